Context: an optimization exercise on an open-source flow, tuned for small area. The choices shown serve that exercise and are no tape-out recipe. The RTL was checked by simulation tests, not by an equivalence proof against the original design. Runs are listed by start time; runs that overlapped did not see each other's results, and the first one shown may already differ from the original design. The series may have gaps, and a smaller design here may also do less where the tests do not look. No activity file was given, so power comes from the tool's default toggle rates.

## flow/run.sh

```bash
#!/bin/bash
# synth_recipe.tcl (not shown) runs the flow's synth.tcl, then flattens the netlist and writes it again
# the make line also repeats each setting of config.mk as NAME=value (left out here)
make -C /OpenROAD-flow-scripts/flow DESIGN_CONFIG=/design/flow/config.mk WORK_HOME=/design/flow/orfs CLKGATE_MAP_FILE= SYNTH_SCRIPT=/design/flow/synth_recipe.tcl finish
```

## flow/design.v

```verilog
module sa_mac (input [7:0] a, input [7:0] b, input [23:0] c, output [23:0] s);
  wire p1;
  assign p1 = a[0] & b[0];
  wire p2;
  assign p2 = a[0] & b[1];
  wire p3;
  assign p3 = a[0] & b[2];
  wire p4;
  assign p4 = a[0] & b[3];
  wire p5;
  assign p5 = a[0] & b[4];
  wire p6;
  assign p6 = a[0] & b[5];
  wire p7;
  assign p7 = a[0] & b[6];
  wire p8;
  assign p8 = ~(a[0] & b[7]);
  wire p9;
  assign p9 = a[1] & b[0];
  wire p10;
  assign p10 = a[1] & b[1];
  wire p11;
  assign p11 = a[1] & b[2];
  wire p12;
  assign p12 = a[1] & b[3];
  wire p13;
  assign p13 = a[1] & b[4];
  wire p14;
  assign p14 = a[1] & b[5];
  wire p15;
  assign p15 = a[1] & b[6];
  wire p16;
  assign p16 = ~(a[1] & b[7]);
  wire p17;
  assign p17 = a[2] & b[0];
  wire p18;
  assign p18 = a[2] & b[1];
  wire p19;
  assign p19 = a[2] & b[2];
  wire p20;
  assign p20 = a[2] & b[3];
  wire p21;
  assign p21 = a[2] & b[4];
  wire p22;
  assign p22 = a[2] & b[5];
  wire p23;
  assign p23 = a[2] & b[6];
  wire p24;
  assign p24 = ~(a[2] & b[7]);
  wire p25;
  assign p25 = a[3] & b[0];
  wire p26;
  assign p26 = a[3] & b[1];
  wire p27;
  assign p27 = a[3] & b[2];
  wire p28;
  assign p28 = a[3] & b[3];
  wire p29;
  assign p29 = a[3] & b[4];
  wire p30;
  assign p30 = a[3] & b[5];
  wire p31;
  assign p31 = a[3] & b[6];
  wire p32;
  assign p32 = ~(a[3] & b[7]);
  wire p33;
  assign p33 = a[4] & b[0];
  wire p34;
  assign p34 = a[4] & b[1];
  wire p35;
  assign p35 = a[4] & b[2];
  wire p36;
  assign p36 = a[4] & b[3];
  wire p37;
  assign p37 = a[4] & b[4];
  wire p38;
  assign p38 = a[4] & b[5];
  wire p39;
  assign p39 = a[4] & b[6];
  wire p40;
  assign p40 = ~(a[4] & b[7]);
  wire p41;
  assign p41 = a[5] & b[0];
  wire p42;
  assign p42 = a[5] & b[1];
  wire p43;
  assign p43 = a[5] & b[2];
  wire p44;
  assign p44 = a[5] & b[3];
  wire p45;
  assign p45 = a[5] & b[4];
  wire p46;
  assign p46 = a[5] & b[5];
  wire p47;
  assign p47 = a[5] & b[6];
  wire p48;
  assign p48 = ~(a[5] & b[7]);
  wire p49;
  assign p49 = a[6] & b[0];
  wire p50;
  assign p50 = a[6] & b[1];
  wire p51;
  assign p51 = a[6] & b[2];
  wire p52;
  assign p52 = a[6] & b[3];
  wire p53;
  assign p53 = a[6] & b[4];
  wire p54;
  assign p54 = a[6] & b[5];
  wire p55;
  assign p55 = a[6] & b[6];
  wire p56;
  assign p56 = ~(a[6] & b[7]);
  wire p57;
  assign p57 = ~(a[7] & b[0]);
  wire p58;
  assign p58 = ~(a[7] & b[1]);
  wire p59;
  assign p59 = ~(a[7] & b[2]);
  wire p60;
  assign p60 = ~(a[7] & b[3]);
  wire p61;
  assign p61 = ~(a[7] & b[4]);
  wire p62;
  assign p62 = ~(a[7] & b[5]);
  wire p63;
  assign p63 = ~(a[7] & b[6]);
  wire p64;
  assign p64 = a[7] & b[7];
  wire s65;
  wire c66;
  sa_mac_ha u_s65 (.x(p6), .y(p13), .s(s65), .co(c66));
  wire s67;
  wire c68;
  sa_mac_fa u_s67 (.x(p7), .y(p14), .z(p21), .s(s67), .co(c68));
  wire s69;
  wire c70;
  sa_mac_ha u_s69 (.x(p28), .y(p35), .s(s69), .co(c70));
  wire s71;
  wire c72;
  sa_mac_fa u_s71 (.x(p8), .y(p15), .z(p22), .s(s71), .co(c72));
  wire s73;
  wire c74;
  sa_mac_fa u_s73 (.x(p29), .y(p36), .z(p43), .s(s73), .co(c74));
  wire s75;
  wire c76;
  sa_mac_ha u_s75 (.x(p50), .y(p57), .s(s75), .co(c76));
  wire s77;
  wire c78;
  sa_mac_fa u_s77 (.x(p16), .y(p23), .z(p30), .s(s77), .co(c78));
  wire s79;
  wire c80;
  sa_mac_fa u_s79 (.x(p37), .y(p44), .z(p51), .s(s79), .co(c80));
  wire s81;
  wire c82;
  sa_mac_fa u_s81 (.x(p58), .y(1'b1), .z(c[8]), .s(s81), .co(c82));
  wire s83;
  wire c84;
  sa_mac_fa u_s83 (.x(p24), .y(p31), .z(p38), .s(s83), .co(c84));
  wire s85;
  wire c86;
  sa_mac_fa u_s85 (.x(p45), .y(p52), .z(p59), .s(s85), .co(c86));
  wire s87;
  wire c88;
  sa_mac_fa u_s87 (.x(p32), .y(p39), .z(p46), .s(s87), .co(c88));
  wire s89;
  wire c90;
  sa_mac_ha u_s89 (.x(p4), .y(p11), .s(s89), .co(c90));
  wire s91;
  wire c92;
  sa_mac_fa u_s91 (.x(p5), .y(p12), .z(p19), .s(s91), .co(c92));
  wire s93;
  wire c94;
  sa_mac_ha u_s93 (.x(p26), .y(p33), .s(s93), .co(c94));
  wire s95;
  wire c96;
  sa_mac_fa u_s95 (.x(s65), .y(p20), .z(p27), .s(s95), .co(c96));
  wire s97;
  wire c98;
  sa_mac_fa u_s97 (.x(p34), .y(p41), .z(c[5]), .s(s97), .co(c98));
  wire s99;
  wire c100;
  sa_mac_fa u_s99 (.x(s67), .y(s69), .z(p42), .s(s99), .co(c100));
  wire s101;
  wire c102;
  sa_mac_fa u_s101 (.x(p49), .y(c[6]), .z(c66), .s(s101), .co(c102));
  wire s103;
  wire c104;
  sa_mac_fa u_s103 (.x(s71), .y(s73), .z(s75), .s(s103), .co(c104));
  wire s105;
  wire c106;
  sa_mac_fa u_s105 (.x(c[7]), .y(c68), .z(c70), .s(s105), .co(c106));
  wire s107;
  wire c108;
  sa_mac_fa u_s107 (.x(s77), .y(s79), .z(s81), .s(s107), .co(c108));
  wire s109;
  wire c110;
  sa_mac_fa u_s109 (.x(c72), .y(c74), .z(c76), .s(s109), .co(c110));
  wire s111;
  wire c112;
  sa_mac_fa u_s111 (.x(s83), .y(s85), .z(c[9]), .s(s111), .co(c112));
  wire s113;
  wire c114;
  sa_mac_fa u_s113 (.x(c78), .y(c80), .z(c82), .s(s113), .co(c114));
  wire s115;
  wire c116;
  sa_mac_fa u_s115 (.x(s87), .y(p53), .z(p60), .s(s115), .co(c116));
  wire s117;
  wire c118;
  sa_mac_fa u_s117 (.x(c[10]), .y(c84), .z(c86), .s(s117), .co(c118));
  wire s119;
  wire c120;
  sa_mac_fa u_s119 (.x(p40), .y(p47), .z(p54), .s(s119), .co(c120));
  wire s121;
  wire c122;
  sa_mac_fa u_s121 (.x(p61), .y(c[11]), .z(c88), .s(s121), .co(c122));
  wire s123;
  wire c124;
  sa_mac_fa u_s123 (.x(p48), .y(p55), .z(p62), .s(s123), .co(c124));
  wire s125;
  wire c126;
  sa_mac_ha u_s125 (.x(p3), .y(p10), .s(s125), .co(c126));
  wire s127;
  wire c128;
  sa_mac_fa u_s127 (.x(s89), .y(p18), .z(p25), .s(s127), .co(c128));
  wire s129;
  wire c130;
  sa_mac_fa u_s129 (.x(s91), .y(s93), .z(c[4]), .s(s129), .co(c130));
  wire s131;
  wire c132;
  sa_mac_fa u_s131 (.x(s95), .y(s97), .z(c92), .s(s131), .co(c132));
  wire s133;
  wire c134;
  sa_mac_fa u_s133 (.x(s99), .y(s101), .z(c96), .s(s133), .co(c134));
  wire s135;
  wire c136;
  sa_mac_fa u_s135 (.x(s103), .y(s105), .z(c100), .s(s135), .co(c136));
  wire s137;
  wire c138;
  sa_mac_fa u_s137 (.x(s107), .y(s109), .z(c104), .s(s137), .co(c138));
  wire s139;
  wire c140;
  sa_mac_fa u_s139 (.x(s111), .y(s113), .z(c108), .s(s139), .co(c140));
  wire s141;
  wire c142;
  sa_mac_fa u_s141 (.x(s115), .y(s117), .z(c112), .s(s141), .co(c142));
  wire s143;
  wire c144;
  sa_mac_fa u_s143 (.x(s119), .y(s121), .z(c116), .s(s143), .co(c144));
  wire s145;
  wire c146;
  sa_mac_fa u_s145 (.x(s123), .y(c[12]), .z(c120), .s(s145), .co(c146));
  wire s147;
  wire c148;
  sa_mac_fa u_s147 (.x(p56), .y(p63), .z(c[13]), .s(s147), .co(c148));
  wire s149;
  wire c150;
  sa_mac_ha u_s149 (.x(p2), .y(p9), .s(s149), .co(c150));
  wire s151;
  wire c152;
  sa_mac_fa u_s151 (.x(s125), .y(p17), .z(c[2]), .s(s151), .co(c152));
  wire s153;
  wire c154;
  sa_mac_fa u_s153 (.x(s127), .y(c[3]), .z(c126), .s(s153), .co(c154));
  wire s155;
  wire c156;
  sa_mac_fa u_s155 (.x(s129), .y(c90), .z(c128), .s(s155), .co(c156));
  wire s157;
  wire c158;
  sa_mac_fa u_s157 (.x(s131), .y(c94), .z(c130), .s(s157), .co(c158));
  wire s159;
  wire c160;
  sa_mac_fa u_s159 (.x(s133), .y(c98), .z(c132), .s(s159), .co(c160));
  wire s161;
  wire c162;
  sa_mac_fa u_s161 (.x(s135), .y(c102), .z(c134), .s(s161), .co(c162));
  wire s163;
  wire c164;
  sa_mac_fa u_s163 (.x(s137), .y(c106), .z(c136), .s(s163), .co(c164));
  wire s165;
  wire c166;
  sa_mac_fa u_s165 (.x(s139), .y(c110), .z(c138), .s(s165), .co(c166));
  wire s167;
  wire c168;
  sa_mac_fa u_s167 (.x(s141), .y(c114), .z(c140), .s(s167), .co(c168));
  wire s169;
  wire c170;
  sa_mac_fa u_s169 (.x(s143), .y(c118), .z(c142), .s(s169), .co(c170));
  wire s171;
  wire c172;
  sa_mac_fa u_s171 (.x(s145), .y(c122), .z(c144), .s(s171), .co(c172));
  wire s173;
  wire c174;
  sa_mac_fa u_s173 (.x(s147), .y(c124), .z(c146), .s(s173), .co(c174));
  wire s175;
  wire c176;
  sa_mac_fa u_s175 (.x(p64), .y(c[14]), .z(c148), .s(s175), .co(c176));
  wire s177;
  wire c178;
  sa_mac_ha u_s177 (.x(1'b1), .y(c[15]), .s(s177), .co(c178));
  wire [15:0] r0 = {s177, s175, s173, s171, s169, s167, s165, s163, s161, s159, s157, s155, s153, s151, s149, p1};
  wire [15:0] r1 = {c176, c174, c172, c170, c168, c166, c164, c162, c160, c158, c156, c154, c152, c150, c[1], c[0]};
  wire [16:0] cy; assign cy[0] = 1'b0;
  sa_mac_ha u_cpa0 (.x(r0[0]), .y(r1[0]), .s(s[0]), .co(cy[1]));
  sa_mac_fa u_cpa1 (.x(r0[1]), .y(r1[1]), .z(cy[1]), .s(s[1]), .co(cy[2]));
  sa_mac_fa u_cpa2 (.x(r0[2]), .y(r1[2]), .z(cy[2]), .s(s[2]), .co(cy[3]));
  sa_mac_fa u_cpa3 (.x(r0[3]), .y(r1[3]), .z(cy[3]), .s(s[3]), .co(cy[4]));
  sa_mac_fa u_cpa4 (.x(r0[4]), .y(r1[4]), .z(cy[4]), .s(s[4]), .co(cy[5]));
  assign {cy[16], s[15:5]} = {1'b0, r0[15:5]} + {1'b0, r1[15:5]} + cy[5];
  wire hi_inc = (c178 & cy[16]);
  wire hi_dec = ~hi_inc & ~(c178 ^ cy[16]);
  wire [7:0] ones, zeros;    
  assign ones[0] = 1'b1; assign zeros[0] = 1'b1;
  assign ones[1] = ones[0] & c[16];
  assign zeros[1] = zeros[0] & ~c[16];
  assign ones[2] = ones[1] & c[17];
  assign zeros[2] = zeros[1] & ~c[17];
  assign ones[3] = ones[2] & c[18];
  assign zeros[3] = zeros[2] & ~c[18];
  assign ones[4] = ones[3] & c[19];
  assign zeros[4] = zeros[3] & ~c[19];
  assign ones[5] = ones[4] & c[20];
  assign zeros[5] = zeros[4] & ~c[20];
  assign ones[6] = ones[5] & c[21];
  assign zeros[6] = zeros[5] & ~c[21];
  assign ones[7] = ones[6] & c[22];
  assign zeros[7] = zeros[6] & ~c[22];
  assign s[23:16] = c[23:16] ^ ((ones & {8{hi_inc}}) | (zeros & {8{hi_dec}}));
endmodule
module sa_mac_fa (input x, input y, input z, output s, output co);
  assign s = x ^ y ^ z;
  assign co = (x & y) | (x & z) | (y & z);
endmodule
module sa_mac_ha (input x, input y, output s, output co);
  assign s = x ^ y;
  assign co = x & y;
endmodule
module sa_array_top (
    input  logic         i_clk,
    input  logic         i_rstn,
    input  logic [31:0]  i_a_arr,         
    input  logic [31:0]  i_b_arr,         
    input  logic [95:0]  i_c_arr,         
    input  logic         i_reg_clear,
    input  logic         i_pipeline_en,
    input  logic [3:0]   i_cswitch_arr,
    input  logic         i_cscan_en,
    input  logic [1:0]   i_thres,
    output logic [95:0]  o_c_arr          
);
logic pen, clr;
assign pen = i_pipeline_en;
assign clr = i_reg_clear;
logic s_ld, s_hold;
assign s_ld   =  pen & ~clr;
assign s_hold = ~pen & ~clr;
logic [3:0][4:0][7:0]  a_q;
logic [4:0][3:0][7:0]  b_q;
logic [3:0][3:0]       cs_q;
logic [3:0][3:0][23:0] mac_q;
logic [3:0][3:0][23:0] sc_q;
logic [1:0]  thr_q;
logic [3:0][3:0]       neg_q;
always_ff @(posedge i_clk or negedge i_rstn) begin
    if (~i_rstn)      thr_q <= '0;
    else if (pen)     thr_q <= i_thres;
end
function automatic logic is_small(input logic [7:0] v, input logic [1:0] t);
    case (t)
        2'd1:    is_small = (v[7:1] == 7'h00) | (v[7:1] == 7'h7f);
        2'd2:    is_small = (v[7:2] == 6'h00) | (v[7:2] == 6'h3f);
        2'd3:    is_small = (v[7:3] == 5'h00) | (v[7:3] == 5'h1f);
        default: is_small = 1'b0;
    endcase
endfunction
genvar r, c;
generate
    for (r = 0; r < 4; r++) begin : g_arow
        for (c = 0; c < 5; c++) begin : g_acol
            logic [7:0] a_in;
            if (c == 0) begin : g_in
                assign a_in = i_a_arr[(3-r)*8 +: 8];
            end else begin : g_nb
                assign a_in = a_q[r][c-1];
            end
            logic [7:0] a_d;
            sa_sel2 #(.W(8)) u_a (.x(a_in), .sx(s_ld), .y(a_q[r][c]), .sy(s_hold), .o(a_d));
            always_ff @(posedge i_clk or negedge i_rstn) begin
                if (~i_rstn) a_q[r][c] <= '0;
                else         a_q[r][c] <= a_d;
            end
        end
    end
    for (r = 0; r < 5; r++) begin : g_brow
        for (c = 0; c < 4; c++) begin : g_bcol
            logic [7:0] b_in;
            if (r == 0) begin : g_in
                assign b_in = i_b_arr[(3-c)*8 +: 8];
            end else begin : g_nb
                assign b_in = b_q[r-1][c];
            end
            logic [7:0] b_d;
            sa_sel2 #(.W(8)) u_b (.x(b_in), .sx(s_ld), .y(b_q[r][c]), .sy(s_hold), .o(b_d));
            always_ff @(posedge i_clk or negedge i_rstn) begin
                if (~i_rstn) b_q[r][c] <= '0;
                else         b_q[r][c] <= b_d;
            end
        end
    end
    for (r = 0; r < 4; r++) begin : g_row
        for (c = 0; c < 4; c++) begin : g_col
            logic        cs_in;
            logic [23:0] c_in;
            logic [7:0]  a_op, b_op;
            logic        neg;
            logic [7:0]  a_g;
            logic [23:0] acc_base, acc_sum;
            if (r == 0) begin : g_csin
                assign cs_in = i_cswitch_arr[3-c];
            end else begin : g_csnb
                assign cs_in = cs_q[r-1][c];
            end
            if (c == 3) begin : g_cin
                assign c_in = i_c_arr[(3-r)*24 +: 24];
            end else begin : g_cnb
                assign c_in = sc_q[r][c+1];
            end
            assign a_op = a_q[r][c+1];
            assign b_op = b_q[r+1][c];
            always_ff @(posedge i_clk or negedge i_rstn) begin
                if (~i_rstn)  neg_q[r][c] <= 1'b0;
                else if (pen) neg_q[r][c] <= is_small(a_q[r][c], thr_q) & is_small(b_q[r][c], thr_q);
            end
            assign neg  = neg_q[r][c];
            assign a_g  = a_op & {8{~neg}};
            sa_sel2 #(.W(24)) u_base (.x(sc_q[r][c]), .sx(cs_q[r][c]), .y(mac_q[r][c]), .sy(~cs_q[r][c]), .o(acc_base));
            sa_mac u_mac (.a(a_g), .b(b_op), .c(acc_base), .s(acc_sum));
            logic s_sc_m, s_sc_c, s_sc_h;
            assign s_sc_m = s_ld &  cs_q[r][c];
            assign s_sc_c = s_ld & ~cs_q[r][c] & i_cscan_en;
            assign s_sc_h = ~clr & ~(pen & (cs_q[r][c] | i_cscan_en));
            logic [23:0] mac_d, sc_d;
            sa_sel2 #(.W(24)) u_macd (.x(acc_sum), .sx(s_ld), .y(mac_q[r][c]), .sy(s_hold), .o(mac_d));
            sa_sel3 #(.W(24)) u_scd (.x(mac_q[r][c]), .sx(s_sc_m), .y(c_in), .sy(s_sc_c),
                                     .z(sc_q[r][c]), .sz(s_sc_h), .o(sc_d));
            always_ff @(posedge i_clk or negedge i_rstn) begin
                if (~i_rstn) begin
                    cs_q[r][c]  <= 1'b0;
                    mac_q[r][c] <= '0;
                    sc_q[r][c]  <= '0;
                end else begin
                    cs_q[r][c]  <= (cs_in & s_ld) | (cs_q[r][c] & s_hold);
                    mac_q[r][c] <= mac_d;
                    sc_q[r][c]  <= sc_d;
                end
            end
        end
        assign o_c_arr[(3-r)*24 +: 24] = sc_q[r][0];
    end
endgenerate
endmodule
module sa_sel2 #(parameter W = 8) (
    input  logic [W-1:0] x, input logic sx,
    input  logic [W-1:0] y, input logic sy,
    output logic [W-1:0] o
);
genvar i;
generate
    for (i = 0; i < W; i++) begin : g_bit
        sa_ao22 u_ao (.a(x[i]), .sa(sx), .b(y[i]), .sb(sy), .o(o[i]));
    end
endgenerate
endmodule
module sa_sel3 #(parameter W = 8) (
    input  logic [W-1:0] x, input logic sx,
    input  logic [W-1:0] y, input logic sy,
    input  logic [W-1:0] z, input logic sz,
    output logic [W-1:0] o
);
genvar i;
generate
    for (i = 0; i < W; i++) begin : g_bit
        sa_ao222 u_ao (.a(x[i]), .sa(sx), .b(y[i]), .sb(sy), .c(z[i]), .sc(sz), .o(o[i]));
    end
endgenerate
endmodule
module sa_ao22 (input logic a, sa, b, sb, output logic o);
assign o = (a & sa) | (b & sb);
endmodule
module sa_ao222 (input logic a, sa, b, sb, c, sc, output logic o);
assign o = (a & sa) | (b & sb) | (c & sc);
endmodule
```

## flow/config.mk

```make
export PLATFORM = sky130hd
export DESIGN_NAME = sa_array_top
export DESIGN_NICKNAME = sa_array_top
export VERILOG_FILES = /design/flow/design.v
export SDC_FILE = /design/flow/constraint.sdc
export NUM_CORES = 4
export LEC_CHECK = 0
export CAP_MARGIN = 20
export CORE_MARGIN = 2
export CORE_UTILIZATION = 55
export CTS_BUF_LIST = sky130_fd_sc_hd__clkbuf_8
export CTS_CLUSTER_SIZE = 20
export PLACE_DENSITY = 0.65
export SETUP_SLACK_MARGIN = 0.15
export SLEW_MARGIN = 20
export SYNTH_HIERARCHICAL = 1
export SYNTH_MINIMUM_KEEP_SIZE = 0
```

## flow/constraint.sdc

```tcl
create_clock -name core_clock -period 6.0 [get_ports {i_clk}]
set_input_delay 1.2000 -clock core_clock [delete_from_list [all_inputs] [get_ports {i_clk}]]
set_output_delay 1.2000 -clock core_clock [all_outputs]
set_load 0.01 [all_outputs]
```

==> notes.md, run 1 <==
DRT iter0 DRCs=6354; VDD IR max=0.270 mV; PortBufs=266; cell taking the most area after synthesis=dfrtp_1; via count=64000; clock power share=0.276; FF+latch count, synth=1122; clock buffer depth=3; Synth Area in Compound Gates=0.210; worst slew pin tran=1.19 ns; Internal=18.8 mW; Power, Total=29.6 mW; Arrival @ worst endpoint=6.40 ns; dpl hpwl=178 mm; CTS tree=done; Pre-antenna DRT Iters=14; multiplexer share of the synthesized area=0.00270; clock sinks=1122; status=no timing/DRC/antenna violations; FMAX=178 MHz; Worst setup SP type=flop; CP endpoint kind=flop; ys async rst share=1.00; top cell type's share of synthesized area=0.341; share of power burned in registers=0.310; ys flop type=dfrtp_1; RR Endpoint=mac_q[383]; core box area=0.149 mm2; Synth-to-Final Area Change=15.6%; P per Cell Area=311 mW/mm2; antenna violations before repair=2; crit path cell chain=nor2b_4, and2_1, fa_1, fa_1, fa_1, fa_1, ha_1, o211ai_1, a21oi_1, nor2_1, o21ai_2, a311oi_2, ha_1, nor4b_2, nand2b_1, nor4_1, a41oi_1, xnor2_1, a22o_1; Worst-Skew Late Latency=0.94 ns; unrepaired setup endpoints after global routing=yes; post-route minimum period=5.61 ns; grt total ovfl=0; synth warn=7; flop2flop setup slack=0.39 ns; Leak=47.7 nW; most common cell type on the critical path=fa_1; Final Cycle Share=0.935; Crit path required time=6.79 ns; Setup Crit Path Kind=reg -> reg; pins over their slew limit=0; Placer Congestion=0.909; synth unique cells=55; relative slew slack=0.204; Detailed Route WL=241 mm; Final Net Count=9257; Wirelength per Cell=24.2 um; Synth top cells by count=dfrtp_1, a22o_1, fa_1; average cell area after synthesis=11.6 um2; Post-Syn Instances=7106; largest net degree at the start of global routing=185; average vias per placed instance=6.41; Crit path largest cell delay=0.59 ns; synthesized cell area=0.0824 mm2; Detail Route Antenna Nets=0; top-count cell post-synth=dfrtp_1; Die ar.=0.153 mm2; # hold bufs at CTS=0; final hold vios=0; DIE WIDTH=391 um; Top Metal Used=met4; starting density of the core=0.552; IO Pins=267; DRC violations left=0; CTS Buf Count=199; worst setup path end=mac_q[383]; final setup TNS=0 ns; WL met3=17.9 mm; post-synthesis simple-gate area fraction=0.125; R2R cell count=19; Slowest-stage cell, CP=dfrtp_4; Clock Pin Slew Worst Setup and Hold Paths=0.07 ns; top cells by area, synth=dfrtp_1, fa_1, a22o_1, and2_1, ha_1; M1 WL=104 mm; clock skew=0.0482 ns; first-pass GRT wire length=383 mm; Final Setup Violations=0; Max FO, Critical Path=9; Synth Area in XOR/XNOR=0.0277; Switching Share=0.365; share of cells above drive strength 1=0.107; Synth Area in Adders=0.265; max cap viols=0; Root Buffer=clkbuf_8; Vert. Die Dim=391 um; critical path launch point=neg_q[15]; post-synthesis sequential area ratio=0.341; Post-synth EDFFs=0; HP Class=in -> async; Combinational Power Share=0.414; Met2 Wirelength=112 mm; NetSw=10.8 mW; GRT Util Overall=0.318; Critical R2R Launch=neg_q[15]; combinational family with the most area after synthesis=adder cells; num rows=142; H-tree depth=4; vias in the first global route=65700
==> routing by layer <==
layer,up-vias,global-route usage
met5,-,0
met4,0,0.107
met3,426,0.0579
met2,2467,0.495
met1,33100,0.452
li1,28000,-
==> critical path, delay by kind of cell, from the launching register on <==
family	cells	cell delay [ns]
AO/OA/AOI/OAI	6	0.99
XOR/XNOR	1	0.15
adder cells (fa/ha/maj)	6	2.46
flip-flops	1	0.59
AND/OR/NAND/NOR	6	1.28
==> Yosys stat by module (local to each module, per instance), excerpt <==
module        cells  times used  flops+latches  cell area (um2)
sa_ao22           1        1088              0             8.76
sa_ao222          2         384              0             13.8
sa_array_top   1698           1           1122            31500
sa_mac          160          16              0             1080
sa_mac_fa         1         848              0             20.0
sa_mac_ha         1         144              0             12.5
==> per-stage QoR <==
| stage | setup WS (ns) | hold WS [ns] | area (um2) | util | cells |
|---|---|---|---|---|---|
| floorplan | 0.395 | 0.458 | 82500 | - | 7122 |
| global placement | 0.186 | 0.477 | 89800 | 0.602 | 9591 |
| detailed placement | 0.0975 | 0.478 | 89800 | 0.602 | 9592 |
| CTS | 0.155 | 0.315 | 94400 | 0.633 | 9954 |
| global route | 0.109 | 0.379 | 95200 | 0.638 | 9976 |
| finish | 0.389 | 0.354 | 95200 | 0.638 | 9978 |
==> power groups by stage <==
stage	clock, mW	combinational, mW	sequential (mW)
floorplan	0	9.37	8.99
finish	8.15	12.2	9.17
CTS	8.29	11.8	9.15
global placement	0	11.5	9.23
detailed placement	0	11.7	9.25
global route	8.65	13.6	9.27
==> layout by cell type (no fill, tap or decap), types with 18 or more instances in the layout <==
cell type,n
dfrtp_1,1091
o21ai_2,18
buf_12,20
xnor2_1,192
a21oi_2,20
a222oi_1,384
nor2b_2,31
a22o_1,1088
o21ai_1,46
a31oi_1,32
o22ai_1,23
and3_1,84
clkbuf_8,254
nor3_1,67
a21oi_1,186
o211ai_1,32
or4_1,32
fa_1,879
xor2_1,69
nor2_1,151
nor2b_4,29
inv_1,599
nand2b_1,49
and2_1,815
buf_4,294
clkdlybuf4s50_1,264
o21bai_1,27
nor2b_1,110
dfrtp_2,30
nand2_1,289
bufinv_16,19
clkinv_2,33
mux2i_1,20
ha_1,326
nand3_1,60
conb_1,32
nor4_1,27
a21o_1,28
==> layout make-up <==
| type | instances | area, um2 |
|---|---|---|
| Sequential cell | 1122 | 28100 |
| Clock buffer | 254 | 3500 |
| Timing Repair Buffer | 586 | 5320 |
| Inverter | 561 | 2120 |
| Tap cell | 1944 | 2430 |
| Clock inverter | 108 | 1040 |
| Fill cell | 12000 | 54000 |
| Multi-Input combinational cell | 5400 | 52700 |
| Antenna cell | 3 | 7.51 |
==> worst min path at each step <==
stage,end,slack [ns],depth (start not counted),from
finish,sc_q[284],0.35,1,i_rstn
detailed placement,a_q[117],0.48,1,a_q[117]
global placement,a_q[118],0.48,1,a_q[118]
floorplan,a_q[112],0.46,1,a_q[112]
global route,sc_q[284],0.38,1,i_rstn
CTS,sc_q[284],0.32,1,i_rstn
==> state kept, by name, summed over array words and instances (netlist names) <==
| register | cells |
|---|---|
| cs_q | 16 |
| b_q | 160 |
| neg_q | 16 |
| a_q | 160 |
| mac_q | 384 |
| thr_q | 2 |
| sc_q | 384 |
==> cells by family (layout without fill, tap and decap cells) <==
family          count (synthesis)  after routing
mux                            22             22
fa+ha+maj                    1216           1216
xor+xnor                      261            261
compound gates               2055           2055
flops                        1122           1122
other cells                    16             35
buf+inv                       600           1509
simple gates                 1814           1814
==> timing repair <==
item                                    4_1_cts  5_1_grt
pin swaps                                     0        9
endpoints found under the setup margin        7       67
buffers inserted                              0       20
resized for setup                            18      163
==> run 2: changes to the inputs <==
--- a/flow/config.mk
+++ b/flow/config.mk
@@ -8,9 +8,6 @@
 export CAP_MARGIN = 20
 export CORE_MARGIN = 2
-export CORE_UTILIZATION = 55
-export CTS_BUF_LIST = sky130_fd_sc_hd__clkbuf_8
-export CTS_CLUSTER_SIZE = 20
-export PLACE_DENSITY = 0.65
-export SETUP_SLACK_MARGIN = 0.15
+export CORE_UTILIZATION = 45
+export PLACE_DENSITY = 0.6
 export SLEW_MARGIN = 20
 export SYNTH_HIERARCHICAL = 1
==> run 2 against run 1 <==
- still clean
- global-route usage down 4.8 points
- synthesized cell count stayed put
- final area up 0.72%
- first-iteration DRC count is 3.3% lower
- routed wire length increased by 3.8%
- area after synthesis is the same
- core utilization fell by 11 points
- count of clock-buffer cells in the layout is 52 lower
- die area increased by 22%
- via count decreased by 1.1%
- critical path depth grew 1
- largest power group unchanged
- sequential power about the same
==> notes.md, run 2 <==
Post-Syn Instances=7106 (unchanged); unrepaired setup endpoints after global routing=yes; Final Cycle Share=0.958 (+0.0229); clock buffer depth=3 (unchanged); clock sinks=1122 (unchanged); Detailed Route WL=251 mm (+3.8%); average cell area after synthesis=11.6 um2 (unchanged); vias in the first global route=65800 (+0.17%); Final Net Count=9244 (-0.14%); synth unique cells=55 (unchanged); CTS tree=done; ys async rst share=1.00 (unchanged); top cells by area, synth=dfrtp_1, fa_1, a22o_1, and2_1, ha_1; dpl hpwl=187 mm (+5.3%); PortBufs=266 (unchanged); DRC violations left=0 (unchanged); Power, Total=29.6 mW (+0.19%); pins over their slew limit=0 (unchanged); Worst-Skew Late Latency=0.79 ns (-0.15 ns); post-synthesis sequential area ratio=0.341 (unchanged); commonest non-fill, non-tap cell in the layout=dfrtp_1; Pre-antenna DRT Iters=14 (unchanged); FF+latch count, synth=1122 (unchanged); Max FO, Critical Path=8 (-1); Synth-to-Final Area Change=16.4%; GRT Util Overall=0.270 (-0.0477); Critical R2R Launch=a_q[9]; DRT iter0 DRCs=6142 (-3.3%); Worst setup SP type=flop; cell taking the most area after synthesis=dfrtp_1; HP Class=in -> async; first-pass GRT wire length=395 mm (+3.3%); CTS Buf Count=138 (-31%); final hold vios=0 (unchanged); largest net degree at the start of global routing=130 (-30%); via count=63300 (-1.1%); top-count cell post-synth=dfrtp_1; status=no timing/DRC/antenna violations; IO Pins=267 (unchanged); DIE WIDTH=432 um (+10%); Final Non-Filler Cells=10400 (+3.8%); Slowest-stage cell, CP=fa_1; crit path cell chain=nor2b_1, buf_4, and2_1, fa_1, fa_1, fa_1, fa_1, ha_1, o211ai_1, a21oi_1, nor2_2, o21ai_1, a311oi_2, ha_2, nor4b_2, nand2b_1, nor4_2, a41oi_1, xnor2_1, a22o_1; Synth top cells by count=dfrtp_1, a22o_1, fa_1; core box area=0.182 mm2 (+22%); Crit path required time=6.66 ns (-0.13 ns); share of cells above drive strength 1=0.0934 (-0.0132); top cell type's share of synthesized area=0.341 (unchanged); # hold bufs at CTS=0 (unchanged); antenna violations before repair=2 (unchanged); max cap viols=0 (unchanged); P per Cell Area=309 mW/mm2 (-0.53%); synthesized cell area=0.0824 mm2 (unchanged); Leak=47.7 nW (about the same); starting density of the core=0.451 (-0.101); most frequent cells in the layout=dfrtp_1, a22o_1, fa_1; post-route minimum period=5.75 ns (+0.137 ns); Placer Congestion=0.891 (-2.0%); Post-synth EDFFs=0 (unchanged); VDD IR max=0.292 mV (+8.3%); Final Setup Violations=0 (unchanged); critical path launch point=a_q[9]; worst slew pin tran=1.24 ns (+0.0469 ns); largest registers=mac_q (384), sc_q (384); FMAX=174 MHz (-2.4%); num rows=157 (+11%); final setup TNS=0 ns (unchanged); Detail Route Antenna Nets=0 (unchanged); grt total ovfl=0 (unchanged); CP endpoint kind=flop; clock skew=0.0292 ns (-0.0190 ns); average vias per placed instance=6.11 (-4.7%); Vert. Die Dim=432 um (+10%); Root Buffer=clkbuf_16; Arrival @ worst endpoint=6.41 ns (about the same); Setup Crit Path Kind=reg -> reg; Crit path largest cell delay=0.61 ns (+0.02 ns); Filler Cell Count=16100 (+34%); synth warn=7 (unchanged); most common cell type on the critical path=fa_1; ys flop type=dfrtp_1; Clock Pin Slew Worst Setup and Hold Paths=0.06 ns (about the same); Die ar.=0.187 mm2 (+22%); Wirelength per Cell=24.2 um (about the same); relative slew slack=0.173 (-0.0313); H-tree depth=4 (unchanged); Placed Cells=10100 (+5.3%)
-- run 2: changes by cell type in the layout (fill, tap and decap cells not counted), sizes merged --
cell / change
buf: +49
bufinv: -12
clkbuf: -53
clkinv: -8
clkinvlp: -1
diode: +3
inv: -42
-- run 2: final timing paths --
check / depth (start not counted) / slack, ns / endpoint
setup / recovery: 20 / 0.25 / mac_q[23]
hold / removal: 1 / 0.49 / sc_q[91]
setup reg to reg: 20 / 0.25 / mac_q[23]
hold reg to reg: 1 / 0.49 / a_q[157]
max in group asynchronous: 2 / 4.02 / sc_q[235]
min in group core_clock: 1 / 0.49 / a_q[157]
-- run 2: cell families (layout without fill, tap and decap cells) --
logic type | after synthesis | in the layout | synth area share
buf+inv | 600 | 1442 | 0.0282
flops | 1122 | 1122 | 0.341
other cells | 16 | 38 | 0.000729
fa+ha+maj | 1216 | 1216 | 0.265
compound gates | 2055 | 2055 | 0.210
mux | 22 | 22 | 0.00270
simple gates | 1814 | 1814 | 0.125
xor+xnor | 261 | 261 | 0.0277
-- run 2: per-module statistics from Yosys, one instance, submodules excluded, a selection --
module / copies in the design / flip-flops and latches / area (um2) / cells inside
sa_ao22: 1088 / 0 / 8.76 / 1
sa_ao222: 384 / 0 / 13.8 / 2
sa_array_top: 1 / 1122 / 31500 / 1698
sa_mac: 16 / 0 / 1080 / 160
sa_mac_fa: 848 / 0 / 20.0 / 1
sa_mac_ha: 144 / 0 / 12.5 / 1
-- run 2: critical path: cells and delay by family (launching register included) --
family / cells / cell delay (ns)
buffers and inverters: 1 / 0.17
adder cells (fa/ha/maj): 6 / 2.64
AO/OA/AOI/OAI: 6 / 1.14
flip-flops: 1 / 0.46
XOR/XNOR: 1 / 0.16
AND/OR/NAND/NOR: 6 / 1.06
-- run 2: through the flow --
stage | instance area (um2) | hold slack [ns] | util | worst slack [ns]
final | 95900 | 0.488 | 0.526 | 0.251
after CTS | 95500 | 0.470 | 0.523 | 0.00855
after floorplan | 82500 | 0.458 | - | 0.0896
after detailed placement | 90900 | 0.475 | 0.498 | 0.0461
after global placement | 90900 | 0.475 | 0.498 | 0.136
after global routing | 95900 | 0.504 | 0.525 | -0.0841
-- run 2: cell type report --
class	count	area, um2	area share
clock buffer	202	4070	0.0424
inverter	561	2120	0.0221
sequential	1122	28100	0.293
multi-input combinational	5400	52400	0.547
timing repair buffer	634	5720	0.0596
clock inverter	45	474	0.00494
antenna	6	15.0	0.000157
tap	2385	2980	0.0311
-- run 2: timing repair --
item	in CTS	in global routing
gates resized for setup	0	107
buffers inserted	0	5
endpoints found under the setup margin	0	60
-- run 2: per-layer routing --
| metal | wire length (um) | up-vias | track usage |
|---|---|---|---|
| met1 | 107000 | 32900 | 0.369 |
| met2 | 120000 | 2005 | 0.437 |
| met5 | 0 | - | 0 |
| met3 | 13400 | 388 | 0.0357 |
| met4 | 10300 | 0 | 0.109 |
| li1 | - | 28000 | - |
-- run 2: where the power goes --
part	leakage [nW]	internal (mW)	total [mW]	switching, mW
sequential	15.3	8.36	9.16	0.797
combinational	30.1	5.67	12.0	6.36
clock	2.23	5.00	8.45	3.45
total	47.7	19.0	29.6	10.6
==> run 3: changes to the inputs <==
--- a/flow/config.mk
+++ b/flow/config.mk
@@ -8,6 +8,11 @@
 export CAP_MARGIN = 20
 export CORE_MARGIN = 2
-export CORE_UTILIZATION = 45
-export PLACE_DENSITY = 0.6
+export CORE_UTILIZATION = 65
+export CTS_BUF_LIST = sky130_fd_sc_hd__clkbuf_16
+export CTS_CLUSTER_DIAMETER = 120
+export CTS_CLUSTER_SIZE = 24
+export GPL_TIMING_DRIVEN = 0
+export PLACE_DENSITY = 0.72
+export SETUP_SLACK_MARGIN = 0.05
 export SLEW_MARGIN = 20
 export SYNTH_HIERARCHICAL = 1
==> run 3 against run 2 <==
- still clean
- clock skew is 0.0042 ns lower
- combinational power hardly changed
- clock power is about 50% lower
- power is 13% lower
- critical path depth is 1 lower
- global-route usage is 9.1 points higher
- final area is 3.4% lower
- worst hold slack worse by 0.17 ns
==> notes.md, run 3 <==
final setup TNS=0 ns (unchanged); Pre-antenna DRT Iters=12 (-2); grt total ovfl=0 (unchanged); IO Pins=267 (unchanged); post-route minimum period=5.80 ns (+0.0505 ns); starting density of the core=0.655 (+0.204); largest registers=mac_q (384), sc_q (384); Final Cycle Share=0.966 (+0.00841); Setup Crit Path Kind=reg -> reg; CTS tree=done; most frequent cells in the layout=a22o_1, dfrtp_1, fa_1; GRT Util Overall=0.361 (+0.0907); share of cells above drive strength 1=0.0860 (-0.00742); top cells by area, synth=dfrtp_1, fa_1, a22o_1, and2_1, ha_1; via count=64000 (+1.2%); pins over their slew limit=0 (unchanged); PortBufs=266 (unchanged); Final Setup Violations=0 (unchanged); average vias per placed instance=6.86 (+12%); Inserted Diodes=0 (-6); synthesized cell area=0.0824 mm2 (unchanged); Die ar.=0.130 mm2 (-31%); CTS Buf Count=53 (-62%); top-count cell post-synth=dfrtp_1; FF+latch count, synth=1122 (unchanged); ys flop type=dfrtp_1; worst slew pin tran=1.18 ns (-0.0567 ns); Worst-Skew Late Latency=0.72 ns (-0.07 ns); Post-Syn Instances=7106 (unchanged); status=no timing/DRC/antenna violations; Clock Pin Slew Worst Setup and Hold Paths=0.10 ns (+0.04 ns); unrepaired setup endpoints after global routing=yes; antenna violations before repair=1 (-1); Wirelength per Cell=25.5 um (+5.4%); DRC violations left=0 (unchanged); DRT iter0 DRCs=8229 (+34%); relative slew slack=0.210 (+0.0378); P per Cell Area=277 mW/mm2 (-10%); Root Buffer=clkbuf_16; synth unique cells=55 (unchanged); cell taking the most area after synthesis=dfrtp_1; Post-synth EDFFs=0 (unchanged); Worst setup SP type=flop; final hold vios=0 (unchanged); Placer Congestion=0.913 (+2.4%); Synth top cells by count=dfrtp_1, a22o_1, fa_1; Detail Route Antenna Nets=0 (unchanged); synth warn=7 (unchanged); Power, Total=25.7 mW (-13%); largest net degree at the start of global routing=149 (+15%); Detailed Route WL=238 mm (-5.0%); dpl hpwl=167 mm (-11%); clock buffer depth=3 (unchanged); commonest non-fill, non-tap cell in the layout=a22o_1; H-tree depth=2 (-2); HP Class=in -> async; Final Net Count=9063 (-2.0%); core box area=0.126 mm2 (-31%); max cap viols=0 (unchanged); placed cell areas=0.0884 mm2 (-2.8%); Vert. Die Dim=360 um (-17%); Max FO, Critical Path=8 (unchanged); FMAX=172 MHz (-0.87%); clock sinks=1122 (unchanged); top cell type's share of synthesized area=0.341 (unchanged); num rows=130 (-17%); worst hold slack=0.322 ns (-0.165 ns); average cell area after synthesis=11.6 um2 (unchanged); first-pass GRT wire length=371 mm (-6.2%); ys async rst share=1.00 (unchanged); vias in the first global route=64600 (-1.9%); Arrival @ worst endpoint=6.40 ns (about the same); CP endpoint kind=flop; Crit path required time=6.60 ns (-0.06 ns); VDD IR max=0.358 mV (+23%); Synth-to-Final Area Change=12.5%; Leak=45.7 nW (-4.1%); clock skew=0.0250 ns (-0.00419 ns); post-synthesis sequential area ratio=0.341 (unchanged); DIE WIDTH=360 um (-17%); Final Instance Area=0.0927 mm2 (-3.4%)
run 3: cell counts after synthesis:
Identical to the previous run, type by type.
run 3: metal layers:
layer / vias up / part of all wire / track usage
met1: 33000 / 0.40 / 0.511
met2: 3161 / 0.47 / 0.562
met4: 2 / 0.038 / 0.124
met3: 408 / 0.097 / 0.0733
li1: 27500 / - / -
met5: - / 0.00010 / 0.00148
run 3: final timing paths:
path                           from         end  slack, ns  depth (start not counted)
setup / recovery           neg_q[6]  mac_q[167]       0.20                         19
hold / removal               i_rstn   sc_q[212]       0.32                          1
setup reg to reg           neg_q[6]  mac_q[167]       0.20                         19
hold reg to reg             a_q[37]     a_q[37]       0.51                          1
max in group asynchronous    i_rstn     cs_q[3]       3.36                          4
min in group core_clock     a_q[37]     a_q[37]       0.51                          1
run 3: area by class of cell:
cell class | instances | area, um2
inverter | 561 | 2170
clock buffer | 53 | 1330
timing repair inverter | 16 | 80.1
fill | 8832 | 33100
sequential | 1122 | 28200
timing repair buffer | 483 | 5090
multi-input combinational | 5400 | 53400
clock inverter | 12 | 87.6
tap | 1650 | 2060
buffer | 39 | 236
run 3: repair_timing:
action	in CTS	in global routing
hold endpoints to repair	0	0
cloned	16	0
hold buffers	0	0
endpoints found under the setup margin	142	69
resized for setup	85	298
setup buffers	56	111
pin swaps	0	10
run 3: power by group:
part	leakage [nW]	internal (mW)	total (mW)	switching [mW]
Sequential	15.3	8.35	9.21	0.859
Clock	0.716	1.64	4.21	2.57
Combinational	29.7	5.80	12.3	6.45
Total	45.7	15.8	25.7	9.88
run 3: kinds of logic (layout without fill, tap and decap cells):
| family | Yosys count | count (layout) | synth area share |
|---|---|---|---|
| adder cells (fa/ha/maj) | 1216 | 1216 | 0.265 |
| buffers and inverters | 600 | 1164 | 0.0282 |
| AND/OR/NAND/NOR | 1814 | 1814 | 0.125 |
| XOR/XNOR | 261 | 261 | 0.0277 |
| multiplexers | 22 | 22 | 0.00270 |
| flip-flops | 1122 | 1122 | 0.341 |
| AO/OA/AOI/OAI | 2055 | 2055 | 0.210 |
| other | 16 | 32 | 0.000729 |
run 3: modules after synthesis, one instance, submodules excluded, excerpt:
module	cells inside	copies in the design	flip-flops and latches	cell area, um2
sa_mac	160	16	0	1080
sa_ao222	2	384	0	13.8
sa_array_top	1698	1	1122	31500
sa_mac_fa	1	848	0	20.0
sa_ao22	1	1088	0	8.76
sa_mac_ha	1	144	0	12.5
run 3: through the flow:
step,util,cells,setup slack [ns]
finish,0.737,9336,0.201
detailed placement,0.703,9087,-0.977
CTS,0.720,9224,0.0304
floorplan,-,7122,0.0896
global placement,0.693,9038,-46.62
global route,0.737,9336,-0.0159
run 3: critical path: stages (launching register included):
cell,delay (ns)
dfrtp_4,0.59
buf_4,0.22
nor2b_4,0.24
and2_1,0.22
fa_1,0.43
fa_1,0.56
fa_1,0.43
fa_1,0.44
ha_1,0.36
a21o_1,0.22
nor2_2,0.17
o21ai_2,0.14
a311oi_2,0.33
ha_1,0.25
nor4b_4,0.23
nand2b_1,0.14
nor4_1,0.21
a41oi_1,0.10
xnor2_1,0.16
a22o_1,0.24
==> run 4: changes to the inputs <==
--- a/flow/design.v
+++ b/flow/design.v
@@ -1,131 +1,131 @@
-module sa_mac (input [7:0] a, input [7:0] b, input [23:0] c, output [23:0] s);
+module sa_mac (input [7:0] a, input [7:0] b, input en, input [23:0] c, output [23:0] s);
   wire p1;
-  assign p1 = a[0] & b[0];
+  sa_mac_pp u_p1 (.a(a[0]), .b(b[0]), .en(en), .p(p1));
   wire p2;
-  assign p2 = a[0] & b[1];
+  sa_mac_pp u_p2 (.a(a[0]), .b(b[1]), .en(en), .p(p2));
   wire p3;
-  assign p3 = a[0] & b[2];
+  sa_mac_pp u_p3 (.a(a[0]), .b(b[2]), .en(en), .p(p3));
   wire p4;
-  assign p4 = a[0] & b[3];
+  sa_mac_pp u_p4 (.a(a[0]), .b(b[3]), .en(en), .p(p4));
   wire p5;
-  assign p5 = a[0] & b[4];
+  sa_mac_pp u_p5 (.a(a[0]), .b(b[4]), .en(en), .p(p5));
   wire p6;
-  assign p6 = a[0] & b[5];
+  sa_mac_pp u_p6 (.a(a[0]), .b(b[5]), .en(en), .p(p6));
   wire p7;
-  assign p7 = a[0] & b[6];
+  sa_mac_pp u_p7 (.a(a[0]), .b(b[6]), .en(en), .p(p7));
   wire p8;
-  assign p8 = ~(a[0] & b[7]);
+  sa_mac_ppn u_p8 (.a(a[0]), .b(b[7]), .en(en), .p(p8));
   wire p9;
-  assign p9 = a[1] & b[0];
+  sa_mac_pp u_p9 (.a(a[1]), .b(b[0]), .en(en), .p(p9));
   wire p10;
-  assign p10 = a[1] & b[1];
+  sa_mac_pp u_p10 (.a(a[1]), .b(b[1]), .en(en), .p(p10));
   wire p11;
-  assign p11 = a[1] & b[2];
+  sa_mac_pp u_p11 (.a(a[1]), .b(b[2]), .en(en), .p(p11));
   wire p12;
-  assign p12 = a[1] & b[3];
+  sa_mac_pp u_p12 (.a(a[1]), .b(b[3]), .en(en), .p(p12));
   wire p13;
-  assign p13 = a[1] & b[4];
+  sa_mac_pp u_p13 (.a(a[1]), .b(b[4]), .en(en), .p(p13));
   wire p14;
-  assign p14 = a[1] & b[5];
+  sa_mac_pp u_p14 (.a(a[1]), .b(b[5]), .en(en), .p(p14));
   wire p15;
-  assign p15 = a[1] & b[6];
+  sa_mac_pp u_p15 (.a(a[1]), .b(b[6]), .en(en), .p(p15));
   wire p16;
-  assign p16 = ~(a[1] & b[7]);
+  sa_mac_ppn u_p16 (.a(a[1]), .b(b[7]), .en(en), .p(p16));
   wire p17;
-  assign p17 = a[2] & b[0];
+  sa_mac_pp u_p17 (.a(a[2]), .b(b[0]), .en(en), .p(p17));
   wire p18;
-  assign p18 = a[2] & b[1];
+  sa_mac_pp u_p18 (.a(a[2]), .b(b[1]), .en(en), .p(p18));
   wire p19;
-  assign p19 = a[2] & b[2];
+  sa_mac_pp u_p19 (.a(a[2]), .b(b[2]), .en(en), .p(p19));
   wire p20;
-  assign p20 = a[2] & b[3];
+  sa_mac_pp u_p20 (.a(a[2]), .b(b[3]), .en(en), .p(p20));
   wire p21;
-  assign p21 = a[2] & b[4];
+  sa_mac_pp u_p21 (.a(a[2]), .b(b[4]), .en(en), .p(p21));
   wire p22;
-  assign p22 = a[2] & b[5];
+  sa_mac_pp u_p22 (.a(a[2]), .b(b[5]), .en(en), .p(p22));
   wire p23;
-  assign p23 = a[2] & b[6];
+  sa_mac_pp u_p23 (.a(a[2]), .b(b[6]), .en(en), .p(p23));
   wire p24;
-  assign p24 = ~(a[2] & b[7]);
+  sa_mac_ppn u_p24 (.a(a[2]), .b(b[7]), .en(en), .p(p24));
   wire p25;
-  assign p25 = a[3] & b[0];
+  sa_mac_pp u_p25 (.a(a[3]), .b(b[0]), .en(en), .p(p25));
   wire p26;
-  assign p26 = a[3] & b[1];
+  sa_mac_pp u_p26 (.a(a[3]), .b(b[1]), .en(en), .p(p26));
   wire p27;
-  assign p27 = a[3] & b[2];
+  sa_mac_pp u_p27 (.a(a[3]), .b(b[2]), .en(en), .p(p27));
   wire p28;
-  assign p28 = a[3] & b[3];
+  sa_mac_pp u_p28 (.a(a[3]), .b(b[3]), .en(en), .p(p28));
   wire p29;
-  assign p29 = a[3] & b[4];
+  sa_mac_pp u_p29 (.a(a[3]), .b(b[4]), .en(en), .p(p29));
   wire p30;
-  assign p30 = a[3] & b[5];
+  sa_mac_pp u_p30 (.a(a[3]), .b(b[5]), .en(en), .p(p30));
   wire p31;
-  assign p31 = a[3] & b[6];
+  sa_mac_pp u_p31 (.a(a[3]), .b(b[6]), .en(en), .p(p31));
   wire p32;
-  assign p32 = ~(a[3] & b[7]);
+  sa_mac_ppn u_p32 (.a(a[3]), .b(b[7]), .en(en), .p(p32));
   wire p33;
-  assign p33 = a[4] & b[0];
+  sa_mac_pp u_p33 (.a(a[4]), .b(b[0]), .en(en), .p(p33));
   wire p34;
-  assign p34 = a[4] & b[1];
+  sa_mac_pp u_p34 (.a(a[4]), .b(b[1]), .en(en), .p(p34));
   wire p35;
-  assign p35 = a[4] & b[2];
+  sa_mac_pp u_p35 (.a(a[4]), .b(b[2]), .en(en), .p(p35));
   wire p36;
-  assign p36 = a[4] & b[3];
+  sa_mac_pp u_p36 (.a(a[4]), .b(b[3]), .en(en), .p(p36));
   wire p37;
-  assign p37 = a[4] & b[4];
+  sa_mac_pp u_p37 (.a(a[4]), .b(b[4]), .en(en), .p(p37));
   wire p38;
-  assign p38 = a[4] & b[5];
+  sa_mac_pp u_p38 (.a(a[4]), .b(b[5]), .en(en), .p(p38));
   wire p39;
-  assign p39 = a[4] & b[6];
+  sa_mac_pp u_p39 (.a(a[4]), .b(b[6]), .en(en), .p(p39));
   wire p40;
-  assign p40 = ~(a[4] & b[7]);
+  sa_mac_ppn u_p40 (.a(a[4]), .b(b[7]), .en(en), .p(p40));
   wire p41;
-  assign p41 = a[5] & b[0];
+  sa_mac_pp u_p41 (.a(a[5]), .b(b[0]), .en(en), .p(p41));
   wire p42;
-  assign p42 = a[5] & b[1];
+  sa_mac_pp u_p42 (.a(a[5]), .b(b[1]), .en(en), .p(p42));
   wire p43;
-  assign p43 = a[5] & b[2];
+  sa_mac_pp u_p43 (.a(a[5]), .b(b[2]), .en(en), .p(p43));
   wire p44;
-  assign p44 = a[5] & b[3];
+  sa_mac_pp u_p44 (.a(a[5]), .b(b[3]), .en(en), .p(p44));
   wire p45;
-  assign p45 = a[5] & b[4];
+  sa_mac_pp u_p45 (.a(a[5]), .b(b[4]), .en(en), .p(p45));
   wire p46;
-  assign p46 = a[5] & b[5];
+  sa_mac_pp u_p46 (.a(a[5]), .b(b[5]), .en(en), .p(p46));
   wire p47;
-  assign p47 = a[5] & b[6];
+  sa_mac_pp u_p47 (.a(a[5]), .b(b[6]), .en(en), .p(p47));
   wire p48;
-  assign p48 = ~(a[5] & b[7]);
+  sa_mac_ppn u_p48 (.a(a[5]), .b(b[7]), .en(en), .p(p48));
   wire p49;
-  assign p49 = a[6] & b[0];
+  sa_mac_pp u_p49 (.a(a[6]), .b(b[0]), .en(en), .p(p49));
   wire p50;
-  assign p50 = a[6] & b[1];
+  sa_mac_pp u_p50 (.a(a[6]), .b(b[1]), .en(en), .p(p50));
   wire p51;
-  assign p51 = a[6] & b[2];
+  sa_mac_pp u_p51 (.a(a[6]), .b(b[2]), .en(en), .p(p51));
   wire p52;
-  assign p52 = a[6] & b[3];
+  sa_mac_pp u_p52 (.a(a[6]), .b(b[3]), .en(en), .p(p52));
   wire p53;
-  assign p53 = a[6] & b[4];
+  sa_mac_pp u_p53 (.a(a[6]), .b(b[4]), .en(en), .p(p53));
   wire p54;
-  assign p54 = a[6] & b[5];
+  sa_mac_pp u_p54 (.a(a[6]), .b(b[5]), .en(en), .p(p54));
   wire p55;
-  assign p55 = a[6] & b[6];
+  sa_mac_pp u_p55 (.a(a[6]), .b(b[6]), .en(en), .p(p55));
   wire p56;
-  assign p56 = ~(a[6] & b[7]);
+  sa_mac_ppn u_p56 (.a(a[6]), .b(b[7]), .en(en), .p(p56));
   wire p57;
-  assign p57 = ~(a[7] & b[0]);
+  sa_mac_ppn u_p57 (.a(a[7]), .b(b[0]), .en(en), .p(p57));
   wire p58;
-  assign p58 = ~(a[7] & b[1]);
+  sa_mac_ppn u_p58 (.a(a[7]), .b(b[1]), .en(en), .p(p58));
   wire p59;
-  assign p59 = ~(a[7] & b[2]);
+  sa_mac_ppn u_p59 (.a(a[7]), .b(b[2]), .en(en), .p(p59));
   wire p60;
-  assign p60 = ~(a[7] & b[3]);
+  sa_mac_ppn u_p60 (.a(a[7]), .b(b[3]), .en(en), .p(p60));
   wire p61;
-  assign p61 = ~(a[7] & b[4]);
+  sa_mac_ppn u_p61 (.a(a[7]), .b(b[4]), .en(en), .p(p61));
   wire p62;
-  assign p62 = ~(a[7] & b[5]);
+  sa_mac_ppn u_p62 (.a(a[7]), .b(b[5]), .en(en), .p(p62));
   wire p63;
-  assign p63 = ~(a[7] & b[6]);
+  sa_mac_ppn u_p63 (.a(a[7]), .b(b[6]), .en(en), .p(p63));
   wire p64;
-  assign p64 = a[7] & b[7];
+  sa_mac_pp u_p64 (.a(a[7]), .b(b[7]), .en(en), .p(p64));
   wire s65;
   wire c66;
@@ -154,5 +154,5 @@
   wire s81;
   wire c82;
-  sa_mac_fa u_s81 (.x(p58), .y(1'b1), .z(c[8]), .s(s81), .co(c82));
+  sa_mac_fa1 u_s81 (.x(p58), .y(c[8]), .s(s81), .co(c82));
   wire s83;
   wire c84;
@@ -298,5 +298,6 @@
   wire s177;
   wire c178;
-  sa_mac_ha u_s177 (.x(1'b1), .y(c[15]), .s(s177), .co(c178));
+  assign s177 = ~c[15];
+  assign c178 = c[15];
   wire [15:0] r0 = {s177, s175, s173, s171, s169, s167, s165, s163, s161, s159, s157, s155, s153, s151, s149, p1};
   wire [15:0] r1 = {c176, c174, c172, c170, c168, c166, c164, c162, c160, c158, c156, c154, c152, c150, c[1], c[0]};
@@ -307,24 +308,89 @@
   sa_mac_fa u_cpa3 (.x(r0[3]), .y(r1[3]), .z(cy[3]), .s(s[3]), .co(cy[4]));
   sa_mac_fa u_cpa4 (.x(r0[4]), .y(r1[4]), .z(cy[4]), .s(s[4]), .co(cy[5]));
-  assign {cy[16], s[15:5]} = {1'b0, r0[15:5]} + {1'b0, r1[15:5]} + cy[5];
-  wire hi_inc = (c178 & cy[16]);
-  wire hi_dec = ~hi_inc & ~(c178 ^ cy[16]);
-  wire [7:0] ones, zeros;    
-  assign ones[0] = 1'b1; assign zeros[0] = 1'b1;
-  assign ones[1] = ones[0] & c[16];
-  assign zeros[1] = zeros[0] & ~c[16];
-  assign ones[2] = ones[1] & c[17];
-  assign zeros[2] = zeros[1] & ~c[17];
-  assign ones[3] = ones[2] & c[18];
-  assign zeros[3] = zeros[2] & ~c[18];
-  assign ones[4] = ones[3] & c[19];
-  assign zeros[4] = zeros[3] & ~c[19];
-  assign ones[5] = ones[4] & c[20];
-  assign zeros[5] = zeros[4] & ~c[20];
-  assign ones[6] = ones[5] & c[21];
-  assign zeros[6] = zeros[5] & ~c[21];
-  assign ones[7] = ones[6] & c[22];
-  assign zeros[7] = zeros[6] & ~c[22];
-  assign s[23:16] = c[23:16] ^ ((ones & {8{hi_inc}}) | (zeros & {8{hi_dec}}));
+  sa_mac_fa u_cpa5 (.x(r0[5]), .y(r1[5]), .z(cy[5]), .s(s[5]), .co(cy[6]));
+  wire pp6, gg6;
+  sa_mac_ha u_pg6 (.x(r0[6]), .y(r1[6]), .s(pp6), .co(gg6));
+  wire pp7, gg7;
+  sa_mac_ha u_pg7 (.x(r0[7]), .y(r1[7]), .s(pp7), .co(gg7));
+  wire pp8, gg8;
+  sa_mac_ha u_pg8 (.x(r0[8]), .y(r1[8]), .s(pp8), .co(gg8));
+  wire pp9, gg9;
+  sa_mac_ha u_pg9 (.x(r0[9]), .y(r1[9]), .s(pp9), .co(gg9));
+  wire pp10, gg10;
+  sa_mac_ha u_pg10 (.x(r0[10]), .y(r1[10]), .s(pp10), .co(gg10));
+  wire pp11, gg11;
+  sa_mac_ha u_pg11 (.x(r0[11]), .y(r1[11]), .s(pp11), .co(gg11));
+  wire pp12, gg12;
+  sa_mac_ha u_pg12 (.x(r0[12]), .y(r1[12]), .s(pp12), .co(gg12));
+  wire pp13, gg13;
+  sa_mac_ha u_pg13 (.x(r0[13]), .y(r1[13]), .s(pp13), .co(gg13));
+  wire pp14, gg14;
+  sa_mac_ha u_pg14 (.x(r0[14]), .y(r1[14]), .s(pp14), .co(gg14));
+  wire pp15, gg15;
+  sa_mac_ha u_pg15 (.x(r0[15]), .y(r1[15]), .s(pp15), .co(gg15));
+  wire G0_1;
+  sa_mac_g u_G0_1 (.gh(gg6), .ph(pp6), .gl(cy[6]), .g(G0_1));
+  wire G0_3;
+  wire P0_3;
+  sa_mac_gp u_G0_3 (.gh(gg8), .ph(pp8), .gl(gg7), .pl(pp7), .g(G0_3), .p(P0_3));
+  wire G0_5;
+  wire P0_5;
+  sa_mac_gp u_G0_5 (.gh(gg10), .ph(pp10), .gl(gg9), .pl(pp9), .g(G0_5), .p(P0_5));
+  wire G0_7;
+  wire P0_7;
+  sa_mac_gp u_G0_7 (.gh(gg12), .ph(pp12), .gl(gg11), .pl(pp11), .g(G0_7), .p(P0_7));
+  wire G0_9;
+  wire P0_9;
+  sa_mac_gp u_G0_9 (.gh(gg14), .ph(pp14), .gl(gg13), .pl(pp13), .g(G0_9), .p(P0_9));
+  wire G1_2;
+  sa_mac_g u_G1_2 (.gh(gg7), .ph(pp7), .gl(G0_1), .g(G1_2));
+  wire G1_3;
+  sa_mac_g u_G1_3 (.gh(G0_3), .ph(P0_3), .gl(G0_1), .g(G1_3));
+  wire G1_6;
+  wire P1_6;
+  sa_mac_gp u_G1_6 (.gh(gg11), .ph(pp11), .gl(G0_5), .pl(P0_5), .g(G1_6), .p(P1_6));
+  wire G1_7;
+  wire P1_7;
+  sa_mac_gp u_G1_7 (.gh(G0_7), .ph(P0_7), .gl(G0_5), .pl(P0_5), .g(G1_7), .p(P1_7));
+  wire G1_10;
+  wire P1_10;
+  sa_mac_gp u_G1_10 (.gh(gg15), .ph(pp15), .gl(G0_9), .pl(P0_9), .g(G1_10), .p(P1_10));
+  wire G2_4;
+  sa_mac_g u_G2_4 (.gh(gg9), .ph(pp9), .gl(G1_3), .g(G2_4));
+  wire G2_5;
+  sa_mac_g u_G2_5 (.gh(G0_5), .ph(P0_5), .gl(G1_3), .g(G2_5));
+  wire G2_6;
+  sa_mac_g u_G2_6 (.gh(G1_6), .ph(P1_6), .gl(G1_3), .g(G2_6));
+  wire G2_7;
+  sa_mac_g u_G2_7 (.gh(G1_7), .ph(P1_7), .gl(G1_3), .g(G2_7));
+  wire G3_8;
+  sa_mac_g u_G3_8 (.gh(gg13), .ph(pp13), .gl(G2_7), .g(G3_8));
+  wire G3_9;
+  sa_mac_g u_G3_9 (.gh(G0_9), .ph(P0_9), .gl(G2_7), .g(G3_9));
+  wire G3_10;
+  sa_mac_g u_G3_10 (.gh(G1_10), .ph(P1_10), .gl(G2_7), .g(G3_10));
+  assign s[6] = pp6 ^ cy[6];
+  assign s[7] = pp7 ^ G0_1;
+  assign s[8] = pp8 ^ G1_2;
+  assign s[9] = pp9 ^ G1_3;
+  assign s[10] = pp10 ^ G2_4;
+  assign s[11] = pp11 ^ G2_5;
+  assign s[12] = pp12 ^ G2_6;
+  assign s[13] = pp13 ^ G2_7;
+  assign s[14] = pp14 ^ G3_8;
+  assign s[15] = pp15 ^ G3_9;
+  assign cy[16] = G3_10;
+  wire hi_inc, hi_dec;
+  sa_mac_hc u_hc (.x(c178), .y(cy[16]), .inc(hi_inc), .dec(hi_dec));
+  wire [7:0] ones, zeros;
+  sa_mac_oz u_oz (.c(c[23:16]), .ones(ones), .zeros(zeros));
+  sa_mac_hs u_hs0 (.c(c[16]), .one(ones[0]), .zero(zeros[0]), .inc(hi_inc), .dec(hi_dec), .s(s[16]));
+  sa_mac_hs u_hs1 (.c(c[17]), .one(ones[1]), .zero(zeros[1]), .inc(hi_inc), .dec(hi_dec), .s(s[17]));
+  sa_mac_hs u_hs2 (.c(c[18]), .one(ones[2]), .zero(zeros[2]), .inc(hi_inc), .dec(hi_dec), .s(s[18]));
+  sa_mac_hs u_hs3 (.c(c[19]), .one(ones[3]), .zero(zeros[3]), .inc(hi_inc), .dec(hi_dec), .s(s[19]));
+  sa_mac_hs u_hs4 (.c(c[20]), .one(ones[4]), .zero(zeros[4]), .inc(hi_inc), .dec(hi_dec), .s(s[20]));
+  sa_mac_hs u_hs5 (.c(c[21]), .one(ones[5]), .zero(zeros[5]), .inc(hi_inc), .dec(hi_dec), .s(s[21]));
+  sa_mac_hs u_hs6 (.c(c[22]), .one(ones[6]), .zero(zeros[6]), .inc(hi_inc), .dec(hi_dec), .s(s[22]));
+  sa_mac_hs u_hs7 (.c(c[23]), .one(ones[7]), .zero(zeros[7]), .inc(hi_inc), .dec(hi_dec), .s(s[23]));
 endmodule
 module sa_mac_fa (input x, input y, input z, output s, output co);
@@ -332,4 +398,37 @@
   assign co = (x & y) | (x & z) | (y & z);
 endmodule
+module sa_mac_fa1 (input x, input y, output s, output co);
+  assign s = ~(x ^ y);
+  assign co = x | y;
+endmodule
+module sa_mac_gp (input gh, input ph, input gl, input pl, output g, output p);
+  assign g = gh | (ph & gl);
+  assign p = ph & pl;
+endmodule
+module sa_mac_g (input gh, input ph, input gl, output g);
+  assign g = gh | (ph & gl);
+endmodule
+module sa_mac_hc (input x, input y, output inc, output dec);
+  assign inc = x & y;
+  assign dec = ~(x | y);
+endmodule
+module sa_mac_oz (input [7:0] c, output [7:0] ones, output [7:0] zeros);
+  assign ones[0] = 1'b1;
+  assign zeros[0] = 1'b1;
+  genvar k;
+  generate for (k = 1; k < 8; k++) begin : g_ch
+    assign ones[k] = ones[k-1] & c[k-1];
+    assign zeros[k] = zeros[k-1] & ~c[k-1];
+  end endgenerate
+endmodule
+module sa_mac_hs (input c, input one, input zero, input inc, input dec, output s);
+  assign s = c ^ ((one & inc) | (zero & dec));
+endmodule
+module sa_mac_pp (input a, input b, input en, output p);
+  assign p = a & b & en;
+endmodule
+module sa_mac_ppn (input a, input b, input en, output p);
+  assign p = ~(a & b & en);
+endmodule
 module sa_mac_ha (input x, input y, output s, output co);
   assign s = x ^ y;
@@ -361,5 +460,5 @@
 logic [3:0][3:0][23:0] sc_q;
 logic [1:0]  thr_q;
-logic [3:0][3:0]       neg_q;
+logic [3:0][3:0]       use_q;    
 always_ff @(posedge i_clk or negedge i_rstn) begin
     if (~i_rstn)      thr_q <= '0;
@@ -413,6 +512,4 @@
             logic [23:0] c_in;
             logic [7:0]  a_op, b_op;
-            logic        neg;
-            logic [7:0]  a_g;
             logic [23:0] acc_base, acc_sum;
             if (r == 0) begin : g_csin
@@ -429,11 +526,9 @@
             assign b_op = b_q[r+1][c];
             always_ff @(posedge i_clk or negedge i_rstn) begin
-                if (~i_rstn)  neg_q[r][c] <= 1'b0;
-                else if (pen) neg_q[r][c] <= is_small(a_q[r][c], thr_q) & is_small(b_q[r][c], thr_q);
+                if (~i_rstn)  use_q[r][c] <= 1'b0;
+                else if (pen) use_q[r][c] <= ~(is_small(a_q[r][c], thr_q) & is_small(b_q[r][c], thr_q));
             end
-            assign neg  = neg_q[r][c];
-            assign a_g  = a_op & {8{~neg}};
             sa_sel2 #(.W(24)) u_base (.x(sc_q[r][c]), .sx(cs_q[r][c]), .y(mac_q[r][c]), .sy(~cs_q[r][c]), .o(acc_base));
-            sa_mac u_mac (.a(a_g), .b(b_op), .c(acc_base), .s(acc_sum));
+            sa_mac u_mac (.a(a_op), .b(b_op), .en(use_q[r][c]), .c(acc_base), .s(acc_sum));
             logic s_sc_m, s_sc_c, s_sc_h;
             assign s_sc_m = s_ld &  cs_q[r][c];
==> run 4 against run 3 <==
- via count down 1.1%
- sequential power down 2%
- largest power group is now registers
- flip-flop and latch count unchanged
- worst hold slack better by 0.038 ns
- non-clock buffer count down 110
- clock power about the same
- critical endpoint is now mac_q[281]
- area after synthesis down 0.63%
==> notes.md, run 4 <==
status=no timing/DRC/antenna violations; most common cell type on the critical path=fa_1; Detailed Route WL=240 mm (+0.68%); Internal=13.8 mW (-12%); placed cell areas=0.0878 mm2 (-0.58%); ys async rst share=1.00 (unchanged); ys flop type=dfrtp_1; Vert. Die Dim=359 um (-0.32%); worst hold slack=0.360 ns (+0.0376 ns); final hold vios=0 (unchanged); via count=63300 (-1.1%); share of cells above drive strength 1=0.0800 (-0.00603); Leak=48.0 nW (+5.0%); Storage cell area=0.0282 mm2 (-0.12%); Worst-Skew Late Latency=0.72 ns (about the same); FMAX=175 MHz (+1.4%); Top Metal Used=met5; Setup Crit Path Kind=reg -> reg; average cell area after synthesis=12.1 um2 (+4.7%); dpl hpwl=165 mm (-1.4%); Wirelength per Cell=27.1 um (+6.3%); clock power share=0.193 (+0.029); post-synthesis sequential area ratio=0.343 (+0.00218); post-layout util=0.717 (-0.0203); area of the multi-input gates=0.0517 mm2 (-3.2%); PortBufs=265 (-0.38%); VDD IR max=0.277 mV (-23%); Filler Cell Count=9028 (+2.2%); NetSw=7.94 mW (-20%); Root Buffer=clkbuf_16; Crit. path cell count=15 (-4); grt total ovfl=0 (unchanged); worst setup path end=mac_q[281]; Final Net Count=8494 (-6.3%); Die ar.=0.129 mm2 (-0.63%); clock sinks=1122 (unchanged); share of power burned in registers=0.413 (+0.054); cell taking the most area after synthesis=dfrtp_1; Clock Pin Slew Worst Setup and Hold Paths=0.11 ns (about the same); first-pass GRT wire length=377 mm (+1.8%); Crit path required time=6.59 ns (about the same); Post-synth EDFFs=0 (unchanged); vias in the first global route=63600 (-1.5%); clock buffer depth=3 (unchanged); cell family with most CP delay=adder cells; P per Cell Area=243 mW/mm2 (-12%); Final Non-Filler Cells=8843 (-5.3%); Arrival @ worst endpoint=6.31 ns (-0.09 ns); post-route minimum period=5.72 ns (-0.0819 ns); DRC violations left=0 (unchanged); Switching Share=0.365 (-0.0202); Synth-to-Final Area Change=9.64%; synth warn=7 (unchanged); num rows=130 (unchanged); Slowest-stage cell, CP=dfrtp_1; WL met3=24.1 mm (+4.6%); clock skew=0.0435 ns (+0.0186 ns); largest registers=mac_q (384), sc_q (384); Met2 Wirelength=108 mm (-2.2%); DIE WIDTH=359 um (-0.32%); Max FO, Critical Path=15 (+7); Post-Syn Instances=6745 (-5.1%); GRT Util Overall=0.371 (+0.00952); DRT iter0 DRCs=8996 (+9.3%); Final Cycle Share=0.953 (-0.0137); crit path cell chain=and3_1, ha_1, fa_1, fa_1, fa_1, fa_1, fa_1, a21o_1, a21o_1, a21o_1, a21o_1, nor2_2, a22oi_2, xnor2_1, a22o_1; Detail Route Antenna Nets=0 (unchanged); average vias per placed instance=7.16 (+4.5%); starting density of the core=0.654 (-0.00162); max cap viols=0 (unchanged); FF+latch count, synth=1122 (unchanged); Final Setup Violations=0 (unchanged); H-tree depth=2 (unchanged); pins over their slew limit=0 (unchanged); M1 WL=99.0 mm (+3.9%); R2R cell count=15 (-4); IO Pins=267 (unchanged); CP endpoint kind=flop; Worst setup SP type=flop; synthesized cell area=0.0819 mm2 (-0.63%); commonest non-fill, non-tap cell in the layout=dfrtp_1; top cell type's share of synthesized area=0.343 (+0.00218); Synth top cells by count=dfrtp_1, a22o_1, fa_1; flop2flop setup slack=0.28 ns (+0.08 ns); synth unique cells=45 (-18%); worst slew pin tran=1.24 ns (+0.0579 ns); top cells by area, synth=dfrtp_1, fa_1, a22o_1, and3_1, a222oi_1; unrepaired setup endpoints after global routing=no; Placer Congestion=0.905 (-0.84%); Final Instance Area=0.0898 mm2 (-3.1%); # hold bufs at CTS=0 (unchanged); most frequent cells in the layout=dfrtp_1, a22o_1, fa_1; largest net degree at the start of global routing=184 (+23%); antenna violations before repair=6 (+5); relative slew slack=0.172 (-0.0386); CTS Buf Count=53 (unchanged); buffers and inverters on the worst path=0 (-1); core box area=0.125 mm2 (-0.39%); top-count cell post-synth=dfrtp_1; CTS tree=done; Pre-antenna DRT Iters=15 (+3); Combinational Power Share=0.394 (-0.083); critical path launch point=b_q[123]; HP Class=in -> async; RR Endpoint=mac_q[281]; Placed Cells=8726 (-4.0%); Crit path largest cell delay=0.96 ns (+0.37 ns); Critical R2R Launch=b_q[123]
run 4: per-stage QoR:
stage	power, mW	setup WS (ns)	TNS [ns]
after floorplan	15.5	0.235	0
after global placement	17.1	-47.00	-
after detailed placement	17.4	-0.852	-75.87
after CTS	21.7	0.0759	0
after global routing	22.9	0.0554	0
final	21.8	0.283	0
run 4: logic make-up (layout without fill, tap and decap cells):
logic type	Yosys count	count (layout)	share of synthesized area
other cells	16	35	0.000734
flops	1122	1122	0.343
compound gates	2014	2014	0.221
fa+ha+maj	1152	1152	0.254
simple gates	1545	1545	0.118
xor+xnor	289	289	0.0309
mux	21	21	0.00260
buf+inv	586	1015	0.0295
run 4: final cells by class:
type,count,area share
timing repair buffer,339,0.0426
antenna,3,0.0000836
multi-input combinational,5053,0.576
inverter,513,0.0221
timing repair inverter,16,0.000892
clock buffer,53,0.0148
clock inverter,21,0.00114
tap,1650,0.0230
buffer,73,0.00585
sequential,1122,0.314
run 4: worst min path at each step:
stage | endpoint | slack [ns] | cells after the start
final | mac_q[377] | 0.36 | 1
after detailed placement | b_q[0] | 0.49 | 1
after global routing | mac_q[377] | 0.41 | 1
after floorplan | a_q[0] | 0.47 | 1
after CTS | mac_q[377] | 0.38 | 1
after global placement | a_q[80] | 0.48 | 1
run 4: Yosys stat by module (local to each module, per instance), excerpt:
module        cells  copies in the design  flops+latches  cell area [um2]
sa_mac_ha         1                   288              0             12.5
sa_mac           11                    16              0             91.3
sa_mac_g          1                   160              0             7.51
sa_mac_hc         2                    16              0             10.0
sa_mac_gp         2                   112              0             13.8
sa_ao22           1                  1088              0             8.76
sa_array_top   1513                     1           1122            30700
sa_mac_fa         1                   848              0             20.0
sa_mac_oz        18                    16              0              135
run 4: power by group through the flow:
stage	sequential [mW]	clock, mW	combinational, mW
finish	9.01	4.20	8.58
global route	9.10	4.50	9.33
CTS	8.97	4.29	8.45
detailed placement	9.11	0	8.32
global placement	9.13	0	7.99
floorplan	8.80	0	6.70
run 4: layer usage:
metal / GRT usage / vias up
met2: 0.552 / 3198
li1: - / 26900
met3: 0.0785 / 407
met1: 0.547 / 32800
met4: 0.121 / 10
met5: 0 / -
run 4: what timing repair did:
action                                  4_1_cts  5_1_grt
endpoints found under the setup margin      146      112
gates cloned                                 15        1
gates resized for setup                      54       19
setup buffers                                 0       23
==> run 5: changes to the inputs <==
--- a/flow/config.mk
+++ b/flow/config.mk
@@ -8,10 +8,10 @@
 export CAP_MARGIN = 20
 export CORE_MARGIN = 2
-export CORE_UTILIZATION = 65
+export CORE_UTILIZATION = 75
 export CTS_BUF_LIST = sky130_fd_sc_hd__clkbuf_16
-export CTS_CLUSTER_DIAMETER = 120
+export CTS_CLUSTER_DIAMETER = 100
 export CTS_CLUSTER_SIZE = 24
 export GPL_TIMING_DRIVEN = 0
-export PLACE_DENSITY = 0.72
+export PLACE_DENSITY = 0.8
 export SETUP_SLACK_MARGIN = 0.05
 export SLEW_MARGIN = 20
==> run 5 against run 4 <==
- critical path depth rose by 2
- global-route usage is 6.0 points higher
- highest routed layer unchanged
- synthesized cell count did not move
- count of clock-buffer cells in the layout grew 2
- die area down 13%
- still clean on timing, DRC and antenna
- via count up 2.8%
- flip-flop and latch count unchanged
- largest cell class unchanged
- sequential power barely moved
- core utilization grew 11 points
- sequential share of layout area grew 0.13 points
- register-to-register slack worse by 0.13 ns
- combinational power about the same
==> notes.md, run 5 <==
status=no timing/DRC/antenna violations; vias in the first global route=66700 (+4.9%); Worst setup SP type=flop; synthesized cell area=0.0819 mm2 (unchanged); relative slew slack=0.160 (-0.0118); post-route minimum period=5.85 ns (+0.134 ns); HP Class=in -> async; flop2flop setup slack=0.15 ns (-0.13 ns); Max FO, Critical Path=30 (+15); Storage cell area=0.0282 mm2 (about the same); dpl hpwl=164 mm (-0.59%); Final WS setup=0.149 ns (-0.134 ns); antenna violations before repair=10 (+4); P per Cell Area=246 mW/mm2 (+1.3%); Die ar.=0.112 mm2 (-13%); share of cells above drive strength 1=0.0782 (-0.00178); first-pass GRT wire length=378 mm (+0.30%); via count=65100 (+2.8%); num rows=121 (-6.9%); Setup WS pre-CTS=-0.819 ns (+0.0335 ns); Wirelength per Cell=27.8 um (+2.7%); Final Setup Violations=0 (unchanged); clock skew=0.0330 ns (-0.0105 ns); Final Non-Filler Cells=8593 (-2.8%); grt total ovfl=0 (unchanged); pins over their slew limit=0 (unchanged); ys flop type=dfrtp_1; IO Pins=267 (unchanged); Root Buffer=clkbuf_16; DRT iter0 DRCs=10500 (+17%); top cells by area, synth=dfrtp_1, fa_1, a22o_1, and3_1, a222oi_1; final setup TNS=0 ns (unchanged); synth warn=7 (unchanged); placed cell areas=0.0874 mm2 (-0.44%); Crit path required time=6.60 ns (about the same); Clock Pin Slew Worst Setup and Hold Paths=0.10 ns (about the same); starting density of the core=0.754 (+0.101); Detail Route Antenna Nets=0 (unchanged); Power, Total=22.0 mW (+0.80%); FF+latch count, synth=1122 (unchanged); Arrival @ worst endpoint=6.45 ns (+0.14 ns); Setup Crit Path Kind=reg -> reg; post-layout util=0.823 (+0.107); CTS Buf Count=54 (+1.9%); Pre-antenna DRT Iters=14 (-1); Final Instance Area=0.0894 mm2 (-0.45%); max cap viols=0 (unchanged); FMAX=171 MHz (-2.3%); H-tree depth=2 (unchanged); average cell area after synthesis=12.1 um2 (unchanged); Worst-Skew Late Latency=0.74 ns (+0.02 ns); unrepaired setup endpoints after global routing=no; DRC violations left=0 (unchanged); cell taking the most area after synthesis=dfrtp_1; Final Cycle Share=0.975 (+0.0223); Placed Cells=8486 (-2.8%); post-synthesis sequential area ratio=0.343 (unchanged); DIE WIDTH=334 um (-6.8%); Post-Syn Instances=6745 (unchanged); area of the multi-input gates=0.0517 mm2 (about the same); worst hold slack=0.336 ns (-0.0238 ns); PortBufs=265 (unchanged); clock buffer depth=3 (unchanged); Placer Congestion=0.925 (+2.2%); clock sinks=1122 (unchanged); final hold vios=0 (unchanged); Filler Cell Count=6490 (-28%); GRT Util Overall=0.431 (+0.0602); Detailed Route WL=239 mm (-0.18%); VDD IR max=0.348 mV (+26%); CTS tree=done; largest net degree at the start of global routing=176 (-4.3%); largest registers=mac_q (384), sc_q (384); synth unique cells=45 (unchanged); CP endpoint kind=flop; ys async rst share=1.00 (unchanged); worst slew pin tran=1.26 ns (+0.0177 ns); Vert. Die Dim=334 um (-6.8%); Synth top cells by count=dfrtp_1, a22o_1, fa_1; Synth-to-Final Area Change=9.15%; top cell type's share of synthesized area=0.343 (unchanged); Leak=47.9 nW (-0.11%); core box area=0.109 mm2 (-13%); average vias per placed instance=7.57 (+5.7%); most frequent cells in the layout=dfrtp_1, a22o_1, fa_1; Post-synth EDFFs=0 (unchanged); Final Net Count=8475 (-0.22%); top-count cell post-synth=dfrtp_1; commonest non-fill, non-tap cell in the layout=dfrtp_1
## run 5: cell type report
| type | instances | share of cell area |
|---|---|---|
| inverters | 513 | 0.0222 |
| clock inverters | 24 | 0.00171 |
| well taps | 1414 | 0.0198 |
| repair inverters | 16 | 0.000896 |
| multi-input cells | 5053 | 0.578 |
| diodes | 4 | 0.000112 |
| repair buffers | 319 | 0.0406 |
| clock buffers | 55 | 0.0154 |
| flip-flops and latches | 1122 | 0.315 |
| plain buffers | 73 | 0.00589 |
## run 5: worst paths after layout
| kind | startpoint | end | cells after the start |
|---|---|---|---|
| max in group asynchronous | i_rstn | use_q[7] | 4 |
| setup reg to reg | cs_q[4] | mac_q[115] | 17 |
| hold / removal | i_rstn | mac_q[378] | 1 |
| hold reg to reg | b_q[24] | b_q[24] | 1 |
| setup / recovery | cs_q[4] | mac_q[115] | 17 |
| min in group core_clock | b_q[24] | b_q[24] | 1 |
## run 5: repair_timing
| item | CTS | global route |
|---|---|---|
| resized for setup | 52 | 18 |
| buffers inserted | 0 | 8 |
| endpoints found under the setup margin | 144 | 113 |
| gates cloned | 16 | 0 |
| hold buffers | 0 | 0 |
## run 5: kinds of logic after synthesis
kind of cell,after synthesis,synth area share
compound gates,2014,0.221
xor+xnor,289,0.0309
fa+ha+maj,1152,0.254
buf+inv,586,0.0295
flops,1122,0.343
mux,21,0.00260
other cells,16,0.000734
simple gates,1545,0.118
## run 5: layer usage
layer  wire, um  GRT usage
met3      30600      0.124
met4      11500      0.192
met5         64          0
met2     108000      0.641
met1      88900      0.596
## run 5: per-module statistics from Yosys (local to each module, per instance), a selection
module        cells inside  cell area, um2  copies in the design  flip-flops and latches
sa_ao22                  1            8.76                  1088                       0
sa_mac_hc                2            10.0                    16                       0
sa_mac_ha                1            12.5                   288                       0
sa_ao222                 2            13.8                   384                       0
sa_mac                  11            91.3                    16                       0
sa_array_top          1513           30700                     1                    1122
## run 5: worst max-delay path: stages, from the launching register on
cell,delay (ns)
dfrtp_4,0.76
clkinvlp_4,0.17
buf_4,0.21
a22o_1,0.22
ha_1,0.22
fa_1,0.43
fa_1,0.44
fa_1,0.44
fa_1,0.43
fa_1,0.45
a21o_1,0.22
a21o_1,0.24
a21o_1,0.26
a21o_1,0.20
nor2_2,0.45
a22oi_2,0.11
xnor2_1,0.17
a22o_1,0.26
## run 5: where the power goes
part	internal, mW	leakage (nW)	switching (mW)
clock network	1.72	0.808	2.60
logic	4.10	31.7	4.50
registers	8.12	15.4	0.920
total	13.9	47.9	8.02
==> run 6: changes to the inputs <==
--- a/flow/design.v
+++ b/flow/design.v
@@ -154,5 +154,5 @@
   wire s81;
   wire c82;
-  sa_mac_fa1 u_s81 (.x(p58), .y(c[8]), .s(s81), .co(c82));
+  sa_mac_fa u_s81 (.x(p58), .y(c[8]), .z(1'b1), .s(s81), .co(c82));
   wire s83;
   wire c84;
@@ -381,16 +381,38 @@
   assign s[15] = pp15 ^ G3_9;
   assign cy[16] = G3_10;
-  wire hi_inc, hi_dec;
-  sa_mac_hc u_hc (.x(c178), .y(cy[16]), .inc(hi_inc), .dec(hi_dec));
-  wire [7:0] ones, zeros;
-  sa_mac_oz u_oz (.c(c[23:16]), .ones(ones), .zeros(zeros));
-  sa_mac_hs u_hs0 (.c(c[16]), .one(ones[0]), .zero(zeros[0]), .inc(hi_inc), .dec(hi_dec), .s(s[16]));
-  sa_mac_hs u_hs1 (.c(c[17]), .one(ones[1]), .zero(zeros[1]), .inc(hi_inc), .dec(hi_dec), .s(s[17]));
-  sa_mac_hs u_hs2 (.c(c[18]), .one(ones[2]), .zero(zeros[2]), .inc(hi_inc), .dec(hi_dec), .s(s[18]));
-  sa_mac_hs u_hs3 (.c(c[19]), .one(ones[3]), .zero(zeros[3]), .inc(hi_inc), .dec(hi_dec), .s(s[19]));
-  sa_mac_hs u_hs4 (.c(c[20]), .one(ones[4]), .zero(zeros[4]), .inc(hi_inc), .dec(hi_dec), .s(s[20]));
-  sa_mac_hs u_hs5 (.c(c[21]), .one(ones[5]), .zero(zeros[5]), .inc(hi_inc), .dec(hi_dec), .s(s[21]));
-  sa_mac_hs u_hs6 (.c(c[22]), .one(ones[6]), .zero(zeros[6]), .inc(hi_inc), .dec(hi_dec), .s(s[22]));
-  sa_mac_hs u_hs7 (.c(c[23]), .one(ones[7]), .zero(zeros[7]), .inc(hi_inc), .dec(hi_dec), .s(s[23]));
+  wire hi_inc, hi_decn;
+  sa_mac_and2 u_inc (.a(c178), .b(cy[16]), .y(hi_inc));
+  sa_mac_or2 u_decn (.a(c178), .b(cy[16]), .y(hi_decn));
+  wire [7:0] ones, nz, t;
+  assign ones[1] = c[16];
+  assign nz[1] = c[16];
+  sa_mac_and2 u_o2 (.a(ones[1]), .b(c[17]), .y(ones[2]));
+  sa_mac_or2 u_z2 (.a(nz[1]), .b(c[17]), .y(nz[2]));
+  sa_mac_and2 u_o3 (.a(ones[2]), .b(c[18]), .y(ones[3]));
+  sa_mac_or2 u_z3 (.a(nz[2]), .b(c[18]), .y(nz[3]));
+  sa_mac_and2 u_o4 (.a(ones[3]), .b(c[19]), .y(ones[4]));
+  sa_mac_or2 u_z4 (.a(nz[3]), .b(c[19]), .y(nz[4]));
+  sa_mac_and2 u_o5 (.a(ones[4]), .b(c[20]), .y(ones[5]));
+  sa_mac_or2 u_z5 (.a(nz[4]), .b(c[20]), .y(nz[5]));
+  sa_mac_and2 u_o6 (.a(ones[5]), .b(c[21]), .y(ones[6]));
+  sa_mac_or2 u_z6 (.a(nz[5]), .b(c[21]), .y(nz[6]));
+  sa_mac_and2 u_o7 (.a(ones[6]), .b(c[22]), .y(ones[7]));
+  sa_mac_or2 u_z7 (.a(nz[6]), .b(c[22]), .y(nz[7]));
+  sa_mac_xnor2 u_t0 (.a(c178), .b(cy[16]), .y(t[0]));
+  sa_mac_sel u_t1 (.one(ones[1]), .inc(hi_inc), .nz(nz[1]), .decn(hi_decn), .t(t[1]));
+  sa_mac_sel u_t2 (.one(ones[2]), .inc(hi_inc), .nz(nz[2]), .decn(hi_decn), .t(t[2]));
+  sa_mac_sel u_t3 (.one(ones[3]), .inc(hi_inc), .nz(nz[3]), .decn(hi_decn), .t(t[3]));
+  sa_mac_sel u_t4 (.one(ones[4]), .inc(hi_inc), .nz(nz[4]), .decn(hi_decn), .t(t[4]));
+  sa_mac_sel u_t5 (.one(ones[5]), .inc(hi_inc), .nz(nz[5]), .decn(hi_decn), .t(t[5]));
+  sa_mac_sel u_t6 (.one(ones[6]), .inc(hi_inc), .nz(nz[6]), .decn(hi_decn), .t(t[6]));
+  sa_mac_sel u_t7 (.one(ones[7]), .inc(hi_inc), .nz(nz[7]), .decn(hi_decn), .t(t[7]));
+  sa_mac_xor2 u_x0 (.a(c[16]), .b(t[0]), .y(s[16]));
+  sa_mac_xor2 u_x1 (.a(c[17]), .b(t[1]), .y(s[17]));
+  sa_mac_xor2 u_x2 (.a(c[18]), .b(t[2]), .y(s[18]));
+  sa_mac_xor2 u_x3 (.a(c[19]), .b(t[3]), .y(s[19]));
+  sa_mac_xor2 u_x4 (.a(c[20]), .b(t[4]), .y(s[20]));
+  sa_mac_xor2 u_x5 (.a(c[21]), .b(t[5]), .y(s[21]));
+  sa_mac_xor2 u_x6 (.a(c[22]), .b(t[6]), .y(s[22]));
+  sa_mac_xor2 u_x7 (.a(c[23]), .b(t[7]), .y(s[23]));
 endmodule
 module sa_mac_fa (input x, input y, input z, output s, output co);
@@ -398,8 +420,4 @@
   assign co = (x & y) | (x & z) | (y & z);
 endmodule
-module sa_mac_fa1 (input x, input y, output s, output co);
-  assign s = ~(x ^ y);
-  assign co = x | y;
-endmodule
 module sa_mac_gp (input gh, input ph, input gl, input pl, output g, output p);
   assign g = gh | (ph & gl);
@@ -409,19 +427,18 @@
   assign g = gh | (ph & gl);
 endmodule
-module sa_mac_hc (input x, input y, output inc, output dec);
-  assign inc = x & y;
-  assign dec = ~(x | y);
+module sa_mac_sel (input one, input inc, input nz, input decn, output t);
+  assign t = (one & inc) | (~nz & ~decn);
+endmodule
+module sa_mac_and2 (input a, input b, output y);
+  assign y = a & b;
+endmodule
+module sa_mac_or2 (input a, input b, output y);
+  assign y = a | b;
 endmodule
-module sa_mac_oz (input [7:0] c, output [7:0] ones, output [7:0] zeros);
-  assign ones[0] = 1'b1;
-  assign zeros[0] = 1'b1;
-  genvar k;
-  generate for (k = 1; k < 8; k++) begin : g_ch
-    assign ones[k] = ones[k-1] & c[k-1];
-    assign zeros[k] = zeros[k-1] & ~c[k-1];
-  end endgenerate
+module sa_mac_xor2 (input a, input b, output y);
+  assign y = a ^ b;
 endmodule
-module sa_mac_hs (input c, input one, input zero, input inc, input dec, output s);
-  assign s = c ^ ((one & inc) | (zero & dec));
+module sa_mac_xnor2 (input a, input b, output y);
+  assign y = ~(a ^ b);
 endmodule
 module sa_mac_pp (input a, input b, input en, output p);
--- a/flow/config.mk
+++ b/flow/config.mk
@@ -8,10 +8,10 @@
 export CAP_MARGIN = 20
 export CORE_MARGIN = 2
-export CORE_UTILIZATION = 75
+export CORE_UTILIZATION = 65
 export CTS_BUF_LIST = sky130_fd_sc_hd__clkbuf_16
-export CTS_CLUSTER_DIAMETER = 100
+export CTS_CLUSTER_DIAMETER = 120
 export CTS_CLUSTER_SIZE = 24
 export GPL_TIMING_DRIVEN = 0
-export PLACE_DENSITY = 0.8
+export PLACE_DENSITY = 0.72
 export SETUP_SLACK_MARGIN = 0.05
 export SLEW_MARGIN = 20
==> run 6 against run 5 <==
- still clean
- clock power shrank 4%
- sequential share of layout area grew 0.20 points
- core utilization down 11 points
- setup slack improved by 0.081 ns
- area after synthesis shrank 0.93%
- register-to-register slack improved by 0.08 ns
- clock skew is 0.0087 ns lower
- worst hold slack improved by 0.024 ns
- final cell count rose by 0.80%
- count of clock-buffer cells in the layout shrank 2
- non-clock buffer count shrank 34
- critical path depth decreased by 2
- critical path type unchanged
==> notes.md, run 6 <==
HP Class=in -> async; Arrival @ worst endpoint=6.37 ns (-0.08 ns); most common cell type on the critical path=fa_1; NetSw=9.90 mW (+23%); M1 WL=96.5 mm (+8.5%); Final Cycle Share=0.962 (-0.0134); Detailed Route WL=237 mm (-1.1%); synth unique cells=40 (-11%); Synth top cells by count=dfrtp_1, a22o_1, fa_1; R2R cell count=15 (-2); ys async rst share=1.00 (unchanged); Placer Congestion=0.895 (-3.2%); top cell type's share of synthesized area=0.346 (+0.00322); Max FO, Critical Path=13 (-57%); Setup Crit Path Kind=reg -> reg; clock sinks=1122 (unchanged); Top Metal Used=met5; crit path cell chain=and3_1, ha_1, fa_1, fa_1, fa_1, fa_1, fa_1, a21o_1, a21o_1, a21o_1, a21o_1, or2_1, o2bb2ai_2, xor2_1, a22o_1; clock power share=0.163 (-0.034); clock skew=0.0243 ns (-0.00874 ns); first-pass GRT wire length=370 mm (-2.3%); share of power burned in registers=0.370 (-0.042); FMAX=173 MHz (+1.4%); pins over their slew limit=0 (unchanged); status=no timing/DRC/antenna violations; CTS Buf Count=52 (-3.7%); Worst setup SP type=flop; Wirelength per Cell=27.3 um (-1.9%); antenna violations before repair=4 (-6); post-synthesis sequential area ratio=0.346 (+0.00322); commonest non-fill, non-tap cell in the layout=dfrtp_1; Crit path required time=6.60 ns (about the same); Crit path largest cell delay=1.02 ns (+0.26 ns); Detail Route Antenna Nets=0 (unchanged); Post-synth EDFFs=0 (unchanged); largest registers=mac_q (384), sc_q (384); Post-Syn Instances=6601 (-2.1%); average vias per placed instance=7.18 (-5.1%); dpl hpwl=162 mm (-0.85%); worst slew pin tran=1.27 ns (+0.00617 ns); H-tree depth=2 (unchanged); share of cells above drive strength 1=0.0561 (-0.0221); VDD IR max=0.309 mV (-11%); via count=62200 (-4.4%); P per Cell Area=288 mW/mm2 (+17%); Slowest-stage cell, CP=dfrtp_1; synth warn=7 (unchanged); vias in the first global route=63100 (-5.5%); starting density of the core=0.655 (-0.0990); worst hold slack=0.360 ns (+0.0236 ns); synthesized cell area=0.0811 mm2 (-0.93%); Leak=48.6 nW (+1.4%); CP endpoint kind=flop; PortBufs=265 (unchanged); DRC violations left=0 (unchanged); Internal=15.7 mW (+12%); ys flop type=dfrtp_1; Final Net Count=8327 (-1.7%); post-route minimum period=5.77 ns (-0.0806 ns); Die ar.=0.128 mm2 (+14%); Clock Pin Slew Worst Setup and Hold Paths=0.10 ns (about the same); Synth-to-Final Area Change=9.50%; Switching Share=0.387 (+0.0219); relative slew slack=0.156 (-0.00411); top-count cell post-synth=dfrtp_1; unrepaired setup endpoints after global routing=no; DRT iter0 DRCs=8764 (-17%); FF+latch count, synth=1122 (unchanged); Final Setup Violations=0 (unchanged); Power, Total=25.6 mW (+16%); IO Pins=267 (unchanged); top cells by area, synth=dfrtp_1, fa_1, a22o_1, and3_1, a222oi_1; GRT Util Overall=0.371 (-0.0598); max cap viols=0 (unchanged); DIE WIDTH=357 um (+6.8%); # hold bufs at CTS=0 (unchanged); Combinational Power Share=0.467 (+0.075); final hold vios=0 (unchanged); Worst-Skew Late Latency=0.72 ns (-0.02 ns); most frequent cells in the layout=dfrtp_1, a22o_1, fa_1; post-layout util=0.717 (-0.106); clock buffer depth=3 (unchanged); Filler Cell Count=8937 (+38%); cell taking the most area after synthesis=dfrtp_1; Root Buffer=clkbuf_16; Met2 Wirelength=107 mm (-1.4%); Vert. Die Dim=357 um (+6.8%); num rows=129 (+6.6%); grt total ovfl=0 (unchanged); Pre-antenna DRT Iters=30 (+16); WL met3=24.2 mm (-21%); average cell area after synthesis=12.3 um2 (+1.2%); largest net degree at the start of global routing=155 (-12%); core box area=0.124 mm2 (+14%); CTS tree=done
## run 6: layout make-up
type	count	area [um2]	area share
timing repair inverter	16	80.1	0.000902
inverter	417	1630	0.0183
sequential	1122	28200	0.317
buffer	25	166	0.00187
clock buffer	53	1330	0.0149
clock inverter	21	90.1	0.00101
timing repair buffer	333	3800	0.0428
multi-input combinational	5037	51500	0.580
antenna	1	2.50	0.0000282
tap	1637	2050	0.0231
## run 6: worst paths after layout
path                              endpoint  slack [ns]     start
worst max-delay path            mac_q[285]        0.23  b_q[122]
worst max register to register  mac_q[285]        0.23  b_q[122]
min in group core_clock            b_q[24]        0.51   b_q[24]
worst min-delay path            mac_q[381]        0.36    i_rstn
worst min register to register     b_q[24]        0.51   b_q[24]
max in group asynchronous          cs_q[7]        3.21    i_rstn
## run 6: cells by family (layout without fill, tap and decap cells)
group           Yosys count  in the layout  synth area share
mux                      21             21           0.00262
xor+xnor                305            305            0.0329
flops                  1122           1122             0.346
other cells              16             17          0.000740
simple gates           1545           1545             0.115
buf+inv                 442            865            0.0209
compound gates         1998           1998             0.224
fa+ha+maj              1152           1152             0.258
## run 6: modules after synthesis (local to each module, per instance), excerpt
module	area, um2	flip-flops and latches	cells inside	times used
sa_ao22	8.76	0	1	1088
sa_mac_xnor2	8.76	0	1	16
sa_mac_xor2	8.76	0	1	128
sa_ao222	13.8	0	2	384
sa_mac_ha	12.5	0	1	288
sa_mac_pp	6.26	0	1	800
sa_mac_and2	6.26	0	1	112
sa_mac_gp	13.8	0	2	112
sa_mac_sel	15.0	0	1	112
## run 6: metal layers
metal | GRT usage | vias to the layer above
met5 | 0.00370 | -
met4 | 0.129 | 8
li1 | - | 26400
met2 | 0.554 | 3005
met3 | 0.0863 | 464
met1 | 0.538 | 32400
## run 6: timing repair
item	4_1_cts	5_1_grt
buffers inserted	0	22
resized for setup	33	9
setup endpoints to repair	131	88
gates cloned	15	1
## run 6: power groups by stage
stage | registers (mW) | clock network [mW] | logic, mW
final | 9.47 | 4.16 | 11.9
after global routing | 9.59 | 4.49 | 13.1
after CTS | 9.42 | 4.26 | 11.9
after detailed placement | 9.56 | 0 | 11.7
after global placement | 9.57 | 0 | 11.3
after floorplan | 9.19 | 0 | 9.48
## run 6: critical path: cells and delay by family (launching register included)
kind	cells	cell delay [ns]
DFF	1	1.02
adders and majority gates	6	2.50
and+or+nand+nor	2	0.66
AOI/OAI and AO/OA	6	1.38
xor gates and xnor gates	1	0.08
## run 6: per-stage QoR
stage               instance area (um2)  setup TNS, ns  std cells  worst slack [ns]
global route                      88800              0       8661            0.0561
detailed placement                86900         -37.73       8549            -0.626
finish                            88800              0       8662             0.230
global placement                  85800              -       8503            -46.86
CTS                               88500              0       8638            0.0551
floorplan                         81100              0       6601             0.235
==> run 7: changes to the inputs <==
==> flow/flow/run.sh (new file) <==
#!/bin/bash
# The standard layout flow, with the port buffers made from the smallest
# buffer cell (buf_1) instead of the flow's default choice, and ORFS's
# power recovery after global routing (downsizing gates on paths with
# positive slack).
set -e
export BUFFER_PORTS_ARGS="-buffer_cell sky130_fd_sc_hd__buf_1"
export RECOVER_POWER=100
bash standard.sh > standard.log 2>&1
==> flow/standard.sh (new file) <==
#!/bin/bash
# synth_recipe.tcl (not shown) runs the flow's synth.tcl, then flattens the netlist and writes it again
# the make line also repeats each setting of config.mk as NAME=value (left out here)
make -C /OpenROAD-flow-scripts/flow DESIGN_CONFIG=/design/flow/config.mk WORK_HOME=/design/flow/orfs CLKGATE_MAP_FILE= SYNTH_SCRIPT=/design/flow/synth_recipe.tcl "${@:-finish}"
--- a/flow/config.mk
+++ b/flow/config.mk
@@ -8,10 +8,10 @@
 export CAP_MARGIN = 20
 export CORE_MARGIN = 2
-export CORE_UTILIZATION = 65
+export CORE_UTILIZATION = 58
 export CTS_BUF_LIST = sky130_fd_sc_hd__clkbuf_16
 export CTS_CLUSTER_DIAMETER = 120
 export CTS_CLUSTER_SIZE = 24
 export GPL_TIMING_DRIVEN = 0
-export PLACE_DENSITY = 0.72
+export PLACE_DENSITY = 0.66
 export SETUP_SLACK_MARGIN = 0.05
 export SLEW_MARGIN = 20
removed: flow/run.sh
==> run 7 against run 6 <==
- the layout now fails its checks (capacitance limit, slew limit)
- power fell by 1.5%
- count of clock-buffer cells in the layout rose by 2
- synthesized cell count did not move
- die area rose by 12%
- sequential power fell by 0.7%
- combinational power fell by 3%
- routed wire length rose by 2.5%
- clock power rose by 3%
- final area fell by 1.6%
- first-iteration DRC count fell by 15%
==> notes.md, run 7 <==
Critical R2R Launch=use_q[13]; clock sinks=1122 (unchanged); Die ar.=0.143 mm2 (+12%); Final Instance Area=0.0874 mm2 (-1.6%); Crit path largest cell delay=1.25 ns (+0.23 ns); Placer Congestion=0.882 (-1.6%); Max FO, Critical Path=14 (+1); worst slew pin tran=3.18 ns (+1.91 ns); max cap viols=14 (+14); R2R cell count=15 (unchanged); most common cell type on the critical path=clkbuf_1; Worst-Skew Late Latency=0.72 ns (about the same); cell taking the most area after synthesis=dfrtp_1; Final Net Count=8384 (+0.68%); H-tree depth=2 (unchanged); status=finished with violations; num rows=137 (+6.2%); Arrival @ worst endpoint=6.47 ns (+0.10 ns); largest registers=mac_q (384), sc_q (384); Final WS setup=0.186 ns (-0.0438 ns); cell family with most CP delay=simple AND/OR/NAND/NOR gates; DRC violations left=0 (unchanged); top cells by area, synth=dfrtp_1, fa_1, a22o_1, and3_1, a222oi_1; flop2flop setup slack=0.26 ns (+0.03 ns); unrepaired setup endpoints after global routing=no; Wirelength per Cell=27.1 um (-0.90%); Leak=47.9 nW (-1.5%); synth warn=7 (unchanged); final setup TNS=0 ns (unchanged); hold wc startpoint=a_q[120]; Clock Pin Slew Worst Setup and Hold Paths=0.10 ns (about the same); pins over their slew limit=639 (+639); synthesized cell area=0.0811 mm2 (unchanged); clock buffer depth=3 (unchanged); post-route minimum period=5.81 ns (+0.0438 ns); average vias per placed instance=6.88 (-4.3%); Hold Path Cell Cnt=1; multiplexer share of the synthesized area=0.00262 (unchanged); FMAX=172 MHz (-0.75%); average cell area after synthesis=12.3 um2 (unchanged); Final Setup Violations=0 (unchanged); FF+latch count, synth=1122 (unchanged); via count=61600 (-0.96%); starting density of the core=0.583 (-0.0724); clock skew=0.0280 ns (+0.00374 ns); largest net degree at the start of global routing=140 (-9.7%); antenna violations before repair=5 (+1); VDD IR max=0.301 mV (-2.8%); Filler Cell Count=11300 (+27%); RR Endpoint=mac_q[335]; Setup WS pre-CTS=-0.663 ns (-0.0373 ns); Pre-antenna DRT Iters=13 (-57%); Synth Area in XOR/XNOR=0.0329 (unchanged); Root Buffer=clkbuf_16; IO Pins=267 (unchanged); Post-Syn Instances=6601 (unchanged); Vert. Die Dim=378 um (+5.8%); Post-synth EDFFs=0 (unchanged); commonest non-fill, non-tap cell in the layout=dfrtp_1; GRT Util Overall=0.342 (-0.0295); Synth Area in Adders=0.258 (unchanged); post-synthesis sequential area ratio=0.346 (unchanged); Detailed Route WL=243 mm (+2.5%); Crit path required time=6.65 ns (+0.05 ns); relative slew slack=-1.12 (-1.27); placed cell areas=0.0866 mm2 (-0.46%); HP Class=reg -> reg; P per Cell Area=288 mW/mm2 (+0.13%); buffers and inverters on the worst path=4 (+4); top-count cell post-synth=dfrtp_1; most frequent cells in the layout=dfrtp_1, a22o_1, fa_1; Final Cycle Share=0.969 (+0.00730); dpl hpwl=168 mm (+3.9%); Slowest-stage cell, CP=nor2b_1; grt total ovfl=0 (unchanged); CTS Buf Count=53 (+1.9%); PortBufs=265 (unchanged); ys async rst share=1.00 (unchanged); top cell type's share of synthesized area=0.346 (unchanged); synth unique cells=40 (unchanged); Synth Area in Compound Gates=0.224 (unchanged); Hold Path End=a_q[120]; post-synthesis simple-gate area fraction=0.115 (unchanged); SO Viols=capacitance limit, slew limit; worst hold slack=0.511 ns (+0.151 ns); share of cells above drive strength 1=0.0487 (-0.00739); ys flop type=dfrtp_1; core box area=0.139 mm2 (+12%); Detail Route Antenna Nets=0 (unchanged); CP endpoint kind=flop; Worst setup SP type=primary input; CTS tree=done; Synth-to-Final Area Change=7.75%; vias in the first global route=62600 (-0.66%); Synth top cells by count=dfrtp_1, a22o_1, fa_1; first-pass GRT wire length=380 mm (+2.8%); combinational family with the most area after synthesis=adder cells; Setup Crit Path Kind=in -> reg; crit path cell chain=clkbuf_1, nor2b_1, nand2_1, clkbuf_1, nor2_1, clkbuf_1, a222oi_1, inv_1; DRT iter0 DRCs=7445 (-15%); DIE WIDTH=378 um (+5.8%); final hold vios=0 (unchanged)
==> run 7: changes by cell type in the layout (fill, tap and decap cells not counted), sizes merged <==
cell | previous run | this run
clkdlybuf4s50 | 264 | 0
buf | 80 | 343
clkinvlp | 32 | 33
clkbuf | 67 | 126
diode | 1 | 3
==> run 7: cell families after synthesis <==
family,Yosys count
mux,21
xor+xnor,305
simple gates,1545
buf+inv,442
fa+ha+maj,1152
flops,1122
compound gates,1998
other cells,16
==> run 7: metrics by stage <==
| stage | power (mW) | cells | utilization |
|---|---|---|---|
| floorplan | 18.7 | 6601 | - |
| global placement | 20.9 | 8742 | 0.607 |
| detailed placement | 21.3 | 8833 | 0.622 |
| CTS | 25.7 | 8926 | 0.634 |
| global route | 26.9 | 8960 | 0.628 |
| finish | 25.2 | 8962 | 0.628 |
==> run 7: per-layer routing <==
layer / global-route usage / wire length (um) / up-vias
li1: - / - / 26500
met1: 0.500 / 103000 / 32300
met2: 0.513 / 109000 / 2532
met3: 0.0728 / 22200 / 321
met4: 0.102 / 7500 / 4
met5: 0 / 21 / -
==> run 7: layout make-up <==
cell class / count / area (um2) / share of cell area
clock inverters: 22 / 106 / 0.00122
multi-input cells: 5037 / 51100 / 0.584
repair buffers: 389 / 2490 / 0.0285
inverters: 417 / 1620 / 0.0185
plain buffers: 25 / 158 / 0.00180
diodes: 3 / 7.51 / 0.0000859
well taps: 1876 / 2350 / 0.0269
flip-flops and latches: 1122 / 28200 / 0.322
clock buffers: 55 / 1380 / 0.0157
repair inverters: 16 / 80.1 / 0.000916
==> run 7: worst max-delay path by stage <==
stage / slack [ns] / cells after the start / startpoint / endpoint
2_1_floorplan: 0.23 / 6 / i_pipeline_en / a_q[0]
3_3_place_gp: -56.89 / 1 / i_rstn / b_q[24]
3_5_place_dp: -0.66 / 16 / cs_q[14] / mac_q[358]
4_1_cts: 0.05 / 16 / cs_q[10] / mac_q[258]
5_1_grt: 0.03 / 5 / i_rstn / cs_q[9]
6_report: 0.19 / 8 / i_reg_clear / sc_q[290]
==> run 7: worst reg2reg max path, delay by kind of cell, from the launching register on <==
| family | cells | cell delay (ns) |
|---|---|---|
| adders and majority gates | 6 | 2.51 |
| xor gates and xnor gates | 1 | 0.10 |
| and+or+nand+nor | 2 | 0.64 |
| DFF | 1 | 0.97 |
| AOI/OAI and AO/OA | 6 | 1.40 |
==> run 7: where the power goes <==
group | leakage (nW) | internal (mW) | switching [mW] | total (mW)
logic | 31.8 | 5.46 | 6.03 | 11.5
clock network | 0.783 | 1.66 | 2.63 | 4.30
registers | 15.3 | 8.37 | 1.03 | 9.40
==> run 7: repair_timing <==
action,in CTS,in global routing
buffers inserted,0,32
setup endpoints to repair,129,100
gates cloned,16,0
hold buffers,0,0
resized for setup,35,5
pin swaps,0,0
==> run 7: modules after synthesis, one instance, submodules excluded, a selection <==
module        copies in the design  cells inside
sa_array_top                     1          1513
sa_mac_xor2                    128             1
sa_mac_sel                     112             1
sa_mac_g                       160             1
sa_mac_gp                      112             2
sa_mac                          16            12
sa_mac_fa                      864             1
==> run 8: changes to the inputs <==
==> flow/flow/run.sh (replaced) <==
#!/bin/bash
# The standard layout flow, with the port buffers made from the smallest
# buffer cell (buf_1) instead of the flow's default choice.
set -e
export BUFFER_PORTS_ARGS="-buffer_cell sky130_fd_sc_hd__buf_1"
bash standard.sh > standard.log 2>&1
==> run 8 against run 7 <==
- die area unchanged
- final cell count about the same
- largest cell class unchanged
- non-clock buffer count unchanged
- the run now finishes clean
==> notes.md, run 8 <==
Final Instance Area=0.0885 mm2 (+1.3%); status=no timing/DRC/antenna violations; Post-synth EDFFs=0 (unchanged); crit path cell chain=and3_1, ha_1, fa_1, fa_1, fa_1, fa_1, fa_1, a21o_1, a21o_1, a21o_1, a21o_1, or2_1, o2bb2ai_2, xor2_1, a22o_1; cell family with most CP delay=adder cells; Pre-antenna DRT Iters=13 (unchanged); CTS tree=done; Crit. path cell count=15 (+7); final setup TNS=0 ns (unchanged); Detail Route Antenna Nets=0 (unchanged); Final Setup Violations=0 (unchanged); Post-Syn Instances=6601 (unchanged); Setup Crit Path Kind=reg -> reg; Detailed Route WL=243 mm (about the same); average vias per placed instance=6.88 (about the same); worst slew pin tran=1.13 ns (-2.05 ns); clock sinks=1122 (unchanged); Placer Congestion=0.882 (unchanged); IO Pins=267 (unchanged); GRT Util Overall=0.342 (unchanged); num rows=137 (unchanged); HP Class=in -> async; Crit path largest cell delay=0.96 ns (-0.29 ns); CP endpoint kind=flop; average cell area after synthesis=12.3 um2 (unchanged); clock power share=0.167 (-0.004); Final Net Count=8384 (unchanged); synth warn=7 (unchanged); Vert. Die Dim=378 um (unchanged); post-layout util=0.636 (+0.00823); clock skew=0.0303 ns (+0.00224 ns); PortBufs=265 (unchanged); R2R cell count=15 (unchanged); Setup WS pre-CTS=-0.663 ns (unchanged); Filler Cell Count=11100 (-1.6%); Die ar.=0.143 mm2 (unchanged); buffers and inverters on the worst path=0 (-4); DIE WIDTH=378 um (unchanged); post-route minimum period=5.73 ns (-0.0871 ns); largest net degree at the start of global routing=140 (unchanged); H-tree depth=2 (unchanged); NetSw=9.93 mW (+2.4%); synth unique cells=40 (unchanged); antenna violations before repair=4 (-1); first-pass GRT wire length=380 mm (unchanged); Leak=48.4 nW (+1.1%); critical path launch point=use_q[13]; grt total ovfl=0 (unchanged); Storage cell area=0.0282 mm2 (unchanged); area of the multi-input gates=0.0515 mm2 (+0.91%); VDD IR max=0.298 mV (-1.0%); ys async rst share=1.00 (unchanged); top cells by area, synth=dfrtp_1, fa_1, a22o_1, and3_1, a222oi_1; placed cell areas=0.0866 mm2 (unchanged); starting density of the core=0.583 (unchanged); max cap viols=0 (-14); Clock Pin Slew Worst Setup and Hold Paths=0.10 ns (about the same); final hold vios=0 (unchanged); vias in the first global route=62600 (unchanged); post-synthesis sequential area ratio=0.346 (unchanged); flop2flop setup slack=0.27 ns (about the same); Critical R2R Launch=use_q[13]; Worst-Skew Late Latency=0.72 ns (about the same); relative slew slack=0.247 (+1.37); via count=61600 (-0.023%); synthesized cell area=0.0811 mm2 (unchanged); Internal=15.7 mW (+1.5%); most frequent cells in the layout=dfrtp_1, a22o_1, fa_1; clock buffer depth=3 (unchanged); Final WS setup=0.273 ns (+0.0871 ns); ys flop type=dfrtp_1; share of cells above drive strength 1=0.0637 (+0.0150); Worst setup SP type=flop; unrepaired setup endpoints after global routing=no; most common cell type on the critical path=fa_1; Synth-to-Final Area Change=9.16%; Combinational Power Share=0.466 (+0.010); Switching Share=0.387 (+0.00222); dpl hpwl=168 mm (unchanged); # hold bufs at CTS=0 (unchanged); FMAX=175 MHz (+1.5%); Slowest-stage cell, CP=dfrtp_2; Max FO, Critical Path=65 (+51); DRT iter0 DRCs=7641 (+2.6%); cell taking the most area after synthesis=dfrtp_1; Arrival @ worst endpoint=6.33 ns (-0.14 ns); FF+latch count, synth=1122 (unchanged); Root Buffer=clkbuf_16; share of power burned in registers=0.366 (-0.007); pins over their slew limit=0 (-100%); Synth top cells by count=dfrtp_1, a22o_1, fa_1; CTS Buf Count=53 (unchanged); top-count cell post-synth=dfrtp_1; P per Cell Area=290 mW/mm2 (+0.53%); Crit path required time=6.60 ns (-0.05 ns); DRC violations left=0 (unchanged); top cell type's share of synthesized area=0.346 (unchanged); commonest non-fill, non-tap cell in the layout=dfrtp_1; core box area=0.139 mm2 (unchanged); Final Cycle Share=0.954 (-0.0145); Wirelength per Cell=27.1 um (about the same); largest registers=mac_q (384), sc_q (384)
-- run 8: what timing repair did --
action,4_1_cts,5_1_grt
endpoints found under the setup margin,129,100
resized for setup,35,5
setup buffers,0,32
cloned,16,0
-- run 8: cell type report --
| type | count | area share |
|---|---|---|
| timing repair buffer | 389 | 0.0357 |
| sequential | 1122 | 0.318 |
| clock buffer | 55 | 0.0155 |
| tap | 1876 | 0.0265 |
| buffer | 25 | 0.00187 |
| inverter | 417 | 0.0184 |
| clock inverter | 22 | 0.00120 |
| timing repair inverter | 16 | 0.000904 |
| multi-input combinational | 5037 | 0.582 |
| antenna | 2 | 0.0000565 |
-- run 8: logic make-up after synthesis --
| family | Yosys count | synth area share |
|---|---|---|
| buffers and inverters | 442 | 0.0209 |
| DFF | 1122 | 0.346 |
| adders and majority gates | 1152 | 0.258 |
| xor gates and xnor gates | 305 | 0.0329 |
| and+or+nand+nor | 1545 | 0.115 |
| muxes | 21 | 0.00262 |
| AOI/OAI and AO/OA | 1998 | 0.224 |
| other | 16 | 0.000740 |
-- run 8: final timing paths --
kind / endpoint
max: mac_q[335]
min: mac_q[377]
max reg2reg: mac_q[335]
min reg2reg: a_q[120]
max in group asynchronous: mac_q[166]
min in group core_clock: a_q[120]
-- run 8: routing by layer --
layer  vias to the layer above  share of wire  track usage
met5                         -       0.000087            0
met4                         4          0.031        0.102
met3                       327          0.092       0.0728
met2                      2556           0.45        0.513
met1                     32200           0.43        0.500
li1                      26500              -            -
-- run 8: per-module statistics from Yosys, one instance, submodules excluded, a selection --
module / times used / cells inside / flip-flops and latches
sa_array_top: 1 / 1513 / 1122
sa_ao222: 384 / 2 / 0
sa_mac_gp: 112 / 2 / 0
sa_mac_xor2: 128 / 1 / 0
sa_mac_g: 160 / 1 / 0
sa_mac_and2: 112 / 1 / 0
-- run 8: stage by stage --
stage | hold WS, ns | power [mW] | cells
after floorplan | 0.467 | 18.7 | 6601
after global routing | 0.468 | 27.5 | 8959
after detailed placement | 0.483 | 21.3 | 8833
after CTS | 0.439 | 25.7 | 8926
final | 0.457 | 25.7 | 8961
after global placement | 0.484 | 20.9 | 8742
-- run 8: power by group through the flow --
stage | combinational, mW | sequential [mW] | clock, mW
finish | 12.0 | 9.40 | 4.29
global route | 13.3 | 9.53 | 4.67
CTS | 11.9 | 9.36 | 4.39
detailed placement | 11.8 | 9.50 | 0
global placement | 11.3 | 9.58 | 0
floorplan | 9.48 | 9.19 | 0
==> run 9: changes to the inputs <==
--- a/flow/config.mk
+++ b/flow/config.mk
@@ -6,5 +6,5 @@
 export NUM_CORES = 4
 export LEC_CHECK = 0
-export CAP_MARGIN = 20
+export CAP_MARGIN = 10
 export CORE_MARGIN = 2
 export CORE_UTILIZATION = 58
@@ -15,5 +15,5 @@
 export PLACE_DENSITY = 0.66
 export SETUP_SLACK_MARGIN = 0.05
-export SLEW_MARGIN = 20
+export SLEW_MARGIN = 10
 export SYNTH_HIERARCHICAL = 1
 export SYNTH_MINIMUM_KEEP_SIZE = 0
==> run 9 against run 8 <==
- register-to-register slack barely moved
- via count barely moved
- largest power group unchanged
- sequential share of layout area rose by 0.10 points
- final cell count fell by 0.12%
- combinational power barely moved
- critical endpoint unchanged
- setup slack got worse by 0.0019 ns
- core utilization fell by 0.20 points
- highest routed layer unchanged
- first-iteration DRC count rose by 2.3%
- count of clock-buffer cells in the layout rose by 2
- clock power rose by 4%
- die area did not move
==> notes.md, run 9 <==
post-synthesis sequential area ratio=0.346 (unchanged); Clock Pin Slew Worst Setup and Hold Paths=0.11 ns (about the same); GRT Util Overall=0.342 (+0.000345); top-count cell post-synth=dfrtp_1; max cap viols=0 (unchanged); CP endpoint kind=flop; Power, Total=25.8 mW (+0.55%); CTS tree=done; Root Buffer=clkbuf_16; average cell area after synthesis=12.3 um2 (unchanged); starting density of the core=0.583 (unchanged); Synth top cells by count=dfrtp_1, a22o_1, fa_1; synth unique cells=40 (unchanged); clock power share=0.173 (+0.006); unrepaired setup endpoints after global routing=no; Placer Congestion=0.882 (unchanged); area of the multi-input gates=0.0515 mm2 (-0.12%); vias in the first global route=62600 (-0.056%); clock skew=0.0320 ns (+0.00177 ns); DIE WIDTH=378 um (unchanged); grt total ovfl=0 (unchanged); most frequent cells in the layout=dfrtp_1, a22o_1, fa_1; Final Non-Filler Cells=8950 (-0.12%); largest net degree at the start of global routing=140 (unchanged); Crit path required time=6.62 ns (+0.02 ns); FF+latch count, synth=1122 (unchanged); VDD IR max=0.312 mV (+4.9%); Internal=15.8 mW (+0.68%); HP Class=in -> async; Worst setup SP type=flop; first-pass GRT wire length=380 mm (about the same); H-tree depth=2 (unchanged); Detail Route Antenna Nets=0 (unchanged); PortBufs=265 (unchanged); NetSw=9.97 mW (+0.36%); Detailed Route WL=243 mm (about the same); Final Setup Violations=0 (unchanged); post-layout util=0.634 (-0.00201); Pre-antenna DRT Iters=13 (unchanged); synth warn=7 (unchanged); post-route minimum period=5.73 ns (+0.00191 ns); Post-synth EDFFs=0 (unchanged); final hold vios=0 (unchanged); status=no timing/DRC/antenna violations; Filler Cell Count=11100 (-0.063%); Leak=48.3 nW (-0.27%); Worst-Skew Late Latency=0.73 ns (about the same); Wirelength per Cell=27.1 um (+0.19%); num rows=137 (unchanged); share of power burned in registers=0.368 (+0.002); DRC violations left=0 (unchanged); ys async rst share=1.00 (unchanged); antenna violations before repair=5 (+1); core box area=0.139 mm2 (unchanged); clock sinks=1122 (unchanged); # hold bufs at CTS=0 (unchanged); Storage cell area=0.0282 mm2 (about the same); clock buffer depth=3 (unchanged); Setup Crit Path Kind=reg -> reg; average vias per placed instance=6.88 (about the same); top cell type's share of synthesized area=0.346 (unchanged); share of cells above drive strength 1=0.0623 (-0.00132); Placed Cells=8821 (-0.14%); Switching Share=0.386 (-0.000760); Final Net Count=8375 (-0.11%); ys flop type=dfrtp_1; Max FO, Critical Path=65 (unchanged); dpl hpwl=168 mm (-0.14%); top cells by area, synth=dfrtp_1, fa_1, a22o_1, and3_1, a222oi_1; CTS Buf Count=54 (+1.9%); Synth-to-Final Area Change=8.82%; Arrival @ worst endpoint=6.34 ns (about the same); relative slew slack=0.0766 (-0.171); Vert. Die Dim=378 um (unchanged); Die ar.=0.143 mm2 (unchanged); Combinational Power Share=0.459 (-0.007); Post-Syn Instances=6601 (unchanged); worst hold slack=0.411 ns (-0.0458 ns); DRT iter0 DRCs=7817 (+2.3%); synthesized cell area=0.0811 mm2 (unchanged); final setup TNS=0 ns (unchanged); largest registers=mac_q (384), sc_q (384); FMAX=175 MHz (about the same); worst slew pin tran=1.39 ns (+0.256 ns); cell taking the most area after synthesis=dfrtp_1; pins over their slew limit=0 (unchanged); via count=61600 (-0.042%); IO Pins=267 (unchanged); Final Cycle Share=0.955 (about the same); P per Cell Area=292 mW/mm2 (+0.87%); commonest non-fill, non-tap cell in the layout=dfrtp_1
-- run 9: stage by stage --
stage          area (um2)  worst slack (ns)
2_1_floorplan       81100             0.235
3_3_place_gp        84500            -56.89
3_5_place_dp        86200            -0.752
4_1_cts             88000            0.0793
5_1_grt             88300            0.0523
6_report            88300             0.271
-- run 9: layout make-up --
class                      instances  share of cell area
antenna                            1           0.0000284
clock inverter                    20             0.00186
sequential                      1122               0.319
buffer                            25             0.00183
timing repair inverter            16            0.000907
inverter                         417              0.0184
tap                             1876              0.0266
multi-input combinational       5037               0.583
timing repair buffer             379              0.0321
clock buffer                      57              0.0162
-- run 9: path summary, 6_finish.rpt --
check,startpoint,slack [ns],endpoint,cells after the start
max,use_q[13],0.27,mac_q[335],15
min,i_rstn,0.41,sc_q[378],1
max reg2reg,use_q[13],0.27,mac_q[335],15
min reg2reg,a_q[0],0.51,a_q[0],1
max in group asynchronous,i_rstn,3.11,mac_q[84],10
min in group core_clock,a_q[0],0.51,a_q[0],1
-- run 9: timing repair --
| item | in CTS | in global routing |
|---|---|---|
| endpoints found under the setup margin | 168 | 108 |
| gates resized for setup | 45 | 4 |
| gates cloned | 16 | 0 |
| buffers inserted | 0 | 35 |
-- run 9: cell families (layout without fill, tap and decap cells) --
kind of cell / Yosys count / in the layout / share of synthesized area
multiplexers: 21 / 21 / 0.00262
adder cells (fa/ha/maj): 1152 / 1152 / 0.258
flip-flops: 1122 / 1122 / 0.346
XOR/XNOR: 305 / 305 / 0.0329
AND/OR/NAND/NOR: 1545 / 1545 / 0.115
other: 16 / 17 / 0.000740
AO/OA/AOI/OAI: 1998 / 1998 / 0.224
buffers and inverters: 442 / 914 / 0.0209
-- run 9: critical path, cell delays in order (launching register included) --
cell,delay [ns]
dfrtp_2,0.95
and3_1,0.27
ha_1,0.25
fa_1,0.51
fa_1,0.44
fa_1,0.42
fa_1,0.43
fa_1,0.45
a21o_1,0.22
a21o_1,0.23
a21o_1,0.26
a21o_1,0.22
or2_1,0.38
o2bb2ai_2,0.22
xor2_1,0.09
a22o_1,0.23
-- run 9: per-module statistics from Yosys, one instance, submodules excluded, excerpt --
module        copies in the design  flops+latches
sa_ao22                       1088              0
sa_ao222                       384              0
sa_array_top                     1           1122
sa_mac                          16              0
sa_mac_and2                    112              0
sa_mac_fa                      864              0
sa_mac_g                       160              0
sa_mac_gp                      112              0
sa_mac_ha                      288              0
sa_mac_or2                     112              0
sa_mac_pp                      800              0
sa_mac_ppn                     224              0
sa_mac_sel                     112              0
sa_mac_xnor2                    16              0
sa_mac_xor2                    128              0
-- run 9: power by group through the flow --
stage / sequential, mW / combinational (mW) / clock [mW]
5_1_grt: 9.62 / 13.1 / 4.82
3_5_place_dp: 9.58 / 11.7 / 0
2_1_floorplan: 9.19 / 9.48 / 0
4_1_cts: 9.45 / 11.8 / 4.58
3_3_place_gp: 9.58 / 11.3 / 0
6_report: 9.49 / 11.8 / 4.46
-- run 9: per-layer routing --
metal	vias up	routed length (um)	track usage
li1	26500	-	-
met2	2547	110000	0.516
met3	335	21400	0.0677
met5	-	7	0
met4	2	7590	0.103
met1	32200	104000	0.502
==> run 10: changes to the inputs <==
--- a/flow/config.mk
+++ b/flow/config.mk
@@ -6,5 +6,5 @@
 export NUM_CORES = 4
 export LEC_CHECK = 0
-export CAP_MARGIN = 10
+export CAP_MARGIN = 0
 export CORE_MARGIN = 2
 export CORE_UTILIZATION = 58
@@ -15,5 +15,5 @@
 export PLACE_DENSITY = 0.66
 export SETUP_SLACK_MARGIN = 0.05
-export SLEW_MARGIN = 10
+export SLEW_MARGIN = 0
 export SYNTH_HIERARCHICAL = 1
 export SYNTH_MINIMUM_KEEP_SIZE = 0
==> run 10 against run 9 <==
- now fails the layout checks on capacitance limit, slew limit
- via count hardly changed
- sequential power hardly changed
- combinational power hardly changed
- area after synthesis stayed put
- worst hold slack better by 0.10 ns
==> notes.md, run 10 <==
unrepaired setup endpoints after global routing=no; starting density of the core=0.583 (unchanged); synthesized cell area=0.0811 mm2 (unchanged); Filler Cell Count=11200 (+0.51%); post-synthesis sequential area ratio=0.346 (unchanged); Hold Path Cell Cnt=1; vias in the first global route=62300 (-0.45%); hold wc startpoint=a_q[0]; crit path cell chain=and3_1, ha_1, fa_1, fa_1, fa_1, fa_1, fa_1, a21o_1, a21o_1, a21o_1, a21o_1, or2_1, o2bb2ai_2, xor2_1, a22o_1; synth warn=7 (unchanged); flop2flop setup slack=0.28 ns (about the same); placed cell areas=0.0860 mm2 (-0.19%); clock sinks=1122 (unchanged); SO Viols=capacitance limit, slew limit; average cell area after synthesis=12.3 um2 (unchanged); CP endpoint kind=flop; Placer Congestion=0.882 (unchanged); DIE WIDTH=378 um (unchanged); CTS tree=done; Setup Crit Path Kind=reg -> reg; Final Instance Area=0.0880 mm2 (-0.26%); H-tree depth=2 (unchanged); top cell type's share of synthesized area=0.346 (unchanged); commonest non-fill, non-tap cell in the layout=dfrtp_1; Crit path required time=6.60 ns (-0.02 ns); Slowest-stage cell, CP=dfrtp_2; Die ar.=0.143 mm2 (unchanged); IO Pins=267 (unchanged); Final Cycle Share=0.953 (-0.00185); RR Endpoint=mac_q[164]; Critical R2R Launch=use_q[6]; status=finished with violations; top cells by area, synth=dfrtp_1, fa_1, a22o_1, and3_1, a222oi_1; antenna violations before repair=5 (unchanged); ys async rst share=1.00 (unchanged); FMAX=175 MHz (+0.19%); num rows=137 (unchanged); Leak=48.2 nW (-0.23%); Synth-to-Final Area Change=8.54%; synth unique cells=40 (unchanged); pins over their slew limit=11 (+11); Clock Pin Slew Worst Setup and Hold Paths=0.11 ns (about the same); Synth top cells by count=dfrtp_1, a22o_1, fa_1; grt total ovfl=0 (unchanged); Post-synth EDFFs=0 (unchanged); HP Class=reg -> reg; share of cells above drive strength 1=0.0613 (-0.00106); Arrival @ worst endpoint=6.32 ns (-0.02 ns); Wirelength per Cell=27.1 um (-0.12%); top-count cell post-synth=dfrtp_1; Detail Route Antenna Nets=0 (unchanged); clock skew=0.0240 ns (-0.00805 ns); Max FO, Critical Path=65 (unchanged); Detailed Route WL=242 mm (-0.20%); final setup TNS=0 ns (unchanged); PortBufs=265 (unchanged); Worst-Skew Late Latency=0.72 ns (about the same); core box area=0.139 mm2 (unchanged); DRC violations left=0 (unchanged); cell taking the most area after synthesis=dfrtp_1; final hold vios=0 (unchanged); max cap viols=1 (+1); # hold bufs at CTS=0 (unchanged); most common cell type on the critical path=fa_1; post-route minimum period=5.72 ns (-0.0111 ns); Worst setup SP type=flop; FF+latch count, synth=1122 (unchanged); Pre-antenna DRT Iters=13 (unchanged); Post-Syn Instances=6601 (unchanged); P per Cell Area=290 mW/mm2 (-0.72%); first-pass GRT wire length=379 mm (-0.26%); worst slew pin tran=1.52 ns (+0.130 ns); R2R cell count=15 (unchanged); DRT iter0 DRCs=7636 (-2.3%); largest net degree at the start of global routing=191 (+36%); GRT Util Overall=0.341 (-0.00109); worst hold slack=0.515 ns (+0.104 ns); Hold Path End=a_q[0]; most frequent cells in the layout=dfrtp_1, a22o_1, fa_1; relative slew slack=-0.0102 (-0.0868); via count=61500 (-0.058%); average vias per placed instance=6.88 (about the same); Final Setup Violations=0 (unchanged); Final Net Count=8376 (+0.012%); Root Buffer=clkbuf_16; CTS Buf Count=53 (-1.9%); ys flop type=dfrtp_1; clock buffer depth=3 (unchanged); Crit path largest cell delay=0.99 ns (+0.04 ns); largest registers=mac_q (384), sc_q (384); dpl hpwl=167 mm (-0.50%); Vert. Die Dim=378 um (unchanged); VDD IR max=0.327 mV (+4.6%)
## run 10: cell counts after synthesis
Identical to the previous run, type by type.
## run 10: cell type report
cell class,instances,area [um2],share of cell area
Antenna cell,2,5.00,0.0000568
Timing Repair inverter,16,80.1,0.000910
Inverter,417,1630,0.0185
Tap cell,1876,2350,0.0267
Timing Repair Buffer,381,2790,0.0317
Sequential cell,1122,28200,0.320
Clock buffer,53,1330,0.0151
Multi-Input combinational cell,5037,51400,0.584
Clock inverter,14,95.1,0.00108
Buffer,25,159,0.00180
## run 10: worst max path at each step
stage                              from         end  slack, ns
after global routing          use_q[15]  mac_q[380]       0.05
after floorplan           i_pipeline_en      a_q[0]       0.23
after CTS                       cs_q[3]   mac_q[91]       0.07
after global placement           i_rstn     b_q[24]     -56.89
final                          use_q[6]  mac_q[164]       0.28
after detailed placement       cs_q[15]  mac_q[383]      -0.76
## run 10: kinds of logic (layout without fill, tap and decap cells)
logic type | Yosys count | in the layout | share of synthesized area
other | 16 | 18 | 0.000740
multiplexers | 21 | 21 | 0.00262
buffers and inverters | 442 | 906 | 0.0209
XOR/XNOR | 305 | 305 | 0.0329
adder cells (fa/ha/maj) | 1152 | 1152 | 0.258
AND/OR/NAND/NOR | 1545 | 1545 | 0.115
AO/OA/AOI/OAI | 1998 | 1998 | 0.224
flip-flops | 1122 | 1122 | 0.346
## run 10: layer usage
metal / up-vias / part of all wire / global-route usage
li1: 26500 / - / -
met1: 32300 / 0.43 / 0.499
met2: 2528 / 0.45 / 0.515
met3: 300 / 0.089 / 0.0720
met4: 6 / 0.028 / 0.0976
met5: - / 0.00012 / 0
## run 10: per-stage QoR
step / util / std cells / setup slack, ns / power [mW]
6_report: 0.633 / 8943 / 0.282 / 25.5
5_1_grt: 0.632 / 8941 / 0.0502 / 27.3
2_1_floorplan: - / 6601 / 0.235 / 18.7
3_3_place_gp: 0.607 / 8742 / -56.89 / 20.9
3_5_place_dp: 0.618 / 8814 / -0.761 / 21.3
4_1_cts: 0.630 / 8900 / 0.0689 / 25.6
## run 10: Yosys stat by module (local to each module, per instance), excerpt
| module | area, um2 | times used | cells inside |
|---|---|---|---|
| sa_mac_g | 7.51 | 160 | 1 |
| sa_mac_fa | 20.0 | 864 | 1 |
| sa_mac_sel | 15.0 | 112 | 1 |
| sa_array_top | 30700 | 1 | 1513 |
| sa_mac | 95.1 | 16 | 12 |
| sa_ao222 | 13.8 | 384 | 2 |
| sa_mac_or2 | 6.26 | 112 | 1 |
| sa_mac_pp | 6.26 | 800 | 1 |
| sa_ao22 | 8.76 | 1088 | 1 |
| sa_mac_and2 | 6.26 | 112 | 1 |
| sa_mac_xnor2 | 8.76 | 16 | 1 |
| sa_mac_gp | 13.8 | 112 | 2 |
| sa_mac_ppn | 5.00 | 224 | 1 |
| sa_mac_xor2 | 8.76 | 128 | 1 |
| sa_mac_ha | 12.5 | 288 | 1 |
## run 10: power by group
part / switching [mW] / leakage [nW] / internal (mW) / total (mW)
registers: 1.11 / 15.3 / 8.37 / 9.48
clock network: 2.59 / 0.728 / 1.64 / 4.23
logic: 6.18 / 32.2 / 5.65 / 11.8
## run 10: worst max-delay path: cells and delay by family, from the launching register on
kind                     cells  cell delay (ns)
adder cells (fa/ha/maj)      6             2.47
AO/OA/AOI/OAI                6             1.35
flip-flops                   1             0.99
AND/OR/NAND/NOR              2             0.66
XOR/XNOR                     1             0.09
## run 10: repair_timing
action,CTS,global route
setup buffers,3,39
endpoints found under the setup margin,168,100
gates resized for setup,55,6
gates cloned,16,0
endpoints found under the hold margin,0,0
==> run 11: changes to the inputs <==
--- a/flow/config.mk
+++ b/flow/config.mk
@@ -6,5 +6,5 @@
 export NUM_CORES = 4
 export LEC_CHECK = 0
-export CAP_MARGIN = 0
+export CAP_MARGIN = 5
 export CORE_MARGIN = 2
 export CORE_UTILIZATION = 58
@@ -15,5 +15,5 @@
 export PLACE_DENSITY = 0.66
 export SETUP_SLACK_MARGIN = 0.05
-export SLEW_MARGIN = 0
+export SLEW_MARGIN = 5
 export SYNTH_HIERARCHICAL = 1
 export SYNTH_MINIMUM_KEEP_SIZE = 0
==> run 11 against run 10 <==
- now clean on timing, DRC and antenna
- critical path depth increased by 2
- fmax decreased by 0.28%
- area after synthesis unchanged
- largest power group unchanged
- worst hold slack got worse by 0.0012 ns
- power about the same
- clock skew increased by 0.0040 ns
- clock power about the same
- sequential share of layout area about the same
- critical path type unchanged
- final area about the same
- first-iteration DRC count increased by 1.2%
- non-clock buffer count increased by 5
- count of clock-buffer cells in the layout unchanged
==> notes.md, run 11 <==
cell family with most CP delay=adder cells; commonest non-fill, non-tap cell in the layout=dfrtp_1; synth unique cells=40 (unchanged); average vias per placed instance=6.88 (about the same); status=no timing/DRC/antenna violations; Pre-antenna DRT Iters=13 (unchanged); num rows=137 (unchanged); post-route minimum period=5.73 ns (+0.0160 ns); first-pass GRT wire length=378 mm (-0.31%); Post-synth EDFFs=0 (unchanged); via count=61600 (+0.073%); worst hold slack=0.513 ns (-0.00123 ns); Final Instance Area=0.0881 mm2 (about the same); Detail Route Antenna Nets=0 (unchanged); Synth-to-Final Area Change=8.64% (about the same); Leak=48.2 nW (about the same); top cell type's share of synthesized area=0.346 (unchanged); relative slew slack=0.0987 (+0.109); clock sinks=1122 (unchanged); pins over their slew limit=0 (-11); ys async rst share=1.00 (unchanged); Final Cycle Share=0.956 (+0.00267); Crit path required time=6.59 ns (about the same); ys flop type=dfrtp_1; Placer Congestion=0.882 (unchanged); post-synthesis sequential area ratio=0.346 (unchanged); DRC violations left=0 (unchanged); Storage cell area=0.0282 mm2 (unchanged); R2R cell count=17 (+2); final setup TNS=0 ns (unchanged); final hold vios=0 (unchanged); area of the multi-input gates=0.0514 mm2 (about the same); clock buffer depth=3 (unchanged); Clock Pin Slew Worst Setup and Hold Paths=0.10 ns (about the same); GRT Util Overall=0.340 (-0.000550); FMAX=174 MHz (-0.28%); largest registers=mac_q (384), sc_q (384); Worst-Skew Late Latency=0.72 ns (about the same); CP endpoint kind=flop; HP Class=in -> async; IO Pins=267 (unchanged); core box area=0.139 mm2 (unchanged); grt total ovfl=0 (unchanged); Final Setup Violations=0 (unchanged); crit path cell chain=clkinvlp_4, buf_4, a22o_1, ha_1, fa_1, fa_1, fa_1, fa_1, fa_1, a21o_1, a21o_1, a21o_1, a21o_1, or2_1, o2bb2ai_2, xor2_1, a22o_1; Detailed Route WL=242 mm (about the same); top cells by area, synth=dfrtp_1, fa_1, a22o_1, and3_1, a222oi_1; average cell area after synthesis=12.3 um2 (unchanged); # hold bufs at CTS=0 (unchanged); dpl hpwl=168 mm (+0.15%); Wirelength per Cell=27.1 um (-0.15%); worst slew pin tran=1.35 ns (-0.163 ns); Worst setup SP type=flop; Max FO, Critical Path=16 (-75%); Die ar.=0.143 mm2 (unchanged); unrepaired setup endpoints after global routing=no; RR Endpoint=mac_q[114]; FF+latch count, synth=1122 (unchanged); max cap viols=0 (-1); Vert. Die Dim=378 um (unchanged); Arrival @ worst endpoint=6.32 ns (about the same); Crit path largest cell delay=0.68 ns (-0.31 ns); largest net degree at the start of global routing=191 (unchanged); synthesized cell area=0.0811 mm2 (unchanged); Synth top cells by count=dfrtp_1, a22o_1, fa_1; Post-Syn Instances=6601 (unchanged); synth warn=7 (unchanged); placed cell areas=0.0861 mm2 (+0.13%); CTS tree=done; vias in the first global route=62200 (-0.22%); CTS Buf Count=53 (unchanged); DIE WIDTH=378 um (unchanged); P per Cell Area=290 mW/mm2 (-0.13%); Power, Total=25.5 mW (about the same); most common cell type on the critical path=fa_1; DRT iter0 DRCs=7725 (+1.2%); top-count cell post-synth=dfrtp_1; VDD IR max=0.309 mV (-5.2%); Setup Crit Path Kind=reg -> reg; post-layout util=0.633 (about the same); Final Net Count=8381 (+0.060%); Slowest-stage cell, CP=dfrtp_4; Critical R2R Launch=cs_q[4]; starting density of the core=0.583 (unchanged); Filler Cell Count=11200 (+0.28%); antenna violations before repair=6 (+1); most frequent cells in the layout=dfrtp_1, a22o_1, fa_1; cell taking the most area after synthesis=dfrtp_1; share of cells above drive strength 1=0.0625 (+0.00119); Root Buffer=clkbuf_16; PortBufs=265 (unchanged); clock skew=0.0280 ns (+0.00401 ns); H-tree depth=2 (unchanged); flop2flop setup slack=0.27 ns (-0.02 ns); buffers and inverters on the worst path=2 (+2)
==> run 11: cell counts after synthesis <==
No cell type changed its count.
==> run 11: modules after synthesis (local to each module, per instance), a selection <==
module	flops+latches	times used
sa_mac_xor2	0	128
sa_mac_sel	0	112
sa_mac_ppn	0	224
sa_mac_gp	0	112
sa_mac_pp	0	800
sa_ao22	0	1088
sa_mac_fa	0	864
sa_mac_g	0	160
sa_array_top	1122	1
sa_mac_or2	0	112
sa_mac_xnor2	0	16
sa_ao222	0	384
==> run 11: cells by family (layout without fill, tap and decap cells) <==
logic type                 after synthesis  count (layout)  share of synthesized area
other                                   16              18                   0.000740
buffers and inverters                  442             915                     0.0209
adders and majority gates             1152            1152                      0.258
DFF                                   1122            1122                      0.346
muxes                                   21              21                    0.00262
xor gates and xnor gates               305             305                     0.0329
and+or+nand+nor                       1545            1545                      0.115
AOI/OAI and AO/OA                     1998            1998                      0.224
==> run 11: per-stage QoR <==
step / setup WS, ns / cells
2_1_floorplan: 0.235 / 6601
5_1_grt: 0.0513 / 8950
3_5_place_dp: -0.775 / 8818
3_3_place_gp: -56.89 / 8742
4_1_cts: 0.0518 / 8909
6_report: 0.266 / 8952
==> run 11: worst max-delay path by stage <==
stage	slack (ns)	from	endpoint	cells after the start
after CTS	0.05	cs_q[10]	mac_q[262]	16
final	0.27	cs_q[4]	mac_q[114]	17
after global routing	0.05	use_q[11]	mac_q[286]	15
after detailed placement	-0.78	cs_q[15]	mac_q[382]	16
after global placement	-56.89	i_rstn	b_q[24]	1
after floorplan	0.23	i_pipeline_en	a_q[0]	6
==> run 11: cell type report <==
cell class	count	share of cell area
multi-input cells	5037	0.584
flip-flops and latches	1122	0.320
repair buffers	386	0.0326
well taps	1876	0.0266
inverters	417	0.0184
clock buffers	53	0.0151
plain buffers	25	0.00183
clock inverters	18	0.000980
repair inverters	16	0.000909
diodes	2	0.0000568
==> run 11: what timing repair did <==
action,CTS,global route
setup endpoints to repair,170,100
gates cloned,16,0
setup buffers,4,40
gates resized for setup,45,7
==> run 11: where the power goes <==
group / switching, mW / total, mW / internal (mW)
registers: 1.12 / 9.49 / 8.37
logic: 6.18 / 11.8 / 5.65
clock network: 2.62 / 4.22 / 1.60
==> run 11: layer usage <==
metal | vias up | GRT usage | share of wire
li1 | 26500 | - | -
met1 | 32200 | 0.501 | 0.43
met2 | 2557 | 0.509 | 0.45
met3 | 320 | 0.0702 | 0.089
met4 | 8 | 0.103 | 0.031
met5 | - | 0 | 0.00023

[afterwards: timing with drivers on the ports]
The results above use ideal ports. As a check the final layouts listed here were re-extracted and re-timed, cells and wires unchanged. Step 1: set_driving_cell puts a clkbuf_16 on i_clk and a buf_2 on each other input, an assumption about the parent block. Step 2 adds t to the input delays and takes it off the output delays; t is the mean of the earliest and latest rising clock arrival at the registers after step 1. Input paths then give back, and output paths get back, about the clock's delay inside the block. a / b / c = no drivers / after step 1 / after step 2; a / b = the first two.
run	t (ns)	setup slack, ns	clock arrival spread, ns	worst data-port slew with drivers (ns)	pins driven straight from the clock port
run 1	0.997	0.389 / 0.389 / 0.389	0.051 / 0.052	0.07	1
run 2	0.867	0.251 / 0.251 / 0.251	0.033 / 0.033	0.13	1
run 3	0.802	0.201 / 0.201 / 0.178	0.030 / 0.030	0.08	1
run 4	0.780	0.283 / 0.283 / -0.094	0.047 / 0.047	0.16	1
run 5	0.799	0.149 / 0.149 / 0.068	0.037 / 0.038	0.15	1
run 6	0.792	0.230 / 0.230 / -0.151	0.030 / 0.030	0.14	1
run 7	0.796	0.186 / 0.229 / -0.566	0.030 / 0.029	0.18	1
run 8	0.797	0.273 / 0.273 / 0.273	0.031 / 0.032	0.17	1
run 9	0.804	0.271 / 0.271 / 0.271	0.035 / 0.035	0.14	1
run 10	0.794	0.282 / 0.282 / 0.282	0.029 / 0.030	0.16	1
run 11	0.788	0.266 / 0.266 / 0.266	0.036 / 0.035	0.15	1
The setup slack of run 7, which loses most, moves by +0.043 ns with the drivers and by -0.752 ns with both steps.
